This design comes from an exercise in tuning for small area and a short achievable clock period on the open sky130 flow, not from production work.
RTL that was checked went through simulation tests only; none was proved equivalent to the original.
The runs stand in the order in which they began. Some may have run side by side, so a run need not build on the results above it, and the first need not be the original design.
Not every run is shown, and edits may drop behaviour that the tests do not exercise.
The RTL of run 1 was laid out without a check of its function.
No driver is modelled on the clock port, so clocking that relies on it looks cheaper here than on a real chip.
Power figures rest on the tool's default switching activity, not on a simulated workload.

## flow/design.v

```verilog
module arb_rr(input clk, rst_n, input [7:0] request, output reg [7:0] grant);
reg [2:0] token_cs;
reg       granted_r;
reg [7:0] grant_ns;
reg [2:0] token_ns;
reg       grant_ro;
reg [2:0] idx;
integer k;
always @* begin
   grant_ns = 8'b0;
   grant_ro = 1'b0;
   token_ns = token_cs;
   idx      = 3'd0;
   for(k = 7; k >= 0; k = k - 1) begin
      idx = token_cs + k[2:0];
      if(request[idx]) begin
         grant_ns      = 8'b0;
         grant_ns[idx] = 1'b1;
         token_ns      = idx;
         grant_ro      = 1'b1;
      end
   end
   if(!grant_ro && granted_r)
      token_ns = token_cs + 3'd1;
end
always @(posedge clk, negedge rst_n)
   if(!rst_n) begin
      token_cs  <= 3'd0;
      granted_r <= 1'b0;
      grant     <= 8'b0;
   end
   else begin
      token_cs  <= token_ns;
      granted_r <= grant_ro;
      grant     <= grant_ns;
   end
endmodule
module fifo(output full, empty, ready, output reg [6:0] head, tail,
   output reg [7:0] cnt, output do_push_o, output reg pushed_last, pushed_last2,
   output [127:0] tap,
   input [31:0] wdata, input [3:0] wgrp,
   input push, pop, reset_n, clock);
parameter WIDTH = 32;
parameter DEPTH = 128;
wire do_pop  = pop && !empty;
wire do_push = push && !full;
assign do_push_o = do_push;
assign full = (cnt == DEPTH);
assign empty = (cnt == 0);
assign ready = !empty;
always @(posedge clock, negedge reset_n) begin
   if(!reset_n) begin
      head <= 0;
      tail <= 0;
      cnt <= 0;
      pushed_last <= 0;
      pushed_last2 <= 0;
   end
   else begin
      pushed_last <= do_push;
      pushed_last2 <= pushed_last;
      if(do_pop)
         tail <= tail + 1;
      if(do_push)
         head <= head + 1;
      if(do_push && !do_pop)
         cnt <= cnt + 1;
      else if(do_pop && !do_push)
         cnt <= cnt - 1;
   end
end
reg [31:0] wd_r;
reg [3:0] wg_r;
always @(posedge clock) wd_r <= wdata;
always @(posedge clock, negedge reset_n)
   if(!reset_n) wg_r <= 4'd0;
   else wg_r <= wgrp;
genvar g;
generate for(g = 0; g < 4; g = g + 1) begin: grp
   reg [32*32-1:0] sr;
   always @(posedge clock)
      sr <= {sr[31*32-1:0], wg_r[g] ? wd_r : sr[32*32-1:31*32]};
   assign tap[g*32 +: 32] = sr[31:0];
end
endgenerate
endmodule
module portin(input clock, reset_n, frame_n, valid_n, di, granted,
   input push_ok,            
   input [6:0] slot,         
   input [4:0] ph,           
   output reg [3:0] addr, output vld,
   output [31:0] gdata,      
   output [31:0] d0, d1,     
   output act0, act1,        
   output [2:0] tj0, tj1,    
   output [1:0] tg0, tg1);   
reg [2:0] cnta;
reg [3:0] inc_addr;
reg [31:0] b0, b1;
reg rb, pb, vld_r;
reg [1:0] pend;
reg [6:0] ts0, ts1;
reg [2:0] j0, j1;
assign vld = vld_r && !granted;
assign gdata = pb ? b1 : b0;
assign d0 = b0;
assign d1 = b1;
assign act0 = pend[0] && (ts0[4:0] == ph + 5'd1);
assign act1 = pend[1] && (ts1[4:0] == ph + 5'd1);
assign tj0 = j0;
assign tj1 = j1;
assign tg0 = ts0[6:5];
assign tg1 = ts1[6:5];
always @(posedge clock)
   if(reset_n && frame_n && !valid_n)
      addr <= inc_addr;
always @(posedge clock) begin
   if(!valid_n && !rb) b0 <= {di, b0[31:1]};
   if(!valid_n &&  rb) b1 <= {di, b1[31:1]};
end
always @(posedge clock, negedge reset_n)
   if(!reset_n) begin
      cnta <= 0;
      inc_addr <= 0;
      rb <= 0;
      pb <= 0;
      vld_r <= 0;
   end
   else begin
      if(!frame_n && valid_n) begin
         if(!cnta[2]) begin
            inc_addr[cnta[1:0]] <= di;
            cnta <= cnta + 1;
         end
      end
      else if(frame_n && !valid_n) begin
         vld_r <= 1;
         cnta <= 0;
         pb <= rb;
         rb <= !rb;
      end
      if(granted)
         vld_r <= 0;
   end
always @(posedge clock, negedge reset_n)
   if(!reset_n) begin
      pend <= 2'b00;
      ts0 <= 0; ts1 <= 0;
      j0 <= 0; j1 <= 0;
   end
   else begin
      if(act0) pend[0] <= 1'b0;
      if(act1) pend[1] <= 1'b0;
      if(granted && push_ok) begin
         pend[pb] <= 1'b1;
         if(pb) begin ts1 <= slot; j1 <= addr[2:0]; end
         else   begin ts0 <= slot; j0 <= addr[2:0]; end
      end
   end
endmodule
module portout(input [31:0] gdata, input [127:0] tap,
   input [7:0] cnt, input [6:0] tail, input do_push, pushed_last, pushed_last2,
   input [4:0] ph,
   input rdy, clock, reset_n, output reg frameo_n, valido_n, dout, pop);
reg [5:0] count;
reg  state;
reg  cb;
reg [31:0] bk0, bk1;
parameter WAIT = 1'b0, READ_PAYLOAD = 1'b1;
wire first = (state == READ_PAYLOAD) && (count == 6'd0);
wire [7:0] d = first ? cnt - 8'd1 : cnt;
wire [6:0] nsl = first ? tail + 7'd1 : tail;
wire ex = d > {6'd0, pushed_last} + {6'd0, pushed_last2};
wire ser = ex && (ph == nsl[4:0] + 5'd1);
reg par;
wire [31:0] sdata = tap[nsl[6:5]*32 +: 32];
wire [31:0] cdata = par ? gdata : sdata;
wire [31:0] sbank = cb ? bk0 : bk1;
always @(posedge clock, negedge reset_n)
   if(!reset_n) par <= 1'b0;
   else par <= do_push && (d == 8'd0);
always @(posedge clock) begin
   if((par || ser) && !cb) bk0 <= cdata;
   if((par || ser) &&  cb) bk1 <= cdata;
end
always @(posedge clock, negedge reset_n)
begin
   if(!reset_n) begin
      dout <= 0;
      frameo_n <= 1;
      valido_n <= 1;
      pop <= 0;
      count <= 0;
      cb <= 0;
      state <= WAIT;
   end
   else
      case(state)
      WAIT:
         if(rdy) begin
            pop <= 1;
            cb <= !cb;
            state <= READ_PAYLOAD;
         end
         else begin
            pop <= 0;
            dout <= 0;
            frameo_n <= 1;
            valido_n <= 1;
            count <= 0;
            state <= WAIT;
         end
      READ_PAYLOAD:
         if(count <= 31) begin
            pop <= 0;
            dout <= sbank[count[4:0]];
            count <= count + 1;
            frameo_n <= 0;
            valido_n <= 0;
            state <= READ_PAYLOAD;
         end
         else begin
            pop <= 0;
            dout <= 0;
            count <= 0;
            frameo_n <= 1;
            valido_n <= 1;
            state <= WAIT;
         end
      endcase
end
endmodule
module switch_fabric(input [255:0] din, input [31:0] addr,
   input [7:0] grant, output [31:0] gbus, output [7:0] push,
   input [511:0] sdata, input [15:0] act, input [47:0] tj, input [31:0] tg,
   output reg [255:0] wdata, output reg [31:0] wgrp);
reg [31:0] gp;
reg [3:0] ga;
integer i, j, g;
always @* begin
   gp = 32'h0;
   ga = 4'h0;
   for(i = 0; i < 8; i = i + 1)
      if(grant[i]) begin
         gp = gp | din[i*32 +: 32];
         ga = ga | addr[i*4 +: 4];
      end
   if(grant == 8'h0)
      ga = 4'b1000;
end
assign gbus = gp;
genvar k;
generate for(k = 0; k < 8; k = k + 1) begin: pd
   assign push[k] = (ga == k);
end
endgenerate
always @* begin
   wdata = 256'h0;
   wgrp = 32'h0;
   for(j = 0; j < 8; j = j + 1)
      for(i = 0; i < 16; i = i + 1)
         if(act[i] && tj[i*3 +: 3] == j) begin
            wdata[j*32 +: 32] = wdata[j*32 +: 32] | sdata[i*32 +: 32];
            for(g = 0; g < 4; g = g + 1)
               if(tg[i*2 +: 2] == g)
                  wgrp[j*4 + g] = 1'b1;
         end
end
endmodule
module router(input clock,  reset_n, input [7:0]frame_n, valid_n, di,
   output [7:0] dout, valido_n, frameo_n);
reg [4:0] ph;
always @(posedge clock, negedge reset_n)
   if(!reset_n) ph <= 5'd0;
   else ph <= ph + 5'd1;
wire [255:0] gdata_from_portin;
wire [31:0] addr_from_portin;
wire [7:0] vld_from_portin;
wire [511:0] sdata;
wire [15:0] act;
wire [47:0] tj;
wire [31:0] tg;
wire [7:0] grant_from_arbiter;
wire [31:0] gbus;
wire [7:0] push_from_switch;
wire [255:0] wdata;
wire [31:0] wgrp;
wire [7:0] ready_from_fifo, full_from_fifo, do_push, pushed_last, pushed_last2;
wire [6:0] head [7:0];
wire [6:0] tail [7:0];
wire [7:0] cnt [7:0];
wire [127:0] tap [7:0];
wire [7:0] pop_from_portout;
reg [6:0] gslot;
integer q;
always @* begin
   gslot = 7'd0;
   for(q = 0; q < 8; q = q + 1)
      if(push_from_switch[q]) gslot = gslot | head[q];
end
wire push_ok = |do_push;
reg [31:0] gbus_r;
always @(posedge clock) gbus_r <= gbus;
arb_rr arbiter(.clk(clock), .rst_n(reset_n), .request(vld_from_portin), .grant(grant_from_arbiter));
switch_fabric switch_fabric(.din(gdata_from_portin), .addr(addr_from_portin), .grant(grant_from_arbiter),
   .gbus(gbus), .push(push_from_switch),
   .sdata(sdata), .act(act), .tj(tj), .tg(tg), .wdata(wdata), .wgrp(wgrp));
genvar i;
generate for(i=0;i<8;i=i+1) begin: inst
   portin portin(.clock(clock), .reset_n(reset_n), .frame_n(frame_n[i]),
      .valid_n(valid_n[i]), .di(di[i]), .granted(grant_from_arbiter[i]),
      .push_ok(push_ok), .slot(gslot), .ph(ph),
      .addr(addr_from_portin[i*4 +: 4]), .vld(vld_from_portin[i]),
      .gdata(gdata_from_portin[i*32 +: 32]),
      .d0(sdata[(2*i)*32 +: 32]), .d1(sdata[(2*i+1)*32 +: 32]),
      .act0(act[2*i]), .act1(act[2*i+1]),
      .tj0(tj[(2*i)*3 +: 3]), .tj1(tj[(2*i+1)*3 +: 3]),
      .tg0(tg[(2*i)*2 +: 2]), .tg1(tg[(2*i+1)*2 +: 2]));
   fifo fifo(.clock(clock), .reset_n(reset_n),
      .push(push_from_switch[i]), .pop(pop_from_portout[i]),
      .full(full_from_fifo[i]), .empty(), .ready(ready_from_fifo[i]),
      .head(head[i]), .tail(tail[i]), .cnt(cnt[i]),
      .do_push_o(do_push[i]), .pushed_last(pushed_last[i]), .pushed_last2(pushed_last2[i]),
      .tap(tap[i]), .wdata(wdata[i*32 +: 32]), .wgrp(wgrp[i*4 +: 4]));
   portout portout(.gdata(gbus_r), .tap(tap[i]), .cnt(cnt[i]), .tail(tail[i]),
      .do_push(do_push[i]), .pushed_last(pushed_last[i]), .pushed_last2(pushed_last2[i]), .ph(ph),
      .rdy(ready_from_fifo[i]),
      .clock(clock), .reset_n(reset_n), .frameo_n(frameo_n[i]),
      .valido_n(valido_n[i]), .dout(dout[i]), .pop(pop_from_portout[i]));
   end
endgenerate
endmodule
```

## flow/run.sh

```bash
#!/bin/bash
# synth_recipe.tcl (not shown) runs the flow's synth.tcl, then flattens the netlist and writes it again
# the make line also repeats each setting of config.mk as NAME=value (left out here)
make -C /OpenROAD-flow-scripts/flow DESIGN_CONFIG=/design/flow/config.mk WORK_HOME=/design/flow/orfs CLKGATE_MAP_FILE= SYNTH_SCRIPT=/design/flow/synth_recipe.tcl finish
```

## flow/config.mk

```make
export PLATFORM = sky130hd
export DESIGN_NAME = router
export DESIGN_NICKNAME = router
export VERILOG_FILES = /design/flow/design.v
export SDC_FILE = /design/flow/constraint.sdc
export NUM_CORES = 8
export LEC_CHECK = 0
export CAP_MARGIN = 20
export CORE_MARGIN = 2
export CORE_UTILIZATION = 65
export SLEW_MARGIN = 20
```

## flow/constraint.sdc

```tcl
create_clock -name core_clock -period 5.5 [get_ports {clock}]
set_input_delay 1.1000 -clock core_clock [delete_from_list [all_inputs] [get_ports {clock}]]
set_output_delay 1.1000 -clock core_clock [all_outputs]
set_load 0.01 [all_outputs]
```

==> flow_summary.json, run 1 <==
{
  "htreeDepth": 8,
  "cts_setup_buffers": 0,
  "yosysWarnings": 6,
  "synth_cells": 44111,
  "ys_ff_latch": 34705,
  "cts_made_buffers": 2906,
  "cts_hold_buf": 1,
  "ys_top_cells_by_area": "dfxtp_1 84%, edfxtp_1 4.0%, mux2_2 2.4%, dfrtp_1 1.9%, mux4_2 1.2%",
  "gp_congestion": 1.09,
  "outcome": "did not finish",
  "ctsResizeCount": 1,
  "clock-sinks": 34705,
  "async_flop_share_pct": 1.71,
  "syn-cell-area_um2": 785000,
  "firstError": "[ERROR DPL-0033] detailed placement checks failed during check placement.",
  "numPortBuffers": 49,
  "syn_area_per_cell_um2": 17.8,
  "rows": 403,
  "synth_ff_type": "dfxtp_1",
  "die_h_um": 1100,
  "initial_core_util_pct": 65.2,
  "dp_hpwl_um": 1230000,
  "syn-num-nets": 44294,
  "synth_cell_types": 111,
  "die_x_um": 1100,
  "synth_top_area_share_pct": 84.3,
  "ioPinCount": 50,
  "cts_root_buffer": "clkbuf_16",
  "synth_edf_count": 1056,
  "stop_stage": "clock tree synthesis",
  "yosysSeqAreaShare_pct": 90.3,
  "clock_path_buffers": 6,
  "synth_largest_area_cell": "dfxtp_1"
}
==> kinds of logic after synthesis <==
group           after synthesis  synth area share, %
simple gates               2405                 1.65
buf+inv                    1559                0.804
fa+ha+maj                   157                0.250
xor+xnor                    387                0.486
flops                     34705                 90.3
compound gates             2703                 2.79
mux                        2195                 3.75
==> through the flow <==
| step | setup WS [ps] | hold slack (ps) | cell area (um^2) | utilization (%) | instances |
|---|---|---|---|---|---|
| floorplan | 730 | 310 | 785000 | - | 44111 |
| global placement | 724 | 309 | 810000 | 67.3 | 59618 |
| detailed placement | 955 | 312 | 810000 | 67.3 | 59631 |
==> worst max-delay path by stage <==
stage / from / to / slack, ps / depth (start not counted)
after global placement: inst[1].fifo.cnt[4] / inst[1].portout.bk1[8] / 720 / 9
after floorplan: inst[6].portout.count[0] / inst[6].portout.bk1[0] / 730 / 14
after detailed placement: ph[0] / inst[1].fifo.wd_r[30] / 950 / 11
==> synth_stat cells (53+ instances only) <==
cell      count
a22o_1      272
and3_1      138
dfrtp_1     585
nor2b_1     168
mux2_2     1679
edfxtp_1   1056
mux2_4       54
mux4_2      409
o21ai_0     176
ha_1        157
xnor2_1     183
mux2i_1      53
a221oi_1    389
dfxtp_1   33056
buf_1       270
nor3_1       67
nand3_1     358
a222oi_1    439
xor2_1      173
a22oi_1     790
a32oi_1      61
nand4_1     250
a21oi_1     164
nor2_1      307
nand2b_1     55
a32o_1       61
clkbuf_1    913
inv_1       148
buf_2       159
nand2_1     724
==> power by group through the flow <==
| stage | Sequential (W) | Clock [W] | Combinational (W) |
|---|---|---|---|
| after floorplan | 0.263 | 0 | 0.0140 |
| after global placement | 0.270 | 0 | 0.0254 |
| after detailed placement | 0.270 | 0 | 0.0255 |
==> inputs of run 2 (changes only) <==
==> flow/design.v (replaced) <==
module arb_rr(input clk, rst_n, input [7:0] request, input [63:0] tgt,
   output reg [7:0] grant, output reg [7:0] push);
reg [2:0] token_cs;
reg       granted_r;
reg [7:0] grant_ns;
reg [2:0] token_ns;
reg       grant_ro;
reg [2:0] idx;
reg [7:0] push_ns;
integer k;
always @* begin
   grant_ns = 8'b0;
   grant_ro = 1'b0;
   token_ns = token_cs;
   idx      = 3'd0;
   for(k = 7; k >= 0; k = k - 1) begin
      idx = token_cs + k[2:0];
      if(request[idx]) begin
         grant_ns      = 8'b0;
         grant_ns[idx] = 1'b1;
         token_ns      = idx;
         grant_ro      = 1'b1;
      end
   end
   if(!grant_ro && granted_r)
      token_ns = token_cs + 3'd1;
   push_ns = 8'b0;
   for(k = 0; k < 8; k = k + 1)
      if(grant_ns[k])
         push_ns = push_ns | tgt[k*8 +: 8];
end
always @(posedge clk, negedge rst_n)
   if(!rst_n) begin
      token_cs  <= 3'd0;
      granted_r <= 1'b0;
      grant     <= 8'b0;
      push      <= 8'b0;
   end
   else begin
      token_cs  <= token_ns;
      granted_r <= grant_ro;
      grant     <= grant_ns;
      push      <= push_ns;
   end
endmodule
module fifo(output full, empty, ready, output reg [6:0] head, tail,
   output reg [7:0] cnt, output do_push_o, do_pop_o, output reg pushed_last,
   output slot_next,
   output [127:0] tap,
   input [31:0] wdata, input [3:0] wgrp,
   input push, pop, reset_n, clock);
parameter WIDTH = 32;
parameter DEPTH = 128;
wire do_pop  = pop && !empty;
wire do_push = push && !full;
assign do_push_o = do_push;
assign do_pop_o = do_pop;
assign full = cnt[7];
assign empty = (cnt == 0);
assign ready = !empty;
reg [4:0] hd;
assign slot_next = (hd == 5'd1);
always @(posedge clock, negedge reset_n) begin
   if(!reset_n) begin
      head <= 0;
      tail <= 0;
      cnt <= 0;
      hd <= 0;
      pushed_last <= 0;
   end
   else begin
      pushed_last <= do_push;
      hd <= do_push ? hd : hd - 5'd1;
      if(do_pop)
         tail <= tail + 1;
      if(do_push)
         head <= head + 1;
      if(do_push && !do_pop)
         cnt <= cnt + 1;
      else if(do_pop && !do_push)
         cnt <= cnt - 1;
   end
end
genvar g;
generate for(g = 0; g < 4; g = g + 1) begin: grp
   reg [32*32-1:0] sr;
   always @(posedge clock)
      sr <= {sr[31*32-1:0], wgrp[g] ? wdata : sr[32*32-1:31*32]};
   assign tap[g*32 +: 32] = sr[31:0];
end
endgenerate
endmodule
module portin(input clock, reset_n, frame_n, valid_n, di, granted,
   input push_ok,            
   input [6:0] slot,         
   input slot_now,           
   input [4:0] ph,           
   output reg [7:0] tgt,     
   output vld,
   output [31:0] gdata,      
   output [31:0] d0, d1,     
   output act0, act1,        
   output [2:0] tj0, tj1,    
   output [1:0] tg0, tg1);   
reg [2:0] cnta;
reg [3:0] inc_addr;
reg [31:0] b0, b1;
reg rb, pb, vld_r;
reg [1:0] pend, actr;
reg [6:0] ts0, ts1;
reg [2:0] j0, j1;
assign vld = vld_r && !granted;
assign gdata = pb ? b1 : b0;
assign d0 = b0;
assign d1 = b1;
assign act0 = actr[0];
assign act1 = actr[1];
assign tj0 = j0;
assign tj1 = j1;
assign tg0 = ts0[6:5];
assign tg1 = ts1[6:5];
wire [2:0] tenc = {|tgt[7:4], tgt[7] | tgt[6] | tgt[3] | tgt[2],
                   tgt[7] | tgt[5] | tgt[3] | tgt[1]};
always @(posedge clock)
   if(reset_n && frame_n && !valid_n)
      tgt <= inc_addr[3] ? 8'd0 : (8'd1 << inc_addr[2:0]);
always @(posedge clock) begin
   if(!valid_n && !rb) b0 <= {di, b0[31:1]};
   if(!valid_n &&  rb) b1 <= {di, b1[31:1]};
end
always @(posedge clock, negedge reset_n)
   if(!reset_n) begin
      cnta <= 0;
      inc_addr <= 0;
      rb <= 0;
      pb <= 0;
      vld_r <= 0;
   end
   else begin
      if(!frame_n && valid_n) begin
         if(!cnta[2]) begin
            inc_addr[cnta[1:0]] <= di;
            cnta <= cnta + 1;
         end
      end
      else if(frame_n && !valid_n) begin
         vld_r <= 1;
         cnta <= 0;
         pb <= rb;
         rb <= !rb;
      end
      if(granted)
         vld_r <= 0;
   end
wire set0 = granted && push_ok && !pb;
wire set1 = granted && push_ok &&  pb;
always @(posedge clock, negedge reset_n)
   if(!reset_n) begin
      pend <= 2'b00;
      actr <= 2'b00;
   end
   else begin
      pend[0] <= set0 || (pend[0] && !actr[0]);
      pend[1] <= set1 || (pend[1] && !actr[1]);
      actr[0] <= set0 ? slot_now : (pend[0] && !actr[0] && ts0[4:0] == ph + 5'd1);
      actr[1] <= set1 ? slot_now : (pend[1] && !actr[1] && ts1[4:0] == ph + 5'd1);
   end
always @(posedge clock) begin
   if(set0) begin ts0 <= slot; j0 <= tenc; end
   if(set1) begin ts1 <= slot; j1 <= tenc; end
end
endmodule
module portout(input [31:0] gdata, input [127:0] tap,
   input [7:0] cnt, input [6:0] tail, input do_push, do_pop, pushed_last,
   input rdy, clock, reset_n, output reg frameo_n, valido_n, dout, pop);
reg [5:0] count;
reg  state;
reg  cb;
reg  par;
reg [4:0] dt;      
reg [31:0] bk0, bk1;
parameter WAIT = 1'b0, READ_PAYLOAD = 1'b1;
wire first = (state == READ_PAYLOAD) && (count == 6'd0);
wire c0 = (cnt == 8'd0);
wire c1 = (cnt == 8'd1);
wire c2 = (cnt == 8'd2);
wire ex = first ? !(c0 || c1 || (c2 && pushed_last)) : !(c0 || (c1 && pushed_last));
wire ser = ex && (first ? (dt == 5'd30) : (dt == 5'd31));
wire [6:0] nsl = first ? tail + 7'd1 : tail;
wire [31:0] sdata = tap[nsl[6:5]*32 +: 32];
wire [31:0] cdata = par ? gdata : sdata;
wire [31:0] sbank = cb ? bk0 : bk1;
always @(posedge clock) begin
   if((par || ser) && !cb) bk0 <= cdata;
   if((par || ser) &&  cb) bk1 <= cdata;
end
always @(posedge clock, negedge reset_n)
   if(!reset_n) begin
      par <= 1'b0;
      dt <= 5'd0;
   end
   else begin
      par <= do_push && (first ? c1 : c0);
      dt <= do_pop ? dt : dt - 5'd1;
   end
always @(posedge clock, negedge reset_n)
begin
   if(!reset_n) begin
      dout <= 0;
      frameo_n <= 1;
      valido_n <= 1;
      pop <= 0;
      count <= 0;
      cb <= 0;
      state <= WAIT;
   end
   else
      case(state)
      WAIT:
         if(rdy) begin
            pop <= 1;
            cb <= !cb;
            state <= READ_PAYLOAD;
         end
         else begin
            pop <= 0;
            dout <= 0;
            frameo_n <= 1;
            valido_n <= 1;
            count <= 0;
            state <= WAIT;
         end
      READ_PAYLOAD:
         if(count <= 31) begin
            pop <= 0;
            dout <= sbank[count[4:0]];
            count <= count + 1;
            frameo_n <= 0;
            valido_n <= 0;
            state <= READ_PAYLOAD;
         end
         else begin
            pop <= 0;
            dout <= 0;
            count <= 0;
            frameo_n <= 1;
            valido_n <= 1;
            state <= WAIT;
         end
      endcase
end
endmodule
module switch_fabric(input [255:0] din, input [7:0] grant, output [31:0] gbus,
   input [511:0] sdata, input [15:0] act, input [47:0] tj, input [31:0] tg,
   output reg [255:0] wdata, output reg [31:0] wgrp);
reg [31:0] gp;
integer i, j, g;
always @* begin
   gp = 32'h0;
   for(i = 0; i < 8; i = i + 1)
      if(grant[i])
         gp = gp | din[i*32 +: 32];
end
assign gbus = gp;
always @* begin
   wdata = 256'h0;
   wgrp = 32'h0;
   for(j = 0; j < 8; j = j + 1)
      for(i = 0; i < 16; i = i + 1)
         if(act[i] && tj[i*3 +: 3] == j) begin
            wdata[j*32 +: 32] = wdata[j*32 +: 32] | sdata[i*32 +: 32];
            for(g = 0; g < 4; g = g + 1)
               if(tg[i*2 +: 2] == g)
                  wgrp[j*4 + g] = 1'b1;
         end
end
endmodule
module router(input clock,  reset_n, input [7:0]frame_n, valid_n, di,
   output [7:0] dout, valido_n, frameo_n);
reg [4:0] ph;
always @(posedge clock, negedge reset_n)
   if(!reset_n) ph <= 5'd0;
   else ph <= ph + 5'd1;
wire [255:0] gdata_from_portin;
wire [63:0] tgt_from_portin;
wire [7:0] vld_from_portin;
wire [511:0] sdata;
wire [15:0] act;
wire [47:0] tj;
wire [31:0] tg;
wire [7:0] grant_from_arbiter, push_from_arbiter;
wire [31:0] gbus;
wire [255:0] wdata;
wire [31:0] wgrp;
wire [7:0] ready_from_fifo, full_from_fifo, do_push, do_pop, pushed_last, slot_next;
wire [6:0] head [7:0];
wire [6:0] tail [7:0];
wire [7:0] cnt [7:0];
wire [127:0] tap [7:0];
wire [7:0] pop_from_portout;
reg [6:0] gslot;
reg gnow;
integer q;
always @* begin
   gslot = 7'd0;
   gnow = 1'b0;
   for(q = 0; q < 8; q = q + 1)
      if(push_from_arbiter[q]) begin
         gslot = gslot | head[q];
         gnow = gnow | slot_next[q];
      end
end
wire push_ok = |do_push;
reg [31:0] gbus_r;
always @(posedge clock) gbus_r <= gbus;
arb_rr arbiter(.clk(clock), .rst_n(reset_n), .request(vld_from_portin),
   .tgt(tgt_from_portin), .grant(grant_from_arbiter), .push(push_from_arbiter));
switch_fabric switch_fabric(.din(gdata_from_portin), .grant(grant_from_arbiter), .gbus(gbus),
   .sdata(sdata), .act(act), .tj(tj), .tg(tg), .wdata(wdata), .wgrp(wgrp));
genvar i;
generate for(i=0;i<8;i=i+1) begin: inst
   portin portin(.clock(clock), .reset_n(reset_n), .frame_n(frame_n[i]),
      .valid_n(valid_n[i]), .di(di[i]), .granted(grant_from_arbiter[i]),
      .push_ok(push_ok), .slot(gslot), .slot_now(gnow), .ph(ph),
      .tgt(tgt_from_portin[i*8 +: 8]), .vld(vld_from_portin[i]),
      .gdata(gdata_from_portin[i*32 +: 32]),
      .d0(sdata[(2*i)*32 +: 32]), .d1(sdata[(2*i+1)*32 +: 32]),
      .act0(act[2*i]), .act1(act[2*i+1]),
      .tj0(tj[(2*i)*3 +: 3]), .tj1(tj[(2*i+1)*3 +: 3]),
      .tg0(tg[(2*i)*2 +: 2]), .tg1(tg[(2*i+1)*2 +: 2]));
   fifo fifo(.clock(clock), .reset_n(reset_n),
      .push(push_from_arbiter[i]), .pop(pop_from_portout[i]),
      .full(full_from_fifo[i]), .empty(), .ready(ready_from_fifo[i]),
      .head(head[i]), .tail(tail[i]), .cnt(cnt[i]),
      .do_push_o(do_push[i]), .do_pop_o(do_pop[i]), .pushed_last(pushed_last[i]),
      .slot_next(slot_next[i]),
      .tap(tap[i]), .wdata(wdata[i*32 +: 32]), .wgrp(wgrp[i*4 +: 4]));
   portout portout(.gdata(gbus_r), .tap(tap[i]), .cnt(cnt[i]), .tail(tail[i]),
      .do_push(do_push[i]), .do_pop(do_pop[i]), .pushed_last(pushed_last[i]),
      .rdy(ready_from_fifo[i]),
      .clock(clock), .reset_n(reset_n), .frameo_n(frameo_n[i]),
      .valido_n(valido_n[i]), .dout(dout[i]), .pop(pop_from_portout[i]));
   end
endgenerate
endmodule
--- a/flow/config.mk
+++ b/flow/config.mk
@@ -7,5 +7,8 @@
 export LEC_CHECK = 0
 export CAP_MARGIN = 20
 export CORE_MARGIN = 2
-export CORE_UTILIZATION = 65
+export CORE_UTILIZATION = 55
+export CTS_CLUSTER_DIAMETER = 60
+export CTS_CLUSTER_SIZE = 24
+export SETUP_SLACK_MARGIN = 2.0
 export SLEW_MARGIN = 20
==> run 2 against run 1 <==
Net effect:
- the run now finishes clean
- synthesized area decreased by 0.86%
- synthesized cell count increased by 2.4%
==> flow_summary.json, run 2 <==
{
  "synth_top_area_share_pct": 84.4,
  "syn_area_per_cell_um2": 17.2,
  "irDropWorstVdd_mv": 0.433,
  "cts_root_buffer": "clkbuf_16",
  "hold_viol_final": 0,
  "cap_viol_max_count": 0,
  "hp-class": "in2async",
  "synth_cells": 45174,
  "drt_iter0_drc": 29505,
  "mostFrequentLayoutCell": "dfxtp_1",
  "power_frac_comb_pct": 7.2,
  "gp_congestion": 0.975,
  "grt_use_total_pct": 24.3,
  "yosysSeqAreaShare_pct": 90.8,
  "fin_setup_tns_ps": 0,
  "top_register": "inst.fifo.grp.sr",
  "stdcell_area_um2": 863000,
  "clock_latency_ps": 1550,
  "clk_pin_slew_ps": 90,
  "cts_tree": "yes",
  "htreeDepth": 7,
  "fin_worst_skew_ps": 185,
  "startpoint": "inst[5].portout.valido_n",
  "start_kind": "register",
  "period_share_pct": 66.1,
  "drive_gt1_share_pct": 10.3,
  "layout_common_cells": "32768 x dfxtp_1, 1857 x clkbuf_16, 1408 x nor2_1, 1248 x edfxtp_1, 1175 x a22oi_1",
  "finalSetupViolCount": 0,
  "finalCoreUtilization_pct": 61.2,
  "synthTopCellsByCount": "32800 x dfxtp_1, 1718 x nor2_1, 1248 x edfxtp_1",
  "r2r-start": "inst[4].portin.j1[1]",
  "grt_pass1_vias": 320182,
  "outcome": "complete, no violations",
  "syn-num-nets": 45365,
  "dieArea_um2": 1420000,
  "clock-sinks": 34545,
  "clock_path_buffers": 6,
  "cts_made_buffers": 1831,
  "final_max_slew_viol_count": 0,
  "drc": 0,
  "powerDensity_nw_per_um2": 544,
  "dp_hpwl_um": 1100000,
  "cp.required_ps": 4400,
  "clock_power_share_pct": 30.3,
  "grt_max_degree": 112,
  "rows": 436,
  "relSlewSlack_pct": 10.2,
  "detail_route.wl_per_cell_um": 26.5,
  "worst_pin_slew_ps": 1350,
  "ys_ff_latch": 34545,
  "antenna_found_initial": 286,
  "min_period_ps": 3640,
  "die_x_um": 1190,
  "async_flop_share_pct": 1.44,
  "synth_largest_area_cell": "dfxtp_1",
  "leakagePower_nw": 338,
  "critPathArrivalTime_ps": 2540,
  "rsz0062_at_grt": "yes",
  "switching_share_pct": 24.1,
  "numPortBuffers": 49,
  "grt_pass1_wl_um": 2430000,
  "ant_nets": 0,
  "p_switching_w": 0.113,
  "core_area_um2": 1410000,
  "routed_via_density": 4.96,
  "cp_max_fo": 3,
  "fmax_mhz": 275,
  "firstDrtPassIters": 10,
  "pwr-share-seq_pct": 62.5,
  "yosysWarnings": 6,
  "drt-total-wl_um": 1760000,
  "grt-ovfl-total": 0,
  "initial_core_util_pct": 55.2,
  "die_h_um": 1190,
  "worstSetupEndpointType": "output port",
  "largest_reg_flops": 32768,
  "syn-cell-area_um2": 778000,
  "final_nets": 46695,
  "ioPinCount": 50,
  "ys_top_cells_by_area": "dfxtp_1 84%, edfxtp_1 4.8%, dfrtp_1 1.6%, mux4_2 1.3%, a22oi_1 1.1%",
  "yosysMostFrequentCell": "dfxtp_1",
  "synth_ff_type": "dfxtp_1",
  "crit_type": "reg2out",
  "synth_cell_types": 94,
  "power.internal_w": 0.356,
  "place_area_um2": 806000,
  "dr_total_vias": 329968,
  "syn_to_final_growth_pct": 11.0,
  "synth_edf_count": 1248
}
==> run 2: changes by cell type after synthesis, sizes merged, moves of 192 or more <==
cell,delta
a22o,+294
nand2,-291
nor2,+1403
edfxtp,+192
a222oi,-439
mux2,-1201
clkbuf,+267
dfxtp,-256
nand3,+304
a21oi,+954
a22oi,+385
buf,-217
==> run 2: timing repair <==
| action | in CTS | in global routing |
|---|---|---|
| resized for setup | 165 | 109 |
| cloned | 2 | 4 |
| endpoints found under the setup margin | 512 | 438 |
| hold buffers | 1 | 0 |
| hold endpoints to repair | 53 | 0 |
| setup buffers | 50 | 45 |
| pin swaps | 20 | 33 |
==> run 2: stage by stage <==
step,setup slack (ps),std cells,total power [W],hold WS [ps]
6_report,1860,66462,0.470,151
5_1_grt,1790,66267,0.486,172
4_1_cts,1750,66101,0.472,207
3_5_place_dp,1400,63399,0.330,312
3_3_place_gp,1290,63390,0.330,309
2_1_floorplan,2010,45174,0.305,310
==> run 2: cells by family after synthesis <==
family          synth area share, %
buf+inv                       0.804
fa+ha+maj                     0.265
mux                            2.08
simple gates                   2.09
flops                          90.8
xor+xnor                      0.402
compound gates                 3.53
==> run 2: worst paths after layout <==
check | endpoint | slack [ps] | cells after the start
min in group core_clock | inst[4].fifo.grp[3].sr[936] | 230 | 0
setup / recovery | frameo_n[5] | 1860 | 2
hold reg to reg | inst[4].fifo.grp[3].sr[936] | 230 | 0
setup reg to reg | inst[5].fifo.grp[0].sr[24] | 1860 | 9
max in group asynchronous | inst[6].portout.dout | 3720 | 3
hold / removal | arbiter.token_cs[1] | 150 | 2
==> run 2: layout make-up <==
| class | count | area [um^2] |
|---|---|---|
| diodes | 308 | 771 |
| clock buffers | 2168 | 48600 |
| clock inverters | 481 | 6280 |
| fillers | 101899 | 546000 |
| inverters | 176 | 677 |
| multi-input cells | 9003 | 67400 |
| flip-flops and latches | 34545 | 707000 |
| well taps | 18834 | 23600 |
| repair buffers | 946 | 9400 |
| repair inverters | 1 | 6.26 |
==> run 2: power groups by stage <==
stage	registers (W)	logic (W)	clock network, W
floorplan	0.289	0.0166	0
global placement	0.299	0.0309	0
detailed placement	0.299	0.0311	0
CTS	0.294	0.0322	0.146
global route	0.296	0.0348	0.155
finish	0.294	0.0336	0.142
==> run 2: routing by layer <==
metal / vias to the layer above / wire, um / track usage [%]
li1: 150814 / - / -
met1: 161283 / 785000 / 33.3
met2: 12697 / 715000 / 34.4
met3: 5094 / 148000 / 7.75
met4: 80 / 114000 / 13.3
met5: - / 1480 / 0.774
==> run 2: worst max-delay path, stage by stage (launching register included) <==
cell	delay (ps)
dfstp_4	800
buf_6	150
buf_6	90
==> inputs of run 3 (changes only) <==
--- a/flow/design.v
+++ b/flow/design.v
@@ -2,28 +2,17 @@
    output reg [7:0] grant, output reg [7:0] push);
 reg [2:0] token_cs;
 reg       granted_r;
-reg [7:0] grant_ns;
-reg [2:0] token_ns;
-reg       grant_ro;
-reg [2:0] idx;
 reg [7:0] push_ns;
 integer k;
+wire [7:0] hi = request & (8'hff << token_cs);
+wire [7:0] hi_first = hi & ~(hi - 8'd1);
+wire [7:0] all_first = request & ~(request - 8'd1);
+wire grant_ro = |request;
+wire [7:0] grant_ns = (|hi) ? hi_first : all_first;
+wire [2:0] gidx = {|grant_ns[7:4], grant_ns[7] | grant_ns[6] | grant_ns[3] | grant_ns[2],
+                   grant_ns[7] | grant_ns[5] | grant_ns[3] | grant_ns[1]};
+wire [2:0] token_ns = grant_ro ? gidx : (granted_r ? token_cs + 3'd1 : token_cs);
 always @* begin
-   grant_ns = 8'b0;
-   grant_ro = 1'b0;
-   token_ns = token_cs;
-   idx      = 3'd0;
-   for(k = 7; k >= 0; k = k - 1) begin
-      idx = token_cs + k[2:0];
-      if(request[idx]) begin
-         grant_ns      = 8'b0;
-         grant_ns[idx] = 1'b1;
-         token_ns      = idx;
-         grant_ro      = 1'b1;
-      end
-   end
-   if(!grant_ro && granted_r)
-      token_ns = token_cs + 3'd1;
    push_ns = 8'b0;
    for(k = 0; k < 8; k = k + 1)
       if(grant_ns[k])
@@ -43,7 +32,7 @@
       push      <= push_ns;
    end
 endmodule
-module fifo(output full, empty, ready, output reg [6:0] head, tail,
+module fifo(output full, empty, ready, output reg [6:0] head, tail, tail1,
    output reg [7:0] cnt, output do_push_o, do_pop_o, output reg pushed_last,
    output slot_next,
    output [127:0] tap,
@@ -64,6 +53,7 @@
    if(!reset_n) begin
       head <= 0;
       tail <= 0;
+      tail1 <= 1;
       cnt <= 0;
       hd <= 0;
       pushed_last <= 0;
@@ -71,8 +61,10 @@
    else begin
       pushed_last <= do_push;
       hd <= do_push ? hd : hd - 5'd1;
-      if(do_pop)
-         tail <= tail + 1;
+      if(do_pop) begin
+         tail <= tail1;
+         tail1 <= tail1 + 1;
+      end
       if(do_push)
          head <= head + 1;
       if(do_push && !do_pop)
@@ -171,8 +163,11 @@
 end
 endmodule
 module portout(input [31:0] gdata, input [127:0] tap,
-   input [7:0] cnt, input [6:0] tail, input do_push, do_pop, pushed_last,
-   input rdy, clock, reset_n, output reg frameo_n, valido_n, dout, pop);
+   input [7:0] cnt, input [6:0] tail, tail1, input do_push, do_pop, pushed_last,
+   input rdy, clock, reset_n, output frameo_n, valido_n, output reg dout, pop);
+reg snd;
+assign frameo_n = !snd;
+assign valido_n = !snd;
 reg [5:0] count;
 reg  state;
 reg  cb;
@@ -186,7 +181,7 @@
 wire c2 = (cnt == 8'd2);
 wire ex = first ? !(c0 || c1 || (c2 && pushed_last)) : !(c0 || (c1 && pushed_last));
 wire ser = ex && (first ? (dt == 5'd30) : (dt == 5'd31));
-wire [6:0] nsl = first ? tail + 7'd1 : tail;
+wire [6:0] nsl = first ? tail1 : tail;
 wire [31:0] sdata = tap[nsl[6:5]*32 +: 32];
 wire [31:0] cdata = par ? gdata : sdata;
 wire [31:0] sbank = cb ? bk0 : bk1;
@@ -207,8 +202,7 @@
 begin
    if(!reset_n) begin
       dout <= 0;
-      frameo_n <= 1;
-      valido_n <= 1;
+      snd <= 0;
       pop <= 0;
       count <= 0;
       cb <= 0;
@@ -225,8 +219,7 @@
          else begin
             pop <= 0;
             dout <= 0;
-            frameo_n <= 1;
-            valido_n <= 1;
+            snd <= 0;
             count <= 0;
             state <= WAIT;
          end
@@ -235,16 +228,14 @@
             pop <= 0;
             dout <= sbank[count[4:0]];
             count <= count + 1;
-            frameo_n <= 0;
-            valido_n <= 0;
+            snd <= 1;
             state <= READ_PAYLOAD;
          end
          else begin
             pop <= 0;
             dout <= 0;
             count <= 0;
-            frameo_n <= 1;
-            valido_n <= 1;
+            snd <= 0;
             state <= WAIT;
          end
       endcase
@@ -295,6 +286,7 @@
 wire [7:0] ready_from_fifo, full_from_fifo, do_push, do_pop, pushed_last, slot_next;
 wire [6:0] head [7:0];
 wire [6:0] tail [7:0];
+wire [6:0] tail1 [7:0];
 wire [7:0] cnt [7:0];
 wire [127:0] tap [7:0];
 wire [7:0] pop_from_portout;
@@ -331,11 +323,11 @@
    fifo fifo(.clock(clock), .reset_n(reset_n),
       .push(push_from_arbiter[i]), .pop(pop_from_portout[i]),
       .full(full_from_fifo[i]), .empty(), .ready(ready_from_fifo[i]),
-      .head(head[i]), .tail(tail[i]), .cnt(cnt[i]),
+      .head(head[i]), .tail(tail[i]), .tail1(tail1[i]), .cnt(cnt[i]),
       .do_push_o(do_push[i]), .do_pop_o(do_pop[i]), .pushed_last(pushed_last[i]),
       .slot_next(slot_next[i]),
       .tap(tap[i]), .wdata(wdata[i*32 +: 32]), .wgrp(wgrp[i*4 +: 4]));
-   portout portout(.gdata(gbus_r), .tap(tap[i]), .cnt(cnt[i]), .tail(tail[i]),
+   portout portout(.gdata(gbus_r), .tap(tap[i]), .cnt(cnt[i]), .tail(tail[i]), .tail1(tail1[i]),
       .do_push(do_push[i]), .do_pop(do_pop[i]), .pushed_last(pushed_last[i]),
       .rdy(ready_from_fifo[i]),
       .clock(clock), .reset_n(reset_n), .frameo_n(frameo_n[i]),
==> flow/flow/run.sh (new file) <==
#!/bin/bash
set -euo pipefail
sed -e 's|^make \(.*\) "\${@:-finish}"$|make \1 MATCH_CELL_FOOTPRINT=0 "${@:-finish}"|' \
   standard.sh > own_standard.sh
grep -q 'MATCH_CELL_FOOTPRINT=0 ' own_standard.sh
bash standard.sh synth > synth.log 2>&1
export BUFFER_PORTS_ARGS="-buffer_cell sky130_fd_sc_hd__buf_4"
bash own_standard.sh floorplan > floorplan.log 2>&1
bash own_standard.sh place > place.log 2>&1
bash own_standard.sh cts > cts.log 2>&1
bash own_standard.sh route > route.log 2>&1
bash own_standard.sh finish > finish.log 2>&1
test -f out/final.def
==> flow/standard.sh (new file) <==
#!/bin/bash
# synth_recipe.tcl (not shown) runs the flow's synth.tcl, then flattens the netlist and writes it again
# the make line also repeats each setting of config.mk as NAME=value (left out here)
make -C /OpenROAD-flow-scripts/flow DESIGN_CONFIG=/design/flow/config.mk WORK_HOME=/design/flow/orfs CLKGATE_MAP_FILE= SYNTH_SCRIPT=/design/flow/synth_recipe.tcl "${@:-finish}"
==> flow/config.mk (replaced) <==
export PLATFORM = sky130hd
export DESIGN_NAME = router
export DESIGN_NICKNAME = router
export VERILOG_FILES = /design/flow/design.v
export SDC_FILE = /design/flow/constraint.sdc
export NUM_CORES = 8
export LEC_CHECK = 0
export CAP_MARGIN = 25
export CORE_MARGIN = 2
export CORE_UTILIZATION = 58
export CTS_CLUSTER_DIAMETER = 60
export CTS_CLUSTER_SIZE = 24
export SETUP_SLACK_MARGIN = 2.5
export SLEW_MARGIN = 25
removed: flow/run.sh
==> run 3 against run 2 <==
Net effect:
- still clean on timing, DRC and antenna
- critical path depth did not move
- final cell count rose by 0.59%
- sequential cell count rose by 16
- fmax rose by 10%
- clock skew fell by 13 ps
- via count rose by 3.5%
- global-route usage rose by 1.5 points
- sequential share of layout area fell by 0.38 points
- cell area rose by 0.53%
- register-to-register slack improved by 440 ps
- worst setup slack improved by 340 ps
==> flow_summary.json, run 3 <==
{
  "grt_pass1_vias": 329658,
  "die_x_um": 1160,
  "crit_chain": "inv_4, buf_6",
  "wl_met2_um": 720000,
  "drt-total-wl_um": 1800000,
  "cts_root_buffer": "clkbuf_16",
  "clock-sinks": 34561,
  "synthTopCellsByCount": "32800 x dfxtp_1, 1538 x nor2_1, 1445 x a22oi_1",
  "fin_worst_skew_ps": 172,
  "highest_layer": "met5",
  "leakagePower_nw": 339,
  "synth_top_area_share_pct": 84.1,
  "core_area_um2": 1340000,
  "cpMaxStageDelayCell": "dfrtp_4",
  "die_h_um": 1160,
  "initial_core_util_pct": 58.1,
  "dieArea_um2": 1360000,
  "drt_iter0_drc": 32613,
  "synth_largest_area_cell": "dfxtp_1",
  "gp_congestion": 0.972,
  "wl_met3_um": 159000,
  "top_register": "inst.fifo.grp.sr",
  "cts_made_buffers": 1804,
  "drive_gt1_share_pct": 9.89,
  "min_period_ps": 3300,
  "cp_slowest_stage_delay_ps": 610,
  "finalSetupViolCount": 0,
  "routed_via_density": 5.11,
  "ioPinCount": 50,
  "final_cells": 66852,
  "synth_ff_type": "dfxtp_1",
  "mostFrequentLayoutCell": "dfxtp_1",
  "final_max_slew_viol_count": 0,
  "ys_top_cells_by_area": "dfxtp_1 84%, edfxtp_1 4.8%, dfrtp_1 1.6%, a22oi_1 1.4%, nor2_1 0.74%",
  "cp_max_fo": 2,
  "syn-cell-area_um2": 781000,
  "syn-num-nets": 46735,
  "grt_max_degree": 97,
  "dp_cells": 63600,
  "setup_ws_ps": 2200,
  "hold_viol_final": 0,
  "htreeDepth": 7,
  "hp-class": "in2reg",
  "synth_cell_types": 103,
  "dr_total_vias": 341563,
  "syn_to_final_growth_pct": 11.2,
  "largest_reg_flops": 32768,
  "cts_tree": "yes",
  "clock_path_buffers": 6,
  "met1Wirelength_um": 787000,
  "period_share_pct": 60.0,
  "critPathArrivalTime_ps": 2200,
  "yosysWarnings": 6,
  "antenna_found_initial": 286,
  "ant_nets": 0,
  "final_nets": 48107,
  "dp_hpwl_um": 1100000,
  "fin_setup_tns_ps": 0,
  "grt-ovfl-total": 0,
  "firstDrtPassIters": 11,
  "outcome": "complete, no violations",
  "syn_area_per_cell_um2": 16.8,
  "fmax_mhz": 303,
  "drc": 0,
  "numPortBuffers": 49,
  "synth_cells": 46552,
  "worstSetupEndpointType": "output port",
  "cap_viol_max_count": 0,
  "detail_route.wl_per_cell_um": 26.9,
  "async_flop_share_pct": 1.48,
  "irDropWorstVdd_mv": 0.387,
  "rsz0062_at_grt": "yes",
  "start_kind": "register",
  "rows": 426,
  "powerDensity_nw_per_um2": 518,
  "layout_common_cells": "32768 x dfxtp_1, 1834 x clkbuf_16, 1445 x a22oi_1, 1284 x nor2_1, 1248 x edfxtp_1",
  "path_buf_inv": 2,
  "grt_pass1_wl_um": 2470000,
  "synth_edf_count": 1248,
  "path_delay_family": "flip-flops",
  "yosysMostFrequentCell": "dfxtp_1",
  "clk_pin_slew_ps": 90,
  "clock_latency_ps": 1420,
  "crit_type": "reg2out",
  "worst_pin_slew_ps": 1270,
  "cp.required_ps": 4400,
  "yosysSeqAreaShare_pct": 90.5,
  "relSlewSlack_pct": 15.1,
  "post-place-ws_ps": 1050,
  "grt_use_total_pct": 25.8,
  "ys_ff_latch": 34561
}
## run 3: logic make-up after synthesis
family	Yosys count	synth area share, %
flops	34561	90.5
simple gates	4695	2.99
compound gates	4425	3.97
buf+inv	1899	1.01
mux	477	0.852
xor+xnor	338	0.379
fa+ha+maj	157	0.252
## run 3: through the flow
| step | total power [W] | util (%) | hold slack, ps | area (um^2) |
|---|---|---|---|---|
| floorplan | 0.293 | - | 310 | 781000 |
| global route | 0.464 | 64.6 | 40.6 | 868000 |
| detailed placement | 0.313 | 59.9 | 312 | 805000 |
| global placement | 0.312 | 59.9 | 309 | 805000 |
| CTS | 0.452 | 64.4 | 16.1 | 865000 |
| finish | 0.450 | 64.6 | 94.2 | 868000 |
## run 3: area by class of cell
cell class | count | area (um^2)
flip-flops and latches | 34561 | 707000
fillers | 92914 | 476000
multi-input cells | 10130 | 70800
clock buffers | 2096 | 47600
well taps | 17976 | 22500
repair buffers | 1246 | 12800
clock inverters | 405 | 5780
inverters | 181 | 736
diodes | 257 | 643
## run 3: worst paths after layout
path                                              from                          end  slack, ps  cells past startpoint
max                                inst[1].portout.snd                  frameo_n[1]       2200                      2
min                                              di[6]        inst[6].portin.b0[31]         90                      1
max reg2reg                     inst[1].portin.actr[1]    inst[4].fifo.grp[2].sr[4]       2300                      8
min reg2reg                inst[5].fifo.grp[2].sr[481]  inst[5].fifo.grp[2].sr[513]        220                      0
max in group asynchronous                      reset_n          inst[3].portout.par       3250                      4
min in group asynchronous                      reset_n   inst[1].portin.inc_addr[0]        540                      2
## run 3: routing by layer
metal / GRT usage [%] / up-vias
li1: - / 155144
met1: 35.2 / 166779
met2: 36.1 / 14077
met3: 8.50 / 5465
met4: 15.0 / 98
met5: 0.917 / -
## run 3: repair_timing
action                     in CTS  in global routing
hold buffers                    4                  0
resized for setup             467                164
cloned                         33                 10
setup endpoints to repair    1804               1039
hold endpoints to repair       59                  0
pin swaps                     104                 50
setup buffers                 326                119
## run 3: report_power, final
group	internal, W	switching [W]	leakage [nW]	total, W
Clock	0.0653	0.0751	26.1	0.140
Combinational	0.00818	0.0176	30.3	0.0258
Sequential	0.270	0.0134	282	0.284
==> inputs of run 4 (changes only) <==
--- a/flow/design.v
+++ b/flow/design.v
@@ -1,4 +1,4 @@
-module arb_rr(input clk, rst_n, input [7:0] request, input [63:0] tgt,
+module arb_rr(input clk, rst_n, input [7:0] request, input [31:0] addr,
    output reg [7:0] grant, output reg [7:0] push);
 reg [2:0] token_cs;
 reg       granted_r;
@@ -16,7 +16,7 @@
    push_ns = 8'b0;
    for(k = 0; k < 8; k = k + 1)
       if(grant_ns[k])
-         push_ns = push_ns | tgt[k*8 +: 8];
+         push_ns = push_ns | (addr[k*4 + 3] ? 8'd0 : (8'd1 << addr[k*4 +: 3]));
 end
 always @(posedge clk, negedge rst_n)
    if(!rst_n) begin
@@ -32,7 +32,7 @@
       push      <= push_ns;
    end
 endmodule
-module fifo(output full, empty, ready, output reg [6:0] head, tail, tail1,
+module fifo(output full, empty, ready, output reg [6:0] head, tail,
    output reg [7:0] cnt, output do_push_o, do_pop_o, output reg pushed_last,
    output slot_next,
    output [127:0] tap,
@@ -53,7 +53,6 @@
    if(!reset_n) begin
       head <= 0;
       tail <= 0;
-      tail1 <= 1;
       cnt <= 0;
       hd <= 0;
       pushed_last <= 0;
@@ -61,10 +60,8 @@
    else begin
       pushed_last <= do_push;
       hd <= do_push ? hd : hd - 5'd1;
-      if(do_pop) begin
-         tail <= tail1;
-         tail1 <= tail1 + 1;
-      end
+      if(do_pop)
+         tail <= tail + 1;
       if(do_push)
          head <= head + 1;
       if(do_push && !do_pop)
@@ -87,7 +84,7 @@
    input [6:0] slot,         
    input slot_now,           
    input [4:0] ph,           
-   output reg [7:0] tgt,     
+   output reg [3:0] addr,    
    output vld,
    output [31:0] gdata,      
    output [31:0] d0, d1,     
@@ -111,11 +108,9 @@
 assign tj1 = j1;
 assign tg0 = ts0[6:5];
 assign tg1 = ts1[6:5];
-wire [2:0] tenc = {|tgt[7:4], tgt[7] | tgt[6] | tgt[3] | tgt[2],
-                   tgt[7] | tgt[5] | tgt[3] | tgt[1]};
 always @(posedge clock)
    if(reset_n && frame_n && !valid_n)
-      tgt <= inc_addr[3] ? 8'd0 : (8'd1 << inc_addr[2:0]);
+      addr <= inc_addr;
 always @(posedge clock) begin
    if(!valid_n && !rb) b0 <= {di, b0[31:1]};
    if(!valid_n &&  rb) b1 <= {di, b1[31:1]};
@@ -158,12 +153,12 @@
       actr[1] <= set1 ? slot_now : (pend[1] && !actr[1] && ts1[4:0] == ph + 5'd1);
    end
 always @(posedge clock) begin
-   if(set0) begin ts0 <= slot; j0 <= tenc; end
-   if(set1) begin ts1 <= slot; j1 <= tenc; end
+   if(set0) begin ts0 <= slot; j0 <= addr[2:0]; end
+   if(set1) begin ts1 <= slot; j1 <= addr[2:0]; end
 end
 endmodule
 module portout(input [31:0] gdata, input [127:0] tap,
-   input [7:0] cnt, input [6:0] tail, tail1, input do_push, do_pop, pushed_last,
+   input [7:0] cnt, input [6:0] tail, input do_push, do_pop, pushed_last,
    input rdy, clock, reset_n, output frameo_n, valido_n, output reg dout, pop);
 reg snd;
 assign frameo_n = !snd;
@@ -181,8 +176,8 @@
 wire c2 = (cnt == 8'd2);
 wire ex = first ? !(c0 || c1 || (c2 && pushed_last)) : !(c0 || (c1 && pushed_last));
 wire ser = ex && (first ? (dt == 5'd30) : (dt == 5'd31));
-wire [6:0] nsl = first ? tail1 : tail;
-wire [31:0] sdata = tap[nsl[6:5]*32 +: 32];
+wire [1:0] ngrp = first ? tail[6:5] + {1'b0, &tail[4:0]} : tail[6:5];
+wire [31:0] sdata = tap[ngrp*32 +: 32];
 wire [31:0] cdata = par ? gdata : sdata;
 wire [31:0] sbank = cb ? bk0 : bk1;
 always @(posedge clock) begin
@@ -273,7 +268,7 @@
    if(!reset_n) ph <= 5'd0;
    else ph <= ph + 5'd1;
 wire [255:0] gdata_from_portin;
-wire [63:0] tgt_from_portin;
+wire [31:0] addr_from_portin;
 wire [7:0] vld_from_portin;
 wire [511:0] sdata;
 wire [15:0] act;
@@ -286,7 +281,6 @@
 wire [7:0] ready_from_fifo, full_from_fifo, do_push, do_pop, pushed_last, slot_next;
 wire [6:0] head [7:0];
 wire [6:0] tail [7:0];
-wire [6:0] tail1 [7:0];
 wire [7:0] cnt [7:0];
 wire [127:0] tap [7:0];
 wire [7:0] pop_from_portout;
@@ -306,7 +300,7 @@
 reg [31:0] gbus_r;
 always @(posedge clock) gbus_r <= gbus;
 arb_rr arbiter(.clk(clock), .rst_n(reset_n), .request(vld_from_portin),
-   .tgt(tgt_from_portin), .grant(grant_from_arbiter), .push(push_from_arbiter));
+   .addr(addr_from_portin), .grant(grant_from_arbiter), .push(push_from_arbiter));
 switch_fabric switch_fabric(.din(gdata_from_portin), .grant(grant_from_arbiter), .gbus(gbus),
    .sdata(sdata), .act(act), .tj(tj), .tg(tg), .wdata(wdata), .wgrp(wgrp));
 genvar i;
@@ -314,7 +308,7 @@
    portin portin(.clock(clock), .reset_n(reset_n), .frame_n(frame_n[i]),
       .valid_n(valid_n[i]), .di(di[i]), .granted(grant_from_arbiter[i]),
       .push_ok(push_ok), .slot(gslot), .slot_now(gnow), .ph(ph),
-      .tgt(tgt_from_portin[i*8 +: 8]), .vld(vld_from_portin[i]),
+      .addr(addr_from_portin[i*4 +: 4]), .vld(vld_from_portin[i]),
       .gdata(gdata_from_portin[i*32 +: 32]),
       .d0(sdata[(2*i)*32 +: 32]), .d1(sdata[(2*i+1)*32 +: 32]),
       .act0(act[2*i]), .act1(act[2*i+1]),
@@ -323,11 +317,11 @@
    fifo fifo(.clock(clock), .reset_n(reset_n),
       .push(push_from_arbiter[i]), .pop(pop_from_portout[i]),
       .full(full_from_fifo[i]), .empty(), .ready(ready_from_fifo[i]),
-      .head(head[i]), .tail(tail[i]), .tail1(tail1[i]), .cnt(cnt[i]),
+      .head(head[i]), .tail(tail[i]), .cnt(cnt[i]),
       .do_push_o(do_push[i]), .do_pop_o(do_pop[i]), .pushed_last(pushed_last[i]),
       .slot_next(slot_next[i]),
       .tap(tap[i]), .wdata(wdata[i*32 +: 32]), .wgrp(wgrp[i*4 +: 4]));
-   portout portout(.gdata(gbus_r), .tap(tap[i]), .cnt(cnt[i]), .tail(tail[i]), .tail1(tail1[i]),
+   portout portout(.gdata(gbus_r), .tap(tap[i]), .cnt(cnt[i]), .tail(tail[i]),
       .do_push(do_push[i]), .do_pop(do_pop[i]), .pushed_last(pushed_last[i]),
       .rdy(ready_from_fifo[i]),
       .clock(clock), .reset_n(reset_n), .frameo_n(frameo_n[i]),
--- a/flow/config.mk
+++ b/flow/config.mk
@@ -8,7 +8,7 @@
 export CAP_MARGIN = 25
 export CORE_MARGIN = 2
 export CORE_UTILIZATION = 58
-export CTS_CLUSTER_DIAMETER = 60
-export CTS_CLUSTER_SIZE = 24
+export CTS_CLUSTER_DIAMETER = 70
+export CTS_CLUSTER_SIZE = 28
 export SETUP_SLACK_MARGIN = 2.5
 export SLEW_MARGIN = 25
==> run 4 against run 3 <==
Net effect:
- sequential share of layout area is 1.7 points higher
- critical path depth is 1 higher
- register-to-register slack better by 60 ps
==> flow_summary.json, run 4 <==
{
  "rows": 424,
  "period_share_pct": 60.1,
  "crit_type": "reg2out",
  "start_kind": "register",
  "drt_iter0_drc": 31315,
  "layout_common_cells": "32768 x dfxtp_1, 1560 x clkbuf_16, 1330 x nor2_1, 1216 x edfxtp_1, 1196 x a22oi_1",
  "outcome": "complete, no violations",
  "syn_to_final_growth_pct": 9.41,
  "async_flop_share_pct": 1.44,
  "hold_path_depth": 2,
  "synth_largest_area_cell": "dfxtp_1",
  "clock-sinks": 34513,
  "cts_root_buffer": "clkbuf_16",
  "min_period_ps": 3300,
  "power_w": 0.415,
  "multi_input_area_um2": 66100,
  "grt_pass1_vias": 314817,
  "syn_area_per_cell_um2": 17.2,
  "power_frac_comb_pct": 5.2,
  "power.internal_w": 0.320,
  "mostFrequentLayoutCell": "dfxtp_1",
  "detail_route.wl_per_cell_um": 26.6,
  "reg2regPathDepth": 8,
  "hold_viol_final": 0,
  "rsz0062_at_grt": "yes",
  "htreeDepth": 7,
  "path_delay_family": "flip-flops",
  "largest_reg_flops": 32768,
  "ys_top_cells_by_area": "dfxtp_1 85%, edfxtp_1 4.7%, dfrtp_1 1.6%, a22oi_1 1.2%, mux4_2 0.98%",
  "n_fill_cell": 93069,
  "final_nets": 46317,
  "cp.required_ps": 4400,
  "antenna_found_initial": 293,
  "dr_total_vias": 327213,
  "powerDensity_nw_per_um2": 489,
  "yosysWarnings": 6,
  "gp_congestion": 1.01,
  "clk_pin_slew_ps": 110,
  "leakagePower_nw": 332,
  "ant_nets": 0,
  "dieArea_um2": 1350000,
  "cp_max_fo": 2,
  "r2r-start": "inst[3].portin.ts0[6]",
  "ys_ff_latch": 34513,
  "syn-cell-area_um2": 776000,
  "synth_top_area_share_pct": 84.7,
  "finalSetupViolCount": 0,
  "regArea_um2": 706000,
  "fin_worst_skew_ps": 155,
  "rr_endpoint": "inst[2].fifo.grp[3].sr[21]",
  "core_area_um2": 1330000,
  "firstDrtPassIters": 12,
  "post-place-ws_ps": 1640,
  "path_buf_inv": 3,
  "dp_hpwl_um": 1060000,
  "drc": 0,
  "fmax_mhz": 303,
  "critPathArrivalTime_ps": 2200,
  "die_h_um": 1160,
  "fin_setup_tns_ps": 0,
  "final_max_slew_viol_count": 0,
  "grt_max_degree": 97,
  "whs_ps": 238,
  "top_register": "inst.fifo.grp.sr",
  "cp_slowest_stage_delay_ps": 450,
  "syn-num-nets": 45216,
  "p_switching_w": 0.0957,
  "cts_made_buffers": 1510,
  "cpMaxStageDelayCell": "dfrtp_2",
  "drive_gt1_share_pct": 9.12,
  "irDropWorstVdd_mv": 0.493,
  "worstHoldStart": "valid_n[3]",
  "grt-ovfl-total": 0,
  "crit_chain": "clkinvlp_4, buf_12, buf_6",
  "final_cells": 64450,
  "hp-class": "in2reg",
  "drt-total-wl_um": 1720000,
  "yosysSeqAreaShare_pct": 91.0,
  "synth_edf_count": 1216,
  "pwr-share-seq_pct": 65.1,
  "synth_ff_type": "dfxtp_1",
  "yosysMostFrequentCell": "dfxtp_1",
  "reg2reg_slack_ps": 2360,
  "switching_share_pct": 23.0,
  "grt_pass1_wl_um": 2360000,
  "clock_latency_ps": 1390,
  "cap_viol_max_count": 0,
  "grt_use_total_pct": 24.8,
  "hold_path_end": "inst[3].portin.b1[31]",
  "clock_power_share_pct": 29.6,
  "worst_pin_slew_ps": 1260,
  "synthTopCellsByCount": "32800 x dfxtp_1, 1659 x nor2_1, 1216 x edfxtp_1",
  "setup_ws_ps": 2200,
  "die_x_um": 1160,
  "clock_path_buffers": 6,
  "synth_cell_types": 91,
  "ioPinCount": 50,
  "cts_tree": "yes",
  "synth_cells": 45017,
  "relSlewSlack_pct": 16.0,
  "initial_core_util_pct": 58.2,
  "dp_cells": 62014,
  "routed_via_density": 5.08,
  "worstSetupEndpointType": "output port",
  "numPortBuffers": 49
}
==> run 4: power groups by stage <==
stage / registers, W / logic (W) / clock network (W)
6_report: 0.271 / 0.0216 / 0.123
5_1_grt: 0.271 / 0.0221 / 0.135
4_1_cts: 0.270 / 0.0207 / 0.126
3_5_place_dp: 0.276 / 0.0199 / 0
3_3_place_gp: 0.276 / 0.0191 / 0
2_1_floorplan: 0.268 / 0.0111 / 0
==> run 4: layout make-up <==
type,instances,share of cell area [%]
diodes,285,0.0841
clock buffers,1738,4.65
clock inverters,142,0.268
inverters,175,0.0839
multi-input cells,8870,7.79
flip-flops and latches,34513,83.2
well taps,17679,2.61
repair buffers,1047,1.33
repair inverters,1,0.000885
==> run 4: stage by stage <==
step / util, % / instance area, um^2
2_1_floorplan: - / 776000
3_3_place_gp: 60.0 / 800000
5_1_grt: 63.6 / 848000
3_5_place_dp: 60.1 / 801000
4_1_cts: 63.4 / 846000
6_report: 63.6 / 848000
==> run 4: logic make-up after synthesis <==
family,count (synthesis),share of synthesized area [%]
multiplexers,976,1.89
AND/OR/NAND/NOR,3498,2.07
AO/OA/AOI/OAI,3887,3.53
flip-flops,34513,91.0
buffers and inverters,1634,0.873
XOR/XNOR,336,0.379
adder cells (fa/ha/maj),173,0.279
==> run 4: worst max-delay path by stage <==
stage                     cells past startpoint                      from                      end
after global placement                       11       inst[7].fifo.cnt[7]      inst[7].fifo.cnt[7]
after floorplan                               1                valid_n[0]     inst[0].portin.b1[0]
after detailed placement                      7  inst[6].portout.count[0]  inst[6].portout.bk0[30]
after CTS                                     3       inst[3].portout.snd              valido_n[3]
after global routing                          3       inst[3].portout.snd              valido_n[3]
final                                         3       inst[3].portout.snd              valido_n[3]
==> run 4: metal layers <==
metal	track usage [%]	up-vias	part of all wire [%]
met5	1.87	-	0.22
met4	13.0	119	6.5
met3	8.47	5124	9.0
met2	34.5	13079	40
met1	34.4	159936	45
li1	-	148955	-
==> run 4: repair_timing <==
action	CTS	global route
buffers inserted	137	105
pin swaps	60	40
hold endpoints to repair	57	0
cloned	4	13
hold buffers	9	0
gates resized for setup	290	164
setup endpoints to repair	1613	1098
==> run 4: worst register-to-register path, delay by kind of cell, from the launching register on <==
kind / cells / cell delay (ps)
compound gates: 2 / 320
buf+inv: 2 / 760
flops: 1 / 430
simple gates: 4 / 1520
==> inputs of run 5 (changes only) <==
--- a/flow/design.v
+++ b/flow/design.v
@@ -160,9 +160,12 @@
 module portout(input [31:0] gdata, input [127:0] tap,
    input [7:0] cnt, input [6:0] tail, input do_push, do_pop, pushed_last,
    input rdy, clock, reset_n, output frameo_n, valido_n, output reg dout, pop);
-reg snd;
-assign frameo_n = !snd;
-assign valido_n = !snd;
+reg sndv, sndf;
+always @(posedge clock, negedge reset_n)
+   if(!reset_n) sndf <= 1'b0;
+   else sndf <= (state == READ_PAYLOAD) && (count != 6'd32);
+assign valido_n = !sndv;
+assign frameo_n = !sndf;
 reg [5:0] count;
 reg  state;
 reg  cb;
@@ -197,7 +200,7 @@
 begin
    if(!reset_n) begin
       dout <= 0;
-      snd <= 0;
+      sndv <= 0;
       pop <= 0;
       count <= 0;
       cb <= 0;
@@ -207,6 +210,8 @@
       case(state)
       WAIT:
          if(rdy) begin
+            dout <= 0;
+            sndv <= 0;
             pop <= 1;
             cb <= !cb;
             state <= READ_PAYLOAD;
@@ -214,7 +219,7 @@
          else begin
             pop <= 0;
             dout <= 0;
-            snd <= 0;
+            sndv <= 0;
             count <= 0;
             state <= WAIT;
          end
@@ -223,14 +228,14 @@
             pop <= 0;
             dout <= sbank[count[4:0]];
             count <= count + 1;
-            snd <= 1;
+            sndv <= 1;
             state <= READ_PAYLOAD;
          end
          else begin
             pop <= 0;
             dout <= 0;
             count <= 0;
-            snd <= 0;
+            sndv <= 0;
             state <= WAIT;
          end
       endcase
--- a/flow/flow/run.sh
+++ b/flow/flow/run.sh
@@ -5,6 +5,8 @@
 grep -q 'MATCH_CELL_FOOTPRINT=0 ' own_standard.sh
 bash standard.sh synth > synth.log 2>&1
 export BUFFER_PORTS_ARGS="-buffer_cell sky130_fd_sc_hd__buf_4"
+export PRE_CTS_TCL="$PWD/flow/pre_cts.tcl"
+export CTS_ARGS="-sink_clustering_enable -repair_clock_nets -sink_clustering_size 28 -sink_clustering_max_diameter 70 -dont_use_dummy_load"
 bash own_standard.sh floorplan > floorplan.log 2>&1
 bash own_standard.sh place > place.log 2>&1
 bash own_standard.sh cts > cts.log 2>&1
==> flow/flow/pre_cts.tcl (new file) <==
# Before clock tree synthesis: move each output port's buffer to the port,
# and the cells that drive it (an inverter, if any, and the register) next
# to the buffer, then legalize the placement. The clock tree is built after
# this, for the registers where they now are.
set block [ord::get_db_block]
proc drv_of {net} {
  if {$net == "" || $net == "NULL"} { return "" }
  foreach it [$net getITerms] {
    if {[$it isOutputSignal]} { return [$it getInst] }
  }
  return ""
}
proc in_net_of {inst} {
  foreach it [$inst getITerms] {
    if {[$it isInputSignal] && [$it getNet] != "NULL"} {
      set n [$it getNet]
      if {[$n getSigType] == "SIGNAL"} { return $n }
    }
  }
  return ""
}
set core [$block getCoreArea]
set cx0 [expr {[$core xMin] + 2000}]
set cy0 [expr {[$core yMin] + 2000}]
set cx1 [expr {[$core xMax] - 8000}]
set cy1 [expr {[$core yMax] - 4000}]
set moved 0
foreach bterm [$block getBTerms] {
  if {[$bterm getIoType] != "OUTPUT"} { continue }
  set buf [drv_of [$bterm getNet]]
  if {$buf == ""} { continue }
  set bb [$bterm getBBox]
  set x [expr {([$bb xMin] + [$bb xMax]) / 2}]
  set y [expr {([$bb yMin] + [$bb yMax]) / 2}]
  set x [expr {min(max($x, $cx0), $cx1)}]
  set y [expr {min(max($y, $cy0), $cy1)}]
  $buf setLocation $x $y
  incr moved
  set d [drv_of [in_net_of $buf]]
  # through an inverter or buffer to the register
  for {set k 0} {$k < 2 && $d != ""} {incr k} {
    if {[[$d getMaster] isSequential]} { break }
    $d setLocation $x $y
    incr moved
    set d [drv_of [in_net_of $d]]
  }
  if {$d != "" && [[$d getMaster] isSequential]} {
    $d setLocation $x $y
    incr moved
  }
}
puts "pre_cts: moved $moved cells to the output ports"
set_placement_padding -global \
  -left $::env(CELL_PAD_IN_SITES_DETAIL_PLACEMENT) \
  -right $::env(CELL_PAD_IN_SITES_DETAIL_PLACEMENT)
detailed_placement
check_placement
==> run 5 against run 4 <==
Net effect:
- count of clock-buffer cells in the layout down 233
- routed wire length up 1.5%
- sequential cell count up 8
- non-clock buffer count up 68
- combinational power down 7%
- clock skew up 29 ps
- global-route usage up 0.30 points
- critical path depth up 5
- highest routed layer unchanged
- critical endpoint is now inst[4].fifo.grp[0].sr[23]
- synthesized cell count up 0.59%
- first-iteration DRC count up 1.3%
- die area up 0.23%
- largest cell class unchanged
- largest power group unchanged
==> flow_summary.json, run 5 <==
{
  "cpMaxStageDelayCell": "and4bb_2",
  "synthTopCellsByCount": "32800 x dfxtp_1, 1458 x nor2_1, 1216 x edfxtp_1",
  "async_flop_share_pct": 1.46,
  "yosysWarnings": 6,
  "synth_cell_types": 99,
  "die_x_um": 1160,
  "routed_via_density": 5.15,
  "cts_made_buffers": 1505,
  "dp_hpwl_um": 1070000,
  "fmax_mhz": 312,
  "grt_pass1_vias": 316476,
  "grt-ovfl-total": 0,
  "syn_to_final_growth_pct": 8.99,
  "power_frac_comb_pct": 4.9,
  "power.internal_w": 0.315,
  "core_area_um2": 1340000,
  "final_nets": 46558,
  "p_switching_w": 0.0916,
  "pwr-share-seq_pct": 66.4,
  "crit_top_cell": "buf_4",
  "drt_iter0_drc": 31716,
  "switching_share_pct": 22.5,
  "ys_top_cells_by_area": "dfxtp_1 84%, edfxtp_1 4.7%, dfrtp_1 1.6%, a221oi_1 1.2%, a22o_1 0.89%",
  "drt-total-wl_um": 1740000,
  "clock_latency_ps": 1420,
  "crit_chain": "buf_4, buf_4, and4bb_2, a22o_1, a221oi_1, nand3_1, nor2_2, a21oi_1",
  "n_fill_cell": 94266,
  "ant_nets": 0,
  "clk_pin_slew_ps": 100,
  "hp-class": "in2reg",
  "clock-sinks": 34521,
  "detail_route.wl_per_cell_um": 27.1,
  "syn-num-nets": 45480,
  "period_share_pct": 58.3,
  "largest_reg_flops": 32768,
  "synth_cells": 45281,
  "syn_area_per_cell_um2": 17.2,
  "worst_pin_slew_ps": 1380,
  "ys_ff_latch": 34521,
  "dr_total_vias": 331943,
  "synth_edf_count": 1216,
  "final_max_slew_viol_count": 0,
  "firstDrtPassIters": 17,
  "critPathArrivalTime_ps": 4400,
  "fin_worst_skew_ps": 185,
  "relSlewSlack_pct": 7.71,
  "initial_core_util_pct": 58.1,
  "min_period_ps": 3210,
  "yosysSeqAreaShare_pct": 90.8,
  "outcome": "complete, no violations",
  "die_h_um": 1160,
  "worstSetupEndpointType": "register",
  "grt_use_total_pct": 25.1,
  "irDropWorstVdd_mv": 0.421,
  "post-place-ws_ps": 1510,
  "drc": 0,
  "multi_input_area_um2": 67800,
  "antenna_found_initial": 294,
  "setup_ws_ps": 2290,
  "ioPinCount": 50,
  "top_register": "inst.fifo.grp.sr",
  "clock_power_share_pct": 28.7,
  "cp.required_ps": 6700,
  "dieArea_um2": 1350000,
  "fin_setup_tns_ps": 0,
  "yosysMostFrequentCell": "dfxtp_1",
  "layout_common_cells": "32768 x dfxtp_1, 1523 x clkbuf_16, 1311 x nor2_1, 1216 x edfxtp_1, 1108 x a21oi_1",
  "regArea_um2": 706000,
  "cts_tree": "yes",
  "synth_ff_type": "dfxtp_1",
  "numPortBuffers": 49,
  "rsz0062_at_grt": "yes",
  "rows": 425,
  "leakagePower_nw": 333,
  "gp_congestion": 0.971,
  "grt_pass1_wl_um": 2390000,
  "finalSetupViolCount": 0,
  "synth_largest_area_cell": "dfxtp_1",
  "crit_type": "reg2reg",
  "powerDensity_nw_per_um2": 481,
  "start_kind": "register",
  "drive_gt1_share_pct": 8.00,
  "grt_max_degree": 137,
  "synth_top_area_share_pct": 84.5,
  "cp_slowest_stage_delay_ps": 700,
  "cap_viol_max_count": 0,
  "hold_viol_final": 0,
  "syn-cell-area_um2": 777000,
  "mostFrequentLayoutCell": "dfxtp_1",
  "cp_max_fo": 13
}
-- run 5: final timing paths --
path,from,endpoint,slack [ps],cells after the start
max,inst[3].portin.j0[1],inst[4].fifo.grp[0].sr[23],2290,8
min,di[6],inst[6].portin.b1[31],130,1
max reg2reg,inst[3].portin.j0[1],inst[4].fifo.grp[0].sr[23],2290,8
min reg2reg,inst[6].fifo.grp[0].sr[592],inst[6].fifo.grp[0].sr[624],230,0
max in group asynchronous,reset_n,inst[7].portout.cb,3130,4
min in group asynchronous,reset_n,inst[2].fifo.cnt[7],250,2
-- run 5: cell families after synthesis --
family / synth area share, %
buffers and inverters: 0.924
AO/OA/AOI/OAI: 3.86
flip-flops: 90.8
AND/OR/NAND/NOR: 2.28
multiplexers: 1.48
adder cells (fa/ha/maj): 0.278
XOR/XNOR: 0.382
-- run 5: repair_timing --
action / in CTS / in global routing
gates resized for setup: 368 / 189
endpoints found under the setup margin: 2145 / 1104
buffers inserted: 301 / 109
endpoints found under the hold margin: 7 / 0
pin swaps: 69 / 26
hold buffers: 4 / 0
gates cloned: 19 / 15
-- run 5: cell type report --
class / instances / share of cell area, %
antenna: 320 / 0.0945
clock buffer: 1505 / 4.45
inverter: 175 / 0.0870
multi-input combinational: 9040 / 8.01
sequential: 34521 / 83.3
tap: 17720 / 2.62
timing repair buffer: 1115 / 1.42
timing repair inverter: 1 / 0.000591
-- run 5: metrics by stage --
stage | cells | hold slack [ps] | instance area (um^2) | power, W | utilization [%]
finish | 64397 | 128 | 847000 | 0.407 | 63.3
global route | 64141 | 33.4 | 847000 | 0.420 | 63.3
CTS | 63950 | 28.8 | 844000 | 0.409 | 63.1
detailed placement | 62121 | 312 | 802000 | 0.294 | 59.9
global placement | 62099 | 309 | 801000 | 0.293 | 59.9
floorplan | 45281 | 310 | 777000 | 0.279 | -
-- run 5: power groups by stage --
stage | combinational, W | sequential (W) | clock, W
3_3_place_gp | 0.0175 | 0.276 | 0
6_report | 0.0200 | 0.270 | 0.117
4_1_cts | 0.0192 | 0.270 | 0.120
3_5_place_dp | 0.0182 | 0.275 | 0
5_1_grt | 0.0206 | 0.271 | 0.129
2_1_floorplan | 0.0108 | 0.268 | 0
-- run 5: critical path: cells and delay by family, from the launching register on --
kind | cells | cell delay, ps
DFF | 1 | 340
buffers and inverters | 2 | 470
AOI/OAI and AO/OA | 3 | 790
and+or+nand+nor | 3 | 1440
-- run 5: layer usage --
metal / global-route usage, % / vias to the layer above / wire length (um)
met2: 35.3 / 13881 / 699000
met3: 8.92 / 5509 / 159000
met1: 34.4 / 162276 / 768000
met5: 1.92 / - / 3380
li1: - / 150177 / -
met4: 12.8 / 100 / 114000
==> inputs of run 6 (changes only) <==
--- a/flow/flow/run.sh
+++ b/flow/flow/run.sh
@@ -6,7 +6,7 @@
 bash standard.sh synth > synth.log 2>&1
 export BUFFER_PORTS_ARGS="-buffer_cell sky130_fd_sc_hd__buf_4"
 export PRE_CTS_TCL="$PWD/flow/pre_cts.tcl"
-export CTS_ARGS="-sink_clustering_enable -repair_clock_nets -sink_clustering_size 28 -sink_clustering_max_diameter 70 -dont_use_dummy_load"
+export CTS_ARGS="-sink_clustering_enable -repair_clock_nets -sink_clustering_size 32 -sink_clustering_max_diameter 80 -dont_use_dummy_load"
 bash own_standard.sh floorplan > floorplan.log 2>&1
 bash own_standard.sh place > place.log 2>&1
 bash own_standard.sh cts > cts.log 2>&1
--- a/flow/config.mk
+++ b/flow/config.mk
@@ -8,7 +8,7 @@
 export CAP_MARGIN = 25
 export CORE_MARGIN = 2
 export CORE_UTILIZATION = 58
-export CTS_CLUSTER_DIAMETER = 70
-export CTS_CLUSTER_SIZE = 28
+export CTS_CLUSTER_DIAMETER = 80
+export CTS_CLUSTER_SIZE = 32
 export SETUP_SLACK_MARGIN = 2.5
 export SLEW_MARGIN = 25
==> run 6 against run 5 <==
Net effect:
- critical path depth up 1
- routed wire length down 0.49%
- global-route usage about the same
- power down 1.4%
- sequential cell count unchanged
- still clean
- via count down 0.64%
- first-iteration DRC count down 2.2%
- clock skew down 16 ps
- highest routed layer unchanged
- die area unchanged
- critical path type unchanged
- clock power down 5%
- synthesized cell count unchanged
==> flow_summary.json, run 6 <==
{
  "rr_endpoint": "inst[3].fifo.grp[2].sr[6]",
  "cts_made_buffers": 1338,
  "clk_pin_slew_ps": 110,
  "dieArea_um2": 1350000,
  "irDropWorstVdd_mv": 0.425,
  "firstDrtPassIters": 17,
  "final_cells": 64193,
  "yosysMostFrequentCell": "dfxtp_1",
  "critPathArrivalTime_ps": 4420,
  "grt_pass1_vias": 314877,
  "ioPinCount": 50,
  "dp_cells": 62121,
  "start_kind": "register",
  "drt_iter0_drc": 31018,
  "leakagePower_nw": 330,
  "die_x_um": 1160,
  "finalCoreUtilization_pct": 63.0,
  "gp_congestion": 0.971,
  "synth_ff_type": "dfxtp_1",
  "ys_top_cells_by_area": "dfxtp_1 84%, edfxtp_1 4.7%, dfrtp_1 1.6%, a221oi_1 1.2%, a22o_1 0.89%",
  "synth_edf_count": 1216,
  "min_period_ps": 3190,
  "numPortBuffers": 49,
  "cp_max_fo": 33,
  "powerDensity_nw_per_um2": 476,
  "r2r-start": "inst[1].portin.j1[0]",
  "stdcell_area_um2": 843000,
  "antenna_found_initial": 312,
  "cts_tree": "yes",
  "cap_viol_max_count": 0,
  "crit_end": "inst[3].fifo.grp[2].sr[6]",
  "dp_hpwl_um": 1070000,
  "rsz0062_at_grt": "yes",
  "mostFrequentLayoutCell": "dfxtp_1",
  "grt-ovfl-total": 0,
  "worst_pin_slew_ps": 1280,
  "drive_gt1_share_pct": 7.63,
  "crit_type": "reg2reg",
  "period_share_pct": 58.0,
  "relSlewSlack_pct": 14.5,
  "reg2regPathDepth": 9,
  "final_nets": 46353,
  "layout_common_cells": "32768 x dfxtp_1, 1353 x clkbuf_16, 1312 x nor2_1, 1216 x edfxtp_1, 1108 x a21oi_1",
  "reg2reg_slack_ps": 2310,
  "rows": 425,
  "synthTopCellsByCount": "32800 x dfxtp_1, 1458 x nor2_1, 1216 x edfxtp_1",
  "clock_latency_ps": 1410,
  "synth_top_area_share_pct": 84.5,
  "detail_route.wl_per_cell_um": 27.0,
  "fin_setup_tns_ps": 0,
  "setup_ws_ps": 2310,
  "fin_worst_skew_ps": 169,
  "syn_to_final_growth_pct": 8.41,
  "startpoint": "inst[1].portin.j1[0]",
  "syn-num-nets": 45480,
  "routed_via_density": 5.14,
  "worstHoldStart": "di[6]",
  "synth_cell_types": 99,
  "top_register": "inst.fifo.grp.sr",
  "synth_cells": 45281,
  "syn_area_per_cell_um2": 17.2,
  "ant_nets": 0,
  "die_h_um": 1160,
  "drt-total-wl_um": 1730000,
  "largest_reg_flops": 32768,
  "ys_ff_latch": 34521,
  "yosysWarnings": 6,
  "fmax_mhz": 314,
  "drc": 0,
  "hold_viol_final": 0,
  "synth_largest_area_cell": "dfxtp_1",
  "grt_pass1_wl_um": 2380000,
  "clock-sinks": 34521,
  "cp.required_ps": 6730,
  "place_area_um2": 802000,
  "worstSetupEndpointType": "register",
  "grt_use_total_pct": 25.1,
  "yosysSeqAreaShare_pct": 90.8,
  "finalSetupViolCount": 0,
  "outcome": "complete, no violations",
  "dr_total_vias": 329817,
  "syn-cell-area_um2": 777000,
  "async_flop_share_pct": 1.46,
  "core_area_um2": 1340000,
  "hp-class": "in2reg",
  "final_max_slew_viol_count": 0,
  "grt_max_degree": 137,
  "initial_core_util_pct": 58.1,
  "post-place-ws_ps": 1510
}
-- run 6: cell types whose count changed in the layout (fill, tap and decap cells not counted), sizes merged --
cell      change
and4bb        -1
buf          -39
clkbuf      -166
clkinvlp      +6
diode         +1
inv           -5
-- run 6: cells by family after synthesis --
logic type                 count (synthesis)  synth area share, %
DFF                                    34521                 90.8
AOI/OAI and AO/OA                       4119                 3.86
and+or+nand+nor                         3425                 2.28
buffers and inverters                   1733                0.924
muxes                                    971                 1.48
xor gates and xnor gates                 339                0.382
adders and majority gates                173                0.278
-- run 6: area by class of cell --
type | count | area [um^2]
Sequential cell | 34521 | 706000
Fill cell | 94735 | 495000
Multi-Input combinational cell | 9039 | 67900
Clock buffer | 1338 | 33500
Tap cell | 17720 | 22200
Timing Repair Buffer | 1077 | 11600
Antenna cell | 321 | 803
Inverter | 175 | 756
Timing Repair inverter | 2 | 12.5
-- run 6: stage by stage --
| stage | hold slack (ps) | total power, W |
|---|---|---|
| finish | 96.5 | 0.401 |
| global placement | 309 | 0.293 |
| detailed placement | 312 | 0.294 |
| global route | 19.8 | 0.414 |
| CTS | 38.2 | 0.403 |
| floorplan | 310 | 0.279 |
-- run 6: worst max-delay path, cell delays in order, from the launching register on --
cell      delay [ps]
edfxtp_1         510
buf_4            260
nand2_1          180
nor3b_2           70
clkbuf_8         380
a22o_1           320
a221oi_1         420
and4_4           400
buf_4            320
a21oi_1          120
-- run 6: layer usage --
metal | routed length, um | track usage, %
met5 | 3420 | 2.58
met4 | 112000 | 13.1
met3 | 160000 | 9.25
met2 | 695000 | 35.1
met1 | 765000 | 34.0
-- run 6: how the worst min path moves through the flow --
stage,endpoint,cells after the start
2_1_floorplan,inst[0].fifo.grp[0].sr[1000],0
3_3_place_gp,inst[6].fifo.grp[2].sr[937],0
3_5_place_dp,inst[0].fifo.grp[0].sr[317],0
4_1_cts,inst[6].portin.b1[31],1
5_1_grt,inst[6].portin.b1[31],1
6_report,inst[6].portin.b1[31],1
-- run 6: timing repair --
item                                    4_1_cts  5_1_grt
hold endpoints to repair                      7        0
gates cloned                                 22        8
resized for setup                           378      198
endpoints found under the setup margin     2141     1193
hold buffers                                  4        0
buffers inserted                            299       76
pin swaps                                    68       24
-- run 6: report_power, final --
part | total [W] | internal (W) | switching (W)
clock | 0.111 | 0.0440 | 0.0670
sequential | 0.270 | 0.260 | 0.0101
combinational | 0.0201 | 0.00640 | 0.0137
==> inputs of run 7 (changes only) <==
--- a/flow/design.v
+++ b/flow/design.v
@@ -88,24 +88,24 @@
    output vld,
    output [31:0] gdata,      
    output [31:0] d0, d1,     
-   output act0, act1,        
-   output [2:0] tj0, tj1,    
+   output [7:0] aj0, aj1,    
    output [1:0] tg0, tg1);   
 reg [2:0] cnta;
 reg [3:0] inc_addr;
 reg [31:0] b0, b1;
 reg rb, pb, vld_r;
-reg [1:0] pend, actr;
+reg [1:0] pend;
+reg [7:0] aj0r, aj1r;
 reg [6:0] ts0, ts1;
 reg [2:0] j0, j1;
 assign vld = vld_r && !granted;
 assign gdata = pb ? b1 : b0;
 assign d0 = b0;
 assign d1 = b1;
-assign act0 = actr[0];
-assign act1 = actr[1];
-assign tj0 = j0;
-assign tj1 = j1;
+wire act0 = |aj0r;
+wire act1 = |aj1r;
+assign aj0 = aj0r;
+assign aj1 = aj1r;
 assign tg0 = ts0[6:5];
 assign tg1 = ts1[6:5];
 always @(posedge clock)
@@ -141,16 +141,21 @@
    end
 wire set0 = granted && push_ok && !pb;
 wire set1 = granted && push_ok &&  pb;
+wire due0 = set0 ? slot_now : (pend[0] && !act0 && ts0[4:0] == ph + 5'd1);
+wire due1 = set1 ? slot_now : (pend[1] && !act1 && ts1[4:0] == ph + 5'd1);
+wire [2:0] nj0 = set0 ? addr[2:0] : j0;
+wire [2:0] nj1 = set1 ? addr[2:0] : j1;
 always @(posedge clock, negedge reset_n)
    if(!reset_n) begin
       pend <= 2'b00;
-      actr <= 2'b00;
+      aj0r <= 8'd0;
+      aj1r <= 8'd0;
    end
    else begin
-      pend[0] <= set0 || (pend[0] && !actr[0]);
-      pend[1] <= set1 || (pend[1] && !actr[1]);
-      actr[0] <= set0 ? slot_now : (pend[0] && !actr[0] && ts0[4:0] == ph + 5'd1);
-      actr[1] <= set1 ? slot_now : (pend[1] && !actr[1] && ts1[4:0] == ph + 5'd1);
+      pend[0] <= set0 || (pend[0] && !act0);
+      pend[1] <= set1 || (pend[1] && !act1);
+      aj0r <= due0 ? (8'd1 << nj0) : 8'd0;
+      aj1r <= due1 ? (8'd1 << nj1) : 8'd0;
    end
 always @(posedge clock) begin
    if(set0) begin ts0 <= slot; j0 <= addr[2:0]; end
@@ -242,7 +247,7 @@
 end
 endmodule
 module switch_fabric(input [255:0] din, input [7:0] grant, output [31:0] gbus,
-   input [511:0] sdata, input [15:0] act, input [47:0] tj, input [31:0] tg,
+   input [511:0] sdata, input [127:0] aj, input [31:0] tg,
    output reg [255:0] wdata, output reg [31:0] wgrp);
 reg [31:0] gp;
 integer i, j, g;
@@ -258,7 +263,7 @@
    wgrp = 32'h0;
    for(j = 0; j < 8; j = j + 1)
       for(i = 0; i < 16; i = i + 1)
-         if(act[i] && tj[i*3 +: 3] == j) begin
+         if(aj[i*8 + j]) begin
             wdata[j*32 +: 32] = wdata[j*32 +: 32] | sdata[i*32 +: 32];
             for(g = 0; g < 4; g = g + 1)
                if(tg[i*2 +: 2] == g)
@@ -276,8 +281,7 @@
 wire [31:0] addr_from_portin;
 wire [7:0] vld_from_portin;
 wire [511:0] sdata;
-wire [15:0] act;
-wire [47:0] tj;
+wire [127:0] aj;
 wire [31:0] tg;
 wire [7:0] grant_from_arbiter, push_from_arbiter;
 wire [31:0] gbus;
@@ -307,7 +311,7 @@
 arb_rr arbiter(.clk(clock), .rst_n(reset_n), .request(vld_from_portin),
    .addr(addr_from_portin), .grant(grant_from_arbiter), .push(push_from_arbiter));
 switch_fabric switch_fabric(.din(gdata_from_portin), .grant(grant_from_arbiter), .gbus(gbus),
-   .sdata(sdata), .act(act), .tj(tj), .tg(tg), .wdata(wdata), .wgrp(wgrp));
+   .sdata(sdata), .aj(aj), .tg(tg), .wdata(wdata), .wgrp(wgrp));
 genvar i;
 generate for(i=0;i<8;i=i+1) begin: inst
    portin portin(.clock(clock), .reset_n(reset_n), .frame_n(frame_n[i]),
@@ -316,8 +320,7 @@
       .addr(addr_from_portin[i*4 +: 4]), .vld(vld_from_portin[i]),
       .gdata(gdata_from_portin[i*32 +: 32]),
       .d0(sdata[(2*i)*32 +: 32]), .d1(sdata[(2*i+1)*32 +: 32]),
-      .act0(act[2*i]), .act1(act[2*i+1]),
-      .tj0(tj[(2*i)*3 +: 3]), .tj1(tj[(2*i+1)*3 +: 3]),
+      .aj0(aj[(2*i)*8 +: 8]), .aj1(aj[(2*i+1)*8 +: 8]),
       .tg0(tg[(2*i)*2 +: 2]), .tg1(tg[(2*i+1)*2 +: 2]));
    fifo fifo(.clock(clock), .reset_n(reset_n),
       .push(push_from_arbiter[i]), .pop(pop_from_portout[i]),
==> run 7 against run 6 <==
Net effect:
- still clean on timing, DRC and antenna
- critical path depth fell by 3
- via count fell by 0.38%
- cell area fell by 0.22%
- count of clock-buffer cells in the layout increased by 2
- synthesized area grew 0.25%
- fmax fell by 0.54%
- largest cell class unchanged
- highest routed layer unchanged
==> flow_summary.json, run 7 <==
{
  "outcome": "complete, no violations",
  "mostFrequentLayoutCell": "dfxtp_1",
  "powerDensity_nw_per_um2": 491,
  "detail_route.wl_per_cell_um": 26.8,
  "synth_cells": 45733,
  "clock-sinks": 34633,
  "synth_ff_type": "dfxtp_1",
  "hold_viol_final": 0,
  "drt_iter0_drc": 32141,
  "cts_made_buffers": 1340,
  "grt-ovfl-total": 0,
  "clock_latency_ps": 1380,
  "cts_tree": "yes",
  "yosysMostFrequentCell": "dfxtp_1",
  "grt_max_degree": 121,
  "irDropWorstVdd_mv": 0.407,
  "die_x_um": 1160,
  "rows": 425,
  "cap_viol_max_count": 0,
  "rsz0062_at_grt": "yes",
  "top_register": "inst.fifo.grp.sr",
  "relSlewSlack_pct": 10.2,
  "worst_pin_slew_ps": 1350,
  "ant_nets": 0,
  "syn-cell-area_um2": 779000,
  "dp_cells": 62491,
  "dp_hpwl_um": 1070000,
  "syn_area_per_cell_um2": 17.0,
  "r2r-start": "inst[6].portin.aj1r[3]",
  "cp.required_ps": 6660,
  "start_kind": "register",
  "core_area_um2": 1340000,
  "largest_reg_flops": 32768,
  "final_max_slew_viol_count": 0,
  "fin_setup_tns_ps": 0,
  "fmax_mhz": 312,
  "antenna_found_initial": 294,
  "grt_pass1_vias": 314546,
  "reg2reg_slack_ps": 2300,
  "worstSetupEndpointType": "register",
  "yosysSeqAreaShare_pct": 90.9,
  "gp_congestion": 1.02,
  "synth_edf_count": 1168,
  "fin_worst_skew_ps": 149,
  "final_cells": 64256,
  "finalSetupViolCount": 0,
  "critPathArrivalTime_ps": 4360,
  "dr_total_vias": 328549,
  "firstDrtPassIters": 9,
  "die_h_um": 1160,
  "async_flop_share_pct": 1.78,
  "rr_endpoint": "inst[3].fifo.grp[2].sr[2]",
  "n_fill_cell": 94942,
  "min_period_ps": 3200,
  "clk_pin_slew_ps": 110,
  "grt_use_total_pct": 24.8,
  "synthTopCellsByCount": "32848 x dfxtp_1, 1564 x nor2_1, 1504 x a22oi_1",
  "cp_max_fo": 25,
  "dieArea_um2": 1350000,
  "synth_cell_types": 97,
  "drive_gt1_share_pct": 7.07,
  "syn_to_final_growth_pct": 7.91,
  "crit_end": "inst[3].fifo.grp[2].sr[2]",
  "syn-num-nets": 45932,
  "numPortBuffers": 49,
  "yosysWarnings": 6,
  "period_share_pct": 58.3,
  "final_nets": 46516,
  "drc": 0,
  "reg2regPathDepth": 6,
  "leakagePower_nw": 331,
  "synth_top_area_share_pct": 84.4,
  "crit_type": "reg2reg",
  "layout_common_cells": "32816 x dfxtp_1, 1504 x a22oi_1, 1349 x clkbuf_16, 1331 x nor2_1, 1168 x edfxtp_1",
  "ioPinCount": 50,
  "ys_top_cells_by_area": "dfxtp_1 84%, edfxtp_1 4.5%, dfrtp_1 2.0%, a22oi_1 1.4%, a221oi_1 0.83%",
  "startpoint": "inst[6].portin.aj1r[3]",
  "drt-total-wl_um": 1720000,
  "ys_ff_latch": 34633,
  "synth_largest_area_cell": "dfxtp_1",
  "routed_via_density": 5.11,
  "grt_pass1_wl_um": 2360000,
  "initial_core_util_pct": 58.2,
  "hp-class": "in2reg"
}
[run 7: what timing repair did]
item / in CTS / in global routing
resized for setup: 235 / 225
hold endpoints to repair: 34 / 0
buffers inserted: 87 / 89
gates cloned: 11 / 7
hold buffers: 2 / 0
setup endpoints to repair: 1433 / 1169
pin swaps: 24 / 31
[run 7: cells by family after synthesis]
family,share of synthesized area (%)
fa+ha+maj,0.278
buf+inv,0.938
compound gates,3.85
xor+xnor,0.385
simple gates,2.17
mux,1.51
flops,90.9
[run 7: worst min-delay path by stage]
stage	start	endpoint	slack, ps	depth (start not counted)
after floorplan	inst[0].fifo.grp[0].sr[968]	inst[0].fifo.grp[0].sr[1000]	310	0
after global placement	inst[7].fifo.grp[1].sr[166]	inst[7].fifo.grp[1].sr[198]	310	0
after detailed placement	inst[0].fifo.grp[0].sr[72]	inst[0].fifo.grp[0].sr[104]	310	0
after CTS	di[6]	inst[6].portin.b0[31]	2	1
after global routing	di[6]	inst[6].portin.b1[31]	20	1
final	di[6]	inst[6].portin.b1[31]	80	1
[run 7: report_power, final]
part	switching (W)	internal [W]
Clock	0.0671	0.0440
Sequential	0.0106	0.266
Combinational	0.0180	0.00744
Total	0.0957	0.317
[run 7: layout make-up]
| cell class | count | area (um^2) | share of cell area, % |
|---|---|---|---|
| sequential | 34633 | 709000 | 84.3 |
| multi-input combinational | 9275 | 66600 | 7.92 |
| clock buffer | 1340 | 33500 | 3.99 |
| tap | 17720 | 22200 | 2.64 |
| timing repair buffer | 847 | 8480 | 1.01 |
| inverter | 220 | 902 | 0.107 |
| antenna | 221 | 553 | 0.0658 |
[run 7: worst max-delay path: stages (launching register included)]
cell and delay (ps):
dfrtp_4 710, buf_4 490, a22o_1 360, a221oi_1 210, nand3_1 120, nor2_1 920, a21oi_1 170
[run 7: routing by layer]
metal,track usage (%),part of all wire (%)
met1,34.0,44
met2,34.1,39
met3,9.37,9.8
met4,13.6,6.9
met5,1.04,0.15
[run 7: stage by stage]
stage	utilization [%]	hold WS (ps)	cell area [um^2]	setup WS (ps)	power [W]
final	62.8	76.9	841000	2300	0.413
after global routing	62.7	17.2	840000	2370	0.426
after CTS	62.6	1.97	838000	2310	0.414
after floorplan	-	310	779000	2520	0.286
after global placement	59.9	309	802000	1470	0.304
after detailed placement	59.9	312	803000	1480	0.305
==> inputs of run 8 (changes only) <==
--- a/flow/design.v
+++ b/flow/design.v
@@ -188,6 +188,14 @@
 wire [31:0] sdata = tap[ngrp*32 +: 32];
 wire [31:0] cdata = par ? gdata : sdata;
 wire [31:0] sbank = cb ? bk0 : bk1;
+wire [31:0] cbank = cb ? bk1 : bk0;
+reg pre;
+always @(posedge clock, negedge reset_n)
+   if(!reset_n) pre <= 1'b0;
+   else if(state == WAIT)
+      pre <= rdy && (par ? gdata[0] : cbank[0]);
+   else
+      pre <= (count <= 6'd30) && sbank[count[4:0] + 5'd1];
 always @(posedge clock) begin
    if((par || ser) && !cb) bk0 <= cdata;
    if((par || ser) &&  cb) bk1 <= cdata;
@@ -231,7 +239,7 @@
       READ_PAYLOAD:
          if(count <= 31) begin
             pop <= 0;
-            dout <= sbank[count[4:0]];
+            dout <= pre;
             count <= count + 1;
             sndv <= 1;
             state <= READ_PAYLOAD;
==> run 8 against run 7 <==
Net effect:
- worst setup slack better by 8.5 ps
- register-to-register slack about the same
- power down 0.30%
- routed wire length down 2.3%
- still clean
- via count down 0.49%
- die area about the same
- clock skew up 27 ps
- sequential cell count up 8
- final cell count down 0.38%
- core utilization up 0.061 points
- critical path type unchanged
- combinational power down 3%
==> flow_summary.json, run 8 <==
{
  "clock-sinks": 34641,
  "critPathArrivalTime_ps": 4340,
  "worstSetupEndpointType": "register",
  "dieArea_um2": 1350000,
  "syn-num-nets": 45486,
  "initial_core_util_pct": 58.2,
  "drc": 0,
  "leakagePower_nw": 329,
  "setup_ws_ps": 2300,
  "fmax_mhz": 313,
  "ys_top_cells_by_area": "dfxtp_1 84%, edfxtp_1 4.5%, dfrtp_1 2.0%, a22oi_1 1.5%, mux4_2 1.1%",
  "die_h_um": 1160,
  "syn_area_per_cell_um2": 17.2,
  "grt-ovfl-total": 0,
  "grt_pass1_wl_um": 2330000,
  "crit_type": "reg2reg",
  "ant_nets": 0,
  "cp.required_ps": 6640,
  "synth_ff_type": "dfxtp_1",
  "ys_ff_latch": 34641,
  "clk_pin_slew_ps": 110,
  "mostFrequentLayoutCell": "dfxtp_1",
  "post-place-ws_ps": 1520,
  "dr_total_vias": 326936,
  "routed_via_density": 5.11,
  "startpoint": "inst[0].portin.aj0r[7]",
  "outcome": "complete, no violations",
  "cp_slowest_stage_delay_ps": 930,
  "cts_made_buffers": 1342,
  "wl_met2_um": 665000,
  "dp_hpwl_um": 1030000,
  "n_fill_cell": 95094,
  "regArea_um2": 709000,
  "crit_chain": "buf_4, buf_4, a22oi_1, nand4_1, nor2_4, a21oi_1",
  "relSlewSlack_pct": 19.6,
  "crit_top_cell": "buf_4",
  "start_kind": "register",
  "firstDrtPassIters": 17,
  "yosys.area_share.simple_pct": 2.01,
  "final_max_slew_viol_count": 0,
  "synth_top_area_share_pct": 84.4,
  "yosysSeqAreaShare_pct": 90.9,
  "antenna_found_initial": 339,
  "wl_met3_um": 162000,
  "core_area_um2": 1340000,
  "yosysMostFrequentCell": "dfxtp_1",
  "synth_edf_count": 1168,
  "fin_worst_skew_ps": 176,
  "largest_reg_flops": 32768,
  "die_x_um": 1160,
  "fin_setup_tns_ps": 0,
  "synth_compound_area_share_pct": 3.55,
  "synth_cells": 45279,
  "final_nets": 46148,
  "synth_fa_ha_area_share_pct": 0.291,
  "rows": 425,
  "synth_top_family_by_area": "compound AO/OA/AOI/OAI gates",
  "numPortBuffers": 49,
  "clock_latency_ps": 1390,
  "worst_pin_slew_ps": 1200,
  "worstHoldStart": "di[7]",
  "synth-xor-area-share_pct": 0.410,
  "multi_input_area_um2": 66300,
  "finalCoreUtilization_pct": 62.8,
  "top_register": "inst.fifo.grp.sr",
  "synthTopCellsByCount": "32848 x dfxtp_1, 1530 x nor2_1, 1513 x a22oi_1",
  "yosysWarnings": 6,
  "async_flop_share_pct": 1.80,
  "finalSetupViolCount": 0,
  "hold_viol_final": 0,
  "cap_viol_max_count": 0,
  "ioPinCount": 50,
  "synth_cell_types": 86,
  "layout_common_cells": "32816 x dfxtp_1, 1512 x a22oi_1, 1357 x clkbuf_16, 1304 x nor2_1, 1168 x edfxtp_1",
  "drive_gt1_share_pct": 8.04,
  "r2r-start": "inst[0].portin.aj0r[7]",
  "hp-class": "in2reg",
  "cp_max_fo": 16,
  "syn_to_final_growth_pct": 8.01,
  "grt_use_total_pct": 24.4,
  "dp_cells": 62084,
  "gp_congestion": 1.01,
  "period_share_pct": 58.1,
  "cts_tree": "yes",
  "highest_layer": "met5",
  "met1Wirelength_um": 731000,
  "grt_max_degree": 121,
  "min_period_ps": 3200,
  "drt_iter0_drc": 32175,
  "cpMaxStageDelayCell": "nor2_4",
  "muxShareOfSynthArea_pct": 1.94,
  "syn-cell-area_um2": 779000,
  "grt_pass1_vias": 311929,
  "power_w": 0.412,
  "detail_route.wl_per_cell_um": 26.3,
  "rsz0062_at_grt": "yes",
  "final_cells": 64012,
  "drt-total-wl_um": 1690000,
  "irDropWorstVdd_mv": 0.489,
  "synth_largest_area_cell": "dfxtp_1",
  "powerDensity_nw_per_um2": 489
}
[run 8: final timing paths]
path / to / slack [ps] / depth (start not counted)
worst max-delay path: inst[7].fifo.grp[0].sr[7] / 2300 / 6
worst min-delay path: inst[7].portin.b1[31] / 90 / 1
worst max register to register: inst[7].fifo.grp[0].sr[7] / 2300 / 6
worst min register to register: inst[4].fifo.grp[1].sr[179] / 250 / 0
max in group asynchronous: inst[5].fifo.hd[1] / 3440 / 4
min in group asynchronous: inst[1].portin.cnta[2] / 390 / 2
[run 8: cell families after synthesis]
logic type	count (synthesis)
flip-flops	34641
AO/OA/AOI/OAI	3933
AND/OR/NAND/NOR	3377
buffers and inverters	1808
multiplexers	976
XOR/XNOR	363
adder cells (fa/ha/maj)	181
[run 8: final cells by class]
cell class,instances,share of cell area (%)
inverter,240,0.118
sequential,34641,84.2
timing repair buffer,884,1.07
antenna,353,0.105
tap,17720,2.63
multi-input combinational,8832,7.88
clock buffer,1342,3.99
[run 8: metal layers]
layer	GRT usage, %	vias to the layer above
li1	-	148534
met1	32.7	159206
met2	33.7	13425
met3	9.19	5621
met4	13.5	150
met5	4.42	-
[run 8: stage by stage]
step	hold slack (ps)	instance area (um^2)
finish	92.0	842000
global route	31.5	841000
CTS	0.755	839000
detailed placement	312	803000
global placement	309	803000
floorplan	310	780000
[run 8: what timing repair did]
| item | in CTS | in global routing |
|---|---|---|
| setup endpoints to repair | 1558 | 1048 |
| pin swaps | 30 | 32 |
| hold buffers | 4 | 0 |
| resized for setup | 189 | 149 |
| cloned | 10 | 11 |
| setup buffers | 85 | 115 |
| endpoints found under the hold margin | 59 | 0 |
[run 8: worst max-delay path: cells and delay by family, from the launching register on]
| family | cells | cell delay [ps] |
|---|---|---|
| AND/OR/NAND/NOR | 2 | 1110 |
| flip-flops | 1 | 710 |
| buffers and inverters | 2 | 670 |
| AO/OA/AOI/OAI | 2 | 420 |
[run 8: report_power, final]
| group | switching [W] | leakage [nW] | internal, W |
|---|---|---|---|
| registers | 0.0103 | 284 | 0.265 |
| clock network | 0.0673 | 16.5 | 0.0441 |
| logic | 0.0170 | 29.0 | 0.00775 |
==> inputs of run 9 (changes only) <==
--- a/flow/design.v
+++ b/flow/design.v
@@ -165,12 +165,6 @@
 module portout(input [31:0] gdata, input [127:0] tap,
    input [7:0] cnt, input [6:0] tail, input do_push, do_pop, pushed_last,
    input rdy, clock, reset_n, output frameo_n, valido_n, output reg dout, pop);
-reg sndv, sndf;
-always @(posedge clock, negedge reset_n)
-   if(!reset_n) sndf <= 1'b0;
-   else sndf <= (state == READ_PAYLOAD) && (count != 6'd32);
-assign valido_n = !sndv;
-assign frameo_n = !sndf;
 reg [5:0] count;
 reg  state;
 reg  cb;
@@ -178,6 +172,12 @@
 reg [4:0] dt;      
 reg [31:0] bk0, bk1;
 parameter WAIT = 1'b0, READ_PAYLOAD = 1'b1;
+reg sndv, sndf;
+always @(posedge clock, negedge reset_n)
+   if(!reset_n) sndf <= 1'b0;
+   else sndf <= (state == READ_PAYLOAD) && (count != 6'd32);
+assign valido_n = !sndv;
+assign frameo_n = !sndf;
 wire first = (state == READ_PAYLOAD) && (count == 6'd0);
 wire c0 = (cnt == 8'd0);
 wire c1 = (cnt == 8'd1);
--- a/flow/config.mk
+++ b/flow/config.mk
@@ -5,10 +5,10 @@
 export SDC_FILE = /design/flow/constraint.sdc
 export NUM_CORES = 8
 export LEC_CHECK = 0
-export CAP_MARGIN = 25
+export CAP_MARGIN = 20
 export CORE_MARGIN = 2
 export CORE_UTILIZATION = 58
 export CTS_CLUSTER_DIAMETER = 80
 export CTS_CLUSTER_SIZE = 32
 export SETUP_SLACK_MARGIN = 2.5
-export SLEW_MARGIN = 25
+export SLEW_MARGIN = 20
==> run 9 against run 8 <==
Net effect:
- global-route usage rose by 0.22 points
- power rose by 0.11%
- hold slack improved by 18 ps
- die area barely moved
- largest power group unchanged
==> flow_summary.json, run 9 <==
{
  "crit_type": "reg2reg",
  "synth_ff_type": "dfxtp_1",
  "cp_slowest_stage_delay_ps": 700,
  "rr_endpoint": "inst[1].fifo.grp[3].sr[20]",
  "relSlewSlack_pct": 11.0,
  "grt_pass1_vias": 309999,
  "clock_power_share_pct": 27.0,
  "cpMaxStageDelayCell": "dfrtp_4",
  "hold_viol_final": 0,
  "cp_max_fo": 64,
  "rsz0062_at_grt": "yes",
  "final_nets": 46235,
  "p_switching_w": 0.0950,
  "crit_end": "inst[1].fifo.grp[3].sr[20]",
  "finalCoreUtilization_pct": 62.7,
  "min_period_ps": 3230,
  "period_share_pct": 58.8,
  "cts_made_buffers": 1343,
  "reg2regPathDepth": 7,
  "final_max_slew_viol_count": 0,
  "synth_largest_area_cell": "dfxtp_1",
  "cts_tree": "yes",
  "power_frac_comb_pct": 6.0,
  "clock_latency_ps": 1380,
  "clock-sinks": 34641,
  "stdcell_area_um2": 842000,
  "powerDensity_nw_per_um2": 489,
  "die_x_um": 1160,
  "firstDrtPassIters": 13,
  "drc": 0,
  "yosysMostFrequentCell": "dfxtp_1",
  "grt_max_degree": 102,
  "mostFrequentLayoutCell": "dfxtp_1",
  "ys_ff_latch": 34641,
  "worstSetupEndpointType": "register",
  "leakagePower_nw": 329,
  "fmax_mhz": 309,
  "ys_top_cells_by_area": "dfxtp_1 84%, edfxtp_1 4.5%, dfrtp_1 2.0%, a22oi_1 1.5%, mux4_2 0.98%",
  "fin_setup_tns_ps": 0,
  "post-place-ws_ps": 1410,
  "rows": 426,
  "top_usage_layer": "met1",
  "initial_core_util_pct": 58.1,
  "outcome": "complete, no violations",
  "grt-ovfl-total": 0,
  "drive_gt1_share_pct": 8.02,
  "core_area_um2": 1340000,
  "ant_nets": 0,
  "antenna_found_initial": 350,
  "clk_pin_slew_ps": 120,
  "place_area_um2": 804000,
  "cp.required_ps": 6620,
  "power.internal_w": 0.317,
  "die_h_um": 1160,
  "critPathArrivalTime_ps": 4350,
  "largest_reg_flops": 32768,
  "r2r-start": "inst[7].portin.aj1r[1]",
  "irDropWorstVdd_mv": 0.384,
  "syn_to_final_growth_pct": 8.02,
  "syn-num-nets": 45532,
  "yosysWarnings": 6,
  "synthTopCellsByCount": "32848 x dfxtp_1, 1528 x nor2_1, 1513 x a22oi_1",
  "finalSetupViolCount": 0,
  "dr_total_vias": 327872,
  "grt_use_total_pct": 24.6,
  "cap_viol_max_count": 0,
  "switching_share_pct": 23.0,
  "yosysSeqAreaShare_pct": 90.8,
  "use_met2_pct": 33.3,
  "startpoint": "inst[7].portin.aj1r[1]",
  "reg2reg_slack_ps": 2270,
  "setup_ws_ps": 2270,
  "worst_pin_slew_ps": 1330,
  "pwr-share-seq_pct": 67.0,
  "gp_congestion": 0.979,
  "hp-class": "in2reg",
  "synth_cells": 45325,
  "met1_usage_pct": 33.7,
  "ioPinCount": 50,
  "syn_area_per_cell_um2": 17.2,
  "synth_cell_types": 87,
  "grtUsageMet3_pct": 10.2,
  "routed_via_density": 5.11,
  "fin_worst_skew_ps": 171,
  "crit_chain": "buf_4, a22o_1, a221oi_1, nand4_1, buf_12, nor2_1, a21oi_1",
  "drt-total-wl_um": 1710000,
  "grt_pass1_wl_um": 2340000,
  "syn-cell-area_um2": 780000,
  "top_register": "inst.fifo.grp.sr",
  "dieArea_um2": 1350000,
  "numPortBuffers": 49,
  "dp_hpwl_um": 1040000,
  "drt_iter0_drc": 32559,
  "async_flop_share_pct": 1.80,
  "start_kind": "register",
  "synth_edf_count": 1168,
  "layout_common_cells": "32816 x dfxtp_1, 1513 x a22oi_1, 1358 x clkbuf_16, 1319 x nor2_1, 1168 x edfxtp_1",
  "detail_route.wl_per_cell_um": 26.7,
  "power_w": 0.412,
  "synth_top_area_share_pct": 84.3
}
run 9: worst min-delay path by stage:
stage | from | end | slack, ps | cells past startpoint
after floorplan | inst[0].fifo.grp[0].sr[968] | inst[0].fifo.grp[0].sr[1000] | 310 | 0
after global placement | inst[2].fifo.grp[2].sr[826] | inst[2].fifo.grp[2].sr[858] | 310 | 0
after detailed placement | inst[0].fifo.grp[0].sr[93] | inst[0].fifo.grp[0].sr[125] | 310 | 0
after CTS | di[7] | inst[7].portin.b0[31] | 40 | 1
after global routing | di[7] | inst[7].portin.b1[31] | 40 | 1
final | di[7] | inst[7].portin.b1[31] | 110 | 1
run 9: cell families (layout without fill, tap and decap cells):
family	count (synthesis)	after routing	share of synthesized area, %
simple gates	3407	3410	2.04
flops	34641	34641	90.8
buf+inv	1814	2510	0.924
other cells	0	356	0
xor+xnor	365	367	0.412
compound gates	3940	3940	3.55
mux	977	977	1.94
fa+ha+maj	181	181	0.290
run 9: power groups by stage:
stage | combinational (W) | clock, W | sequential (W)
2_1_floorplan | 0.0129 | 0 | 0.273
3_3_place_gp | 0.0221 | 0 | 0.281
3_5_place_dp | 0.0225 | 0 | 0.281
4_1_cts | 0.0235 | 0.114 | 0.276
5_1_grt | 0.0257 | 0.123 | 0.277
6_report | 0.0249 | 0.111 | 0.276
run 9: metrics by stage:
step | instances | hold WS (ps)
2_1_floorplan | 45325 | 310
3_3_place_gp | 62200 | 309
3_5_place_dp | 62210 | 312
4_1_cts | 63672 | 37.8
5_1_grt | 63885 | 41.9
6_report | 64144 | 110
run 9: worst max-delay path, delay by kind of cell (launching register included):
| kind | cells | cell delay (ps) |
|---|---|---|
| flops | 1 | 700 |
| buf+inv | 2 | 700 |
| simple gates | 2 | 640 |
| compound gates | 3 | 590 |
run 9: layout make-up:
type	instances	area [um^2]
fill	95107	500000
timing repair buffer	928	9190
multi-input combinational	8875	66700
inverter	239	998
antenna	356	891
clock buffer	1343	33600
sequential	34641	709000
tap	17762	22200
run 9: what timing repair did:
item / 4_1_cts / 5_1_grt
hold endpoints to repair: 39 / 0
gates cloned: 12 / 11
hold buffers: 7 / 0
pin swaps: 23 / 15
buffers inserted: 100 / 98
setup endpoints to repair: 1694 / 885
resized for setup: 223 / 158
run 9: per-layer routing:
metal | routed length [um] | part of all wire [%]
met3 | 176000 | 10
met5 | 4690 | 0.27
met2 | 667000 | 39
met1 | 757000 | 44
met4 | 106000 | 6.2
==> inputs of run 10 (changes only) <==
--- a/flow/design.v
+++ b/flow/design.v
@@ -33,7 +33,7 @@
    end
 endmodule
 module fifo(output full, empty, ready, output reg [6:0] head, tail,
-   output reg [7:0] cnt, output do_push_o, do_pop_o, output reg pushed_last,
+   output reg [7:0] cnt, output do_push_o, do_pop_o, output reg pushed_last, pushed_last2,
    output slot_next,
    output [127:0] tap,
    input [31:0] wdata, input [3:0] wgrp,
@@ -48,7 +48,7 @@
 assign empty = (cnt == 0);
 assign ready = !empty;
 reg [4:0] hd;
-assign slot_next = (hd == 5'd1);
+assign slot_next = (hd == 5'd2);
 always @(posedge clock, negedge reset_n) begin
    if(!reset_n) begin
       head <= 0;
@@ -56,9 +56,11 @@
       cnt <= 0;
       hd <= 0;
       pushed_last <= 0;
+      pushed_last2 <= 0;
    end
    else begin
       pushed_last <= do_push;
+      pushed_last2 <= pushed_last;
       hd <= do_push ? hd : hd - 5'd1;
       if(do_pop)
          tail <= tail + 1;
@@ -70,11 +72,17 @@
          cnt <= cnt - 1;
    end
 end
+reg [31:0] wd_r;
+reg [3:0] wg_r;
+always @(posedge clock) wd_r <= wdata;
+always @(posedge clock, negedge reset_n)
+   if(!reset_n) wg_r <= 4'd0;
+   else wg_r <= wgrp;
 genvar g;
 generate for(g = 0; g < 4; g = g + 1) begin: grp
    reg [32*32-1:0] sr;
    always @(posedge clock)
-      sr <= {sr[31*32-1:0], wgrp[g] ? wdata : sr[32*32-1:31*32]};
+      sr <= {sr[31*32-1:0], wg_r[g] ? wd_r : sr[32*32-1:31*32]};
    assign tap[g*32 +: 32] = sr[31:0];
 end
 endgenerate
@@ -141,8 +149,8 @@
    end
 wire set0 = granted && push_ok && !pb;
 wire set1 = granted && push_ok &&  pb;
-wire due0 = set0 ? slot_now : (pend[0] && !act0 && ts0[4:0] == ph + 5'd1);
-wire due1 = set1 ? slot_now : (pend[1] && !act1 && ts1[4:0] == ph + 5'd1);
+wire due0 = set0 ? slot_now : (pend[0] && !act0 && ts0[4:0] == ph + 5'd2);
+wire due1 = set1 ? slot_now : (pend[1] && !act1 && ts1[4:0] == ph + 5'd2);
 wire [2:0] nj0 = set0 ? addr[2:0] : j0;
 wire [2:0] nj1 = set1 ? addr[2:0] : j1;
 always @(posedge clock, negedge reset_n)
@@ -163,7 +171,7 @@
 end
 endmodule
 module portout(input [31:0] gdata, input [127:0] tap,
-   input [7:0] cnt, input [6:0] tail, input do_push, do_pop, pushed_last,
+   input [7:0] cnt, input [6:0] tail, input do_push, do_pop, pushed_last, pushed_last2,
    input rdy, clock, reset_n, output frameo_n, valido_n, output reg dout, pop);
 reg [5:0] count;
 reg  state;
@@ -182,7 +190,13 @@
 wire c0 = (cnt == 8'd0);
 wire c1 = (cnt == 8'd1);
 wire c2 = (cnt == 8'd2);
-wire ex = first ? !(c0 || c1 || (c2 && pushed_last)) : !(c0 || (c1 && pushed_last));
+wire ge1 = |cnt;
+wire ge2 = |cnt[7:1];
+wire ge3 = |cnt[7:2] || (cnt[1] && cnt[0]);
+wire ge4 = |cnt[7:2];
+wire r0 = !pushed_last && !pushed_last2;
+wire r2 = pushed_last && pushed_last2;
+wire ex = first ? (r0 ? ge2 : r2 ? ge4 : ge3) : (r0 ? ge1 : r2 ? ge3 : ge2);
 wire ser = ex && (first ? (dt == 5'd30) : (dt == 5'd31));
 wire [1:0] ngrp = first ? tail[6:5] + {1'b0, &tail[4:0]} : tail[6:5];
 wire [31:0] sdata = tap[ngrp*32 +: 32];
@@ -193,7 +207,7 @@
 always @(posedge clock, negedge reset_n)
    if(!reset_n) pre <= 1'b0;
    else if(state == WAIT)
-      pre <= rdy && (par ? gdata[0] : cbank[0]);
+      pre <= rdy && ((par || ser) ? cdata[0] : cbank[0]);
    else
       pre <= (count <= 6'd30) && sbank[count[4:0] + 5'd1];
 always @(posedge clock) begin
@@ -295,7 +309,7 @@
 wire [31:0] gbus;
 wire [255:0] wdata;
 wire [31:0] wgrp;
-wire [7:0] ready_from_fifo, full_from_fifo, do_push, do_pop, pushed_last, slot_next;
+wire [7:0] ready_from_fifo, full_from_fifo, do_push, do_pop, pushed_last, pushed_last2, slot_next;
 wire [6:0] head [7:0];
 wire [6:0] tail [7:0];
 wire [7:0] cnt [7:0];
@@ -334,12 +348,12 @@
       .push(push_from_arbiter[i]), .pop(pop_from_portout[i]),
       .full(full_from_fifo[i]), .empty(), .ready(ready_from_fifo[i]),
       .head(head[i]), .tail(tail[i]), .cnt(cnt[i]),
-      .do_push_o(do_push[i]), .do_pop_o(do_pop[i]), .pushed_last(pushed_last[i]),
+      .do_push_o(do_push[i]), .do_pop_o(do_pop[i]), .pushed_last(pushed_last[i]), .pushed_last2(pushed_last2[i]),
       .slot_next(slot_next[i]),
       .tap(tap[i]), .wdata(wdata[i*32 +: 32]), .wgrp(wgrp[i*4 +: 4]));
    portout portout(.gdata(gbus_r), .tap(tap[i]), .cnt(cnt[i]), .tail(tail[i]),
       .do_push(do_push[i]), .do_pop(do_pop[i]), .pushed_last(pushed_last[i]),
-      .rdy(ready_from_fifo[i]),
+      .pushed_last2(pushed_last2[i]), .rdy(ready_from_fifo[i]),
       .clock(clock), .reset_n(reset_n), .frameo_n(frameo_n[i]),
       .valido_n(valido_n[i]), .dout(dout[i]), .pop(pop_from_portout[i]));
    end
==> run 10 against run 9 <==
Net effect:
- still clean
- power is 2.4% lower
- clock skew shrank 17 ps
- final cell count shrank 1.3%
- routed wire length fell by 1.7%
- hold slack improved by 3.8 ps
- synthesized cell count fell by 2.8%
- critical path depth decreased by 3
==> flow_summary.json, run 10 <==
{
  "clock_latency_ps": 1380,
  "cp.required_ps": 6250,
  "synth_compound_area_share_pct": 3.05,
  "antenna_found_initial": 396,
  "power_w": 0.402,
  "clock-sinks": 34937,
  "firstDrtPassIters": 13,
  "dr_total_vias": 320488,
  "yosysSeqAreaShare_pct": 90.8,
  "cts_made_buffers": 1356,
  "ys_top_cells_by_area": "dfxtp_1 84%, edfxtp_1 4.5%, mux2_2 2.1%, dfrtp_1 2.1%, a22o_1 1.3%",
  "syn-num-nets": 44278,
  "top_usage_layer": "met2",
  "grt_max_degree": 89,
  "syn_to_final_growth_pct": 7.74,
  "yosysMostFrequentCell": "dfxtp_1",
  "grt_pass1_wl_um": 2320000,
  "crit_type": "reg2reg",
  "grt_pass1_vias": 305653,
  "syn-cell-area_um2": 787000,
  "hold_viol_final": 0,
  "grt-ovfl-total": 0,
  "synth-xor-area-share_pct": 0.404,
  "numPortBuffers": 49,
  "mostFrequentLayoutCell": "dfxtp_1",
  "detail_route.wl_per_cell_um": 26.6,
  "largest_reg_flops": 32768,
  "synth_top_family_by_area": "multiplexers",
  "min_period_ps": 3280,
  "critPathArrivalTime_ps": 4030,
  "grtUsageMet3_pct": 8.98,
  "die_h_um": 1170,
  "synthTopCellsByCount": "33104 x dfxtp_1, 1486 x mux2_2, 1168 x edfxtp_1",
  "r2r-start": "inst[5].portin.aj1r[0]",
  "ioPinCount": 50,
  "synth_edf_count": 1168,
  "cp_max_fo": 26,
  "cap_viol_max_count": 0,
  "start_kind": "register",
  "yosysWarnings": 6,
  "hp-class": "in2reg",
  "worstHoldStart": "di[0]",
  "fin_worst_skew_ps": 154,
  "die_x_um": 1170,
  "layout_common_cells": "33037 x dfxtp_1, 1486 x mux2_2, 1363 x clkbuf_16, 1168 x edfxtp_1, 1167 x a22o_1",
  "outcome": "complete, no violations",
  "async_flop_share_pct": 1.90,
  "whs_ps": 114,
  "synth_cell_types": 95,
  "gp_congestion": 1.01,
  "grt_use_total_pct": 24.0,
  "dp_cells": 61201,
  "syn_area_per_cell_um2": 17.9,
  "fin_setup_tns_ps": 0,
  "core_area_um2": 1360000,
  "rows": 428,
  "crit_chain": "buf_4, a22o_1, a221oi_1, nand4_1",
  "yosys.area_share.simple_pct": 1.35,
  "relSlewSlack_pct": 6.60,
  "met1_usage_pct": 33.0,
  "startpoint": "inst[5].portin.aj1r[0]",
  "clk_pin_slew_ps": 90,
  "drive_gt1_share_pct": 9.86,
  "final_cells": 63293,
  "dp_hpwl_um": 1040000,
  "synth_largest_area_cell": "dfxtp_1",
  "drt_iter0_drc": 29896,
  "ant_nets": 0,
  "worst_pin_slew_ps": 1400,
  "synth_top_area_share_pct": 84.2,
  "drc": 0,
  "synth_ff_type": "dfxtp_1",
  "path_buf_inv": 1,
  "cp_slowest_stage_delay_ps": 970,
  "path_delay_family": "simple AND/OR/NAND/NOR gates",
  "synth_cells": 44078,
  "dieArea_um2": 1370000,
  "use_met2_pct": 33.3,
  "ys_ff_latch": 34937,
  "cpMaxStageDelayCell": "nand4_1",
  "drt-total-wl_um": 1680000,
  "period_share_pct": 59.6,
  "irDropWorstVdd_mv": 0.384,
  "synth_fa_ha_area_share_pct": 0.277,
  "finalSetupViolCount": 0,
  "initial_core_util_pct": 58.1,
  "final_max_slew_viol_count": 0,
  "cts_tree": "yes",
  "top_register": "inst.fifo.grp.sr",
  "leakagePower_nw": 332,
  "final_nets": 44886,
  "fmax_mhz": 305,
  "rsz0062_at_grt": "yes",
  "muxShareOfSynthArea_pct": 3.32,
  "routed_via_density": 5.06,
  "worstSetupEndpointType": "register",
  "powerDensity_nw_per_um2": 474
}
[run 10: cell types whose count changed after synthesis, sizes merged, moves of 256 or more]
| cell | delta |
|---|---|
| nand3 | -377 |
| nor2 | -1272 |
| a21oi | -1032 |
| a22oi | -1338 |
| mux2 | +987 |
| a22o | +670 |
| dfxtp | +256 |
| a221oi | +661 |
[run 10: kinds of logic after synthesis]
group                    Yosys count
AO/OA/AOI/OAI                   2859
XOR/XNOR                         363
adder cells (fa/ha/maj)          174
buffers and inverters           1708
flip-flops                     34937
multiplexers                    1985
AND/OR/NAND/NOR                 2052
[run 10: worst paths after layout]
path                                                to  slack, ps  cells after the start
max                               inst[0].fifo.wg_r[3]       2220                      4
min                              inst[0].portin.b1[31]        110                      1
max reg2reg                       inst[0].fifo.wg_r[3]       2220                      4
min reg2reg                inst[2].fifo.grp[1].sr[145]        240                      0
max in group asynchronous         inst[0].fifo.wg_r[1]       3470                      4
min in group asynchronous         inst[1].fifo.head[4]        420                      2
[run 10: power by group]
part	leakage (nW)	switching [W]	total [W]	internal, W
registers	286	0.00921	0.268	0.259
clock network	16.7	0.0679	0.112	0.0446
logic	29.5	0.0148	0.0220	0.00716
total	332	0.0919	0.402	0.310
[run 10: per-stage QoR]
| stage | cell area [um^2] | setup slack (ps) | utilization, % |
|---|---|---|---|
| 2_1_floorplan | 787000 | 2480 | - |
| 4_1_cts | 846000 | 2340 | 62.4 |
| 6_report | 848000 | 2220 | 62.6 |
| 5_1_grt | 847000 | 2340 | 62.5 |
| 3_5_place_dp | 810000 | 1320 | 59.7 |
| 3_3_place_gp | 809000 | 1480 | 59.7 |
[run 10: routing by layer]
layer | vias to the layer above | part of all wire, %
met3 | 5096 | 9.6
met1 | 156552 | 44
met2 | 13124 | 40
met5 | - | 0.15
li1 | 145562 | -
met4 | 154 | 6.3
[run 10: what timing repair did]
action,CTS,global route
resized for setup,158,109
pin swaps,23,23
hold buffers,2,0
hold endpoints to repair,52,0
gates cloned,15,4
endpoints found under the setup margin,1322,718
setup buffers,94,68
[run 10: cell type report]
class                      instances  area, um^2
tap                            18060       22600
inverter                         212         842
fill                           95750      508000
antenna                          549        1370
timing repair buffer             736        6850
sequential                     34937      715000
clock buffer                    1356       33900
multi-input combinational       7443       67300
==> inputs of run 11 (changes only) <==
==> flow/design.v: back to that of run 8 <==
==> flow/config.mk (replaced) <==
export PLATFORM = sky130hd
export DESIGN_NAME = router
export DESIGN_NICKNAME = router
export VERILOG_FILES = /design/flow/design.v
export SDC_FILE = /design/flow/constraint.sdc
export NUM_CORES = 8
export LEC_CHECK = 0
export CAP_MARGIN = 25
export CORE_MARGIN = 2
export CORE_UTILIZATION = 58
export CTS_CLUSTER_DIAMETER = 80
export CTS_CLUSTER_SIZE = 32
export SETUP_SLACK_MARGIN = 2.7
export SLEW_MARGIN = 25
==> run 11 against run 10 <==
Net effect:
- synthesized area down 1.0%
- core utilization up 0.65 points
- global-route usage grew 0.55 points
- via count is 2.8% higher
- non-clock buffer count up 363
- final cell count increased by 1.5%
- critical path type is now reg2out
- largest cell class unchanged
- synthesized cell count increased by 2.7%
- critical path depth is 2 lower
==> flow_summary.json, run 11 <==
{
  "cts_tree": "yes",
  "relSlewSlack_pct": 20.1,
  "grt_pass1_wl_um": 2350000,
  "routed_via_density": 5.13,
  "fmax_mhz": 330,
  "cp_max_fo": 1,
  "worstSetupEndpointType": "output port",
  "hp-class": "in2reg",
  "final_nets": 46371,
  "fin_setup_tns_ps": 0,
  "dp_hpwl_um": 1040000,
  "clock-sinks": 34641,
  "synth_cell_types": 86,
  "synth_cells": 45279,
  "ys_top_cells_by_area": "dfxtp_1 84%, edfxtp_1 4.5%, dfrtp_1 2.0%, a22oi_1 1.5%, mux4_2 1.1%",
  "min_period_ps": 3030,
  "syn-num-nets": 45486,
  "syn-cell-area_um2": 779000,
  "irDropWorstVdd_mv": 0.430,
  "dieArea_um2": 1350000,
  "ant_nets": 0,
  "synth_largest_area_cell": "dfxtp_1",
  "outcome": "complete, no violations",
  "initial_core_util_pct": 58.2,
  "period_share_pct": 55.2,
  "cap_viol_max_count": 0,
  "yosysMostFrequentCell": "dfxtp_1",
  "post-place-ws_ps": 1430,
  "grt_pass1_vias": 312914,
  "final_max_slew_viol_count": 0,
  "clock_latency_ps": 1390,
  "clk_pin_slew_ps": 110,
  "finalSetupViolCount": 0,
  "antenna_found_initial": 347,
  "yosysSeqAreaShare_pct": 90.9,
  "start_kind": "register",
  "synth_top_area_share_pct": 84.4,
  "rows": 425,
  "firstDrtPassIters": 17,
  "critPathArrivalTime_ps": 1930,
  "mostFrequentLayoutCell": "dfxtp_1",
  "rsz0062_at_grt": "yes",
  "synth_edf_count": 1168,
  "drive_gt1_share_pct": 8.99,
  "numPortBuffers": 49,
  "detail_route.wl_per_cell_um": 26.6,
  "hold_viol_final": 0,
  "grt_use_total_pct": 24.6,
  "yosysWarnings": 6,
  "syn_to_final_growth_pct": 8.65,
  "synthTopCellsByCount": "32848 x dfxtp_1, 1530 x nor2_1, 1513 x a22oi_1",
  "synth_ff_type": "dfxtp_1",
  "top_register": "inst.fifo.grp.sr",
  "largest_reg_flops": 32768,
  "syn_area_per_cell_um2": 17.2,
  "setup_ws_ps": 2470,
  "drt_iter0_drc": 32488,
  "drt-total-wl_um": 1710000,
  "cts_made_buffers": 1348,
  "crit_type": "reg2out",
  "ys_ff_latch": 34641,
  "fin_worst_skew_ps": 170,
  "gp_congestion": 0.980,
  "drc": 0,
  "core_area_um2": 1340000,
  "die_h_um": 1160,
  "dr_total_vias": 329530,
  "grt-ovfl-total": 0,
  "worst_pin_slew_ps": 1200,
  "grt_max_degree": 142,
  "layout_common_cells": "32816 x dfxtp_1, 1512 x a22oi_1, 1379 x clkbuf_16, 1256 x nor2_1, 1168 x edfxtp_1",
  "ioPinCount": 50,
  "powerDensity_nw_per_um2": 489,
  "leakagePower_nw": 331,
  "cp.required_ps": 4400,
  "async_flop_share_pct": 1.80,
  "die_x_um": 1160
}
==> run 11: cell types whose count changed in the layout (fill, tap and decap cells not counted), sizes merged, moves of 180 or more <==
cell / previous run / this run
a21oi: 91 / 1115
a221oi: 1158 / 494
a22o: 1167 / 498
a22oi: 175 / 1513
buf: 727 / 1059
dfxtp: 33104 / 32848
diode: 549 / 368
mux2: 1487 / 497
nand2: 669 / 489
nand3: 118 / 497
nor2: 260 / 1531
==> run 11: report_power, final <==
group | switching [W] | internal (W) | total [W]
Clock | 0.0674 | 0.0443 | 0.112
Combinational | 0.0176 | 0.00868 | 0.0263
Sequential | 0.0103 | 0.265 | 0.276
Total | 0.0953 | 0.318 | 0.414
==> run 11: area by class of cell <==
class	instances	area [um^2]
Fill cell	94455	493000
Clock buffer	1348	33700
Multi-Input combinational cell	8834	68000
Sequential cell	34641	709000
Timing Repair Buffer	1099	12100
Antenna cell	368	921
Inverter	240	1080
Tap cell	17720	22200
==> run 11: cell families (layout without fill, tap and decap cells) <==
logic type / after synthesis / in the layout / synth area share [%]
and+or+nand+nor: 3377 / 3381 / 2.01
muxes: 976 / 976 / 1.94
xor gates and xnor gates: 363 / 363 / 0.410
DFF: 34641 / 34641 / 90.9
AOI/OAI and AO/OA: 3933 / 3933 / 3.55
adders and majority gates: 181 / 181 / 0.291
buffers and inverters: 1808 / 2687 / 0.911
other: 0 / 368 / 0
==> run 11: repair_timing <==
item | in CTS | in global routing
gates cloned | 29 | 13
gates resized for setup | 510 | 379
endpoints found under the setup margin | 2148 | 1211
setup buffers | 241 | 126
hold buffers | 6 | 0
pin swaps | 86 | 79
endpoints found under the hold margin | 49 | 0
==> run 11: per-layer routing <==
metal | part of all wire [%] | track usage [%] | vias up
li1 | - | - | 149043
met1 | 44 | 33.6 | 160938
met2 | 40 | 34.0 | 13657
met5 | 0.23 | 2.63 | -
met3 | 9.3 | 8.74 | 5775
met4 | 6.8 | 13.4 | 117
==> run 11: per-stage QoR <==
| step | cells | instance area [um^2] | total power [W] | hold WS, ps | utilization, % |
|---|---|---|---|---|---|
| after floorplan | 45279 | 780000 | 0.287 | 310 | - |
| after global placement | 62089 | 803000 | 0.303 | 309 | 59.9 |
| after detailed placement | 62112 | 804000 | 0.304 | 312 | 60.0 |
| after CTS | 63736 | 843000 | 0.415 | 0.637 | 62.9 |
| after global routing | 64015 | 846000 | 0.427 | 27.8 | 63.2 |
| final | 64250 | 847000 | 0.414 | 68.6 | 63.2 |
==> run 11: critical path: stages, from the launching register on <==
cell	delay [ps]
dfrtp_1	400
inv_2	60
buf_6	100
==> run 11: path summary, 6_finish.rpt <==
path | from | to | slack, ps | cells after the start
min in group asynchronous | reset_n | inst[7].portout.sndv | 180 | 2
max in group asynchronous | reset_n | inst[2].portout.count[0] | 3000 | 5
worst max register to register | inst[0].portin.aj0r[4] | inst[4].fifo.grp[0].sr[27] | 2530 | 7
worst min register to register | inst[2].fifo.grp[1].sr[839] | inst[2].fifo.grp[1].sr[871] | 210 | 0
worst min-delay path | di[6] | inst[6].portin.b1[31] | 70 | 1
worst max-delay path | inst[3].portout.sndf | frameo_n[3] | 2470 | 2
==> inputs of run 12 (changes only) <==
--- a/flow/config.mk
+++ b/flow/config.mk
@@ -10,5 +10,5 @@
 export CORE_UTILIZATION = 58
 export CTS_CLUSTER_DIAMETER = 80
 export CTS_CLUSTER_SIZE = 32
-export SETUP_SLACK_MARGIN = 2.7
+export SETUP_SLACK_MARGIN = 2.6
 export SLEW_MARGIN = 25
==> run 12 against run 11 <==
Net effect:
- critical endpoint is now inst[5].portin.aj1r[5]
- critical path depth rose by 5
- clock skew fell by 15 ps
- now fails the layout checks on antenna rules
- largest cell class unchanged
- highest routed layer unchanged
- non-clock buffer count fell by 136
- die area did not move
- critical path type is now reg2reg
==> flow_summary.json, run 12 <==
{
  "outcome": "finished with violations",
  "violations": "antenna rules",
  "ant_nets": 3,
  "leakagePower_nw": 329,
  "n_fill_cell": 94939,
  "ioPinCount": 50,
  "drt-total-wl_um": 1670000,
  "min_period_ps": 3140,
  "syn-cell-area_um2": 779000,
  "worstSetupEndpointType": "register",
  "yosys.area_share.simple_pct": 2.01,
  "relSlewSlack_pct": 13.2,
  "dp_hpwl_um": 1030000,
  "syn-num-nets": 45486,
  "yosysWarnings": 6,
  "fin_setup_tns_ps": 0,
  "place_area_um2": 803000,
  "synth_fa_ha_area_share_pct": 0.291,
  "dr_total_vias": 328252,
  "start_kind": "register",
  "firstDrtPassIters": 20,
  "clock_latency_ps": 1380,
  "cap_viol_max_count": 0,
  "fmax_mhz": 318,
  "gp_congestion": 1.02,
  "detail_route.wl_per_cell_um": 26.0,
  "initial_core_util_pct": 58.2,
  "mostFrequentLayoutCell": "dfxtp_1",
  "synth_compound_area_share_pct": 3.55,
  "largest_reg_flops": 32768,
  "synthTopCellsByCount": "32848 x dfxtp_1, 1530 x nor2_1, 1513 x a22oi_1",
  "yosysMostFrequentCell": "dfxtp_1",
  "powerDensity_nw_per_um2": 489,
  "worst_pin_slew_ps": 1300,
  "cts_made_buffers": 1336,
  "grt-ovfl-total": 0,
  "cp_max_fo": 15,
  "async_flop_share_pct": 1.80,
  "finalSetupViolCount": 0,
  "regArea_um2": 709000,
  "routed_via_density": 5.12,
  "dieArea_um2": 1350000,
  "layout_common_cells": "32816 x dfxtp_1, 1512 x a22oi_1, 1353 x clkbuf_16, 1269 x nor2_1, 1168 x edfxtp_1",
  "yosysSeqAreaShare_pct": 90.9,
  "synth_top_area_share_pct": 84.4,
  "syn_area_per_cell_um2": 17.2,
  "ys_top_cells_by_area": "dfxtp_1 84%, edfxtp_1 4.5%, dfrtp_1 2.0%, a22oi_1 1.5%, mux4_2 1.1%",
  "synth_top_family_by_area": "compound AO/OA/AOI/OAI gates",
  "period_share_pct": 57.1,
  "clk_pin_slew_ps": 110,
  "hp-class": "in2reg",
  "drive_gt1_share_pct": 8.67,
  "grt_use_total_pct": 24.1,
  "crit_type": "reg2reg",
  "die_x_um": 1160,
  "drc": 0,
  "synth_cell_types": 86,
  "antenna_found_initial": 345,
  "fin_worst_skew_ps": 155,
  "critPathArrivalTime_ps": 4330,
  "ys_ff_latch": 34641,
  "synth_cells": 45279,
  "clock-sinks": 34641,
  "grt_max_degree": 140,
  "cts_tree": "yes",
  "multi_input_area_um2": 67500,
  "synth-xor-area-share_pct": 0.410,
  "synth_ff_type": "dfxtp_1",
  "muxShareOfSynthArea_pct": 1.94,
  "die_h_um": 1160,
  "final_max_slew_viol_count": 0,
  "grt_pass1_wl_um": 2300000,
  "grt_pass1_vias": 309184,
  "hold_viol_final": 0,
  "drt_iter0_drc": 32333,
  "synth_edf_count": 1168,
  "syn_to_final_growth_pct": 8.28,
  "final_nets": 46220,
  "numPortBuffers": 49,
  "rsz0062_at_grt": "yes",
  "synth_largest_area_cell": "dfxtp_1",
  "stdcell_area_um2": 844000,
  "cp.required_ps": 6690,
  "rows": 425,
  "top_register": "inst.fifo.grp.sr",
  "irDropWorstVdd_mv": 0.460,
  "core_area_um2": 1340000
}
[run 12: final cells by class]
cell class              instances  share of cell area, %
diodes                        372                  0.110
clock buffers                1336                   3.96
inverters                     240                  0.129
multi-input cells            8831                   7.99
flip-flops and latches      34641                   84.0
well taps                   17720                   2.63
repair buffers                963                   1.17
[run 12: per-stage QoR]
stage | utilization, % | cells | power (W) | setup slack [ps] | hold slack (ps)
floorplan | - | 45279 | 0.286 | 2600 | 310
global placement | 59.9 | 62060 | 0.303 | 1540 | 309
detailed placement | 59.9 | 62084 | 0.303 | 1540 | 312
CTS | 62.7 | 63579 | 0.413 | 2370 | 30.7
global route | 62.9 | 63838 | 0.426 | 2390 | 50.0
finish | 63.0 | 64103 | 0.412 | 2360 | 115
[run 12: repair_timing]
item,4_1_cts,5_1_grt
hold buffers,3,0
pin swaps,46,83
gates resized for setup,336,376
endpoints found under the hold margin,69,0
gates cloned,15,8
endpoints found under the setup margin,1638,1205
setup buffers,141,138
[run 12: metal layers]
metal  vias to the layer above  track usage (%)  wire (um)
met2                     14036             33.3     658000
met5                         -             2.09       4310
met3                      5840             8.64     156000
met1                    159552             33.0     735000
li1                     148703                -          -
met4                       121             12.8     115000
[run 12: power breakdown]
| group | internal (W) | switching (W) | total [W] | leakage [nW] |
|---|---|---|---|---|
| Combinational | 0.00843 | 0.0169 | 0.0254 | 29.6 |
| Sequential | 0.265 | 0.0106 | 0.276 | 283 |
| Clock | 0.0439 | 0.0671 | 0.111 | 16.5 |
| Total | 0.318 | 0.0947 | 0.412 | 329 |
[run 12: cell families (layout without fill, tap and decap cells)]
logic type | Yosys count | after routing
other | 0 | 372
XOR/XNOR | 363 | 363
AND/OR/NAND/NOR | 3377 | 3377
adder cells (fa/ha/maj) | 181 | 181
flip-flops | 34641 | 34641
AO/OA/AOI/OAI | 3933 | 3934
buffers and inverters | 1808 | 2539
multiplexers | 976 | 976
[run 12: critical path, cell delays in order (launching register included)]
cell and delay [ps]:
dfrtp_4 680, buf_4 380, nor4_2 470, nand4b_1 220, nor4_2 730, nand3_2 180, o31ai_4 120, and3_4 220
[run 12: worst paths after layout]
kind                                                  from                          to  slack (ps)  depth (start not counted)
min in group asynchronous                          reset_n    inst[2].portout.count[1]         450                          2
max in group asynchronous                          reset_n         inst[4].fifo.cnt[0]        3320                          3
worst max register to register      inst[5].portin.aj1r[3]      inst[5].portin.aj1r[5]        2360                          7
worst max-delay path                inst[5].portin.aj1r[3]      inst[5].portin.aj1r[5]        2360                          7
worst min-delay path                                 di[5]       inst[5].portin.b1[31]         120                          1
worst min register to register  inst[1].fifo.grp[1].sr[64]  inst[1].fifo.grp[1].sr[96]         240                          0

[re-timing with driven ports]
In the flow no input, the clock included, has a driving cell. The finished layouts below were timed again as built, in two steps.
Step 1: set_driving_cell puts a clkbuf_16 on clock and a buf_2 on each other input, an assumption about the parent block.
Step 2 times the ports against the registers' clock, not the clock port: input delays grow and output delays shrink by t, the midpoint of the rising clock arrivals with the driver on.
a / b / c = no drivers / after step 1 / after step 2; a / b = the first two.
run | t, ns | setup slack, ns | hold WS [ns]
run 2 | 1.575 | 1.862 / 1.739 / 1.628 | 0.151 / 0.053 / 0.226
run 3 | 1.511 | 2.201 / 2.008 / 1.741 | 0.094 / 0.015 / 0.217
run 4 | 1.485 | 2.195 / 2.020 / 1.966 | 0.238 / 0.173 / 0.255
run 5 | 1.506 | 2.292 / 2.266 / 1.775 | 0.128 / 0.025 / 0.232
run 6 | 1.500 | 2.313 / 2.275 / 1.763 | 0.096 / 0.013 / 0.255
run 7 | 1.461 | 2.295 / 2.295 / 2.029 | 0.077 / 0.082 / 0.250
run 8 | 1.473 | 2.304 / 2.286 / 2.076 | 0.092 / 0.056 / 0.246
run 9 | 1.472 | 2.266 / 2.266 / 1.920 | 0.110 / 0.120 / 0.220
run 10 | 1.482 | 2.223 / 2.223 / 2.137 | 0.114 / 0.021 / 0.242
run 11 | 1.499 | 2.467 / 2.268 / 1.682 | 0.069 / 0.005 / 0.210
run 12 | 1.492 | 2.360 / 2.319 / 1.980 | 0.115 / 0.065 / 0.243
The setup slack of run 11, which loses most, moves by -0.199 ns with the drivers and by -0.785 ns with both steps. Setup slack includes reset recovery checks.
